Background: an optimization exercise with open tools, aiming at small area, a short achievable clock period and few clock cycles. Do not read the settings as production practice.
Only simulation tests tie the RTL to the original design; equivalence was not proved.
The runs stand in the order in which they began. Some may have run side by side, so a run need not build on the results above it, and the first need not be the original design.
Some runs may be left out. An edit can pass the tests and still lose a function that they never use.
Power figures rest on the tool's default switching activity, not on a simulated workload.

**flow/config.mk**
```make
export PLATFORM = sky130hd
export DESIGN_NAME = tiny_riscv_processor
export DESIGN_NICKNAME = tiny_riscv_processor
export VERILOG_FILES = /design/flow/design.v
export SDC_FILE = /design/flow/constraint.sdc
export NUM_CORES = 4
export LEC_CHECK = 0
export CAP_MARGIN = 20
export CORE_MARGIN = 2
export CORE_UTILIZATION = 40
export SLEW_MARGIN = 20
```
**flow/constraint.sdc**
```tcl
create_clock -name core_clock -period 10.0 [get_ports {i_Clk}]
set_input_delay 2.0000 -clock core_clock [delete_from_list [all_inputs] [get_ports {i_Clk}]]
set_output_delay 2.0000 -clock core_clock [all_outputs]
set_load 0.01 [all_outputs]
```
**flow/design.v**
```verilog
`default_nettype none
module tiny_riscv_processor(
    input wire i_Clk,
    input wire i_Rst_N,
    output wire [31:0] o_mem_addr,
    input wire [31:0] i_mem_data,
    output wire o_read_strobe,
    output wire [31:0] o_mem_write_data,
    output wire [3:0]  o_mem_write_mask
);
    assign o_mem_addr = (r_state == STATE_WAIT_INSTR || r_state == STATE_FETCH_INSTR) ? r_PC : w_load_or_store_address;
    assign o_read_strobe = (r_state == STATE_FETCH_INSTR || r_state == STATE_LOAD_DATA);
    assign o_mem_write_mask = {4{r_state == STATE_STORE_DATA}} & r_store_write_mask;
    assign o_mem_write_data = r_mem_write_data;
    reg [31:0] r_PC;
    reg [31:0] r_instr;
    wire w_is_fence_instr          =  r_instr[6:0] == 7'b000_1111;
    wire w_is_ecall_instr          =  r_instr[6:0] == 7'b111_0011;
    wire w_is_ebreak_instr         =  r_instr[6:0] == 7'b111_0011;
    wire w_is_system_instr         =  r_instr[6:0] == 7'b111_0011;
    wire w_is_ALU_reg_instr        =  r_instr[6:0] == 7'b011_0011;  
    wire w_is_ALU_imm_instr        =  r_instr[6:0] == 7'b001_0011;  
    wire w_is_store_instr          =  r_instr[6:0] == 7'b010_0011;  
    wire w_is_load_instr           =  r_instr[6:0] == 7'b000_0011;
    wire w_is_branch_instr         =  r_instr[6:0] == 7'b110_0011;
    wire w_is_jump_link_r_instr    =  r_instr[6:0] == 7'b110_0111;
    wire w_is_jump_link_instr      =  r_instr[6:0] == 7'b110_1111;
    wire w_is_add_ui_pc_instr      =  r_instr[6:0] == 7'b001_0111;
    wire w_is_load_ui_instr        =  r_instr[6:0] == 7'b011_0111;
    wire [4:0] w_rs1_param = r_instr[19:15];
    wire [4:0] w_rs2_param = r_instr[24:20];
    wire [4:0] w_rd_param  = r_instr[11:7];
    wire [2:0] w_funct3 = r_instr[14:12];
    wire [6:0] w_funct7 = r_instr[31:25];
    wire [31:0] w_U_type_imm = {r_instr[31:12], {12{1'b0}}};  
    wire [31:0] w_I_type_imm = {{21{r_instr[31]}}, r_instr[30:20]};
    wire [31:0] w_S_type_imm = {{21{r_instr[31]}}, r_instr[30:25], r_instr[11:7]};
    wire [31:0] w_B_type_imm = {{20{r_instr[31]}}, r_instr[7], r_instr[30:25], r_instr[11:8], 1'b0};
    wire [31:0] w_J_type_imm = {{12{r_instr[31]}}, r_instr[19:12], r_instr[20], r_instr[30:21], 1'b0};
    reg [31:0] r_RegisterBank[0:31];
    reg [31:0] rs1;
    reg [31:0] rs2;
    wire [31:0] w_load_or_store_address = rs1 + (w_is_store_instr ? w_S_type_imm : w_I_type_imm);
    wire [15:0] w_load_halfword = w_load_or_store_address[1] ? i_mem_data[31:16] : i_mem_data[15:0];          
    reg [7:0] w_load_byte; 
    always @(*) begin
        case(w_load_or_store_address[1:0])
            2'b00: w_load_byte = i_mem_data[7:0];
            2'b01: w_load_byte = i_mem_data[15:8];
            2'b10: w_load_byte = i_mem_data[23:16];
            2'b11: w_load_byte = i_mem_data[31:24];
        endcase
    end
    reg [31:0] w_load_data;
    always @(*) begin
        case(w_funct3)
            3'b000: w_load_data = {{25{w_load_byte[7]}}, w_load_byte[6:0]};              
            3'b001: w_load_data = {{17{w_load_halfword[15]}}, w_load_halfword[14:0]};    
            3'b010: w_load_data = i_mem_data;                                            
            3'b100: w_load_data = {{24{1'b0}},w_load_byte};                              
            3'b101: w_load_data = {{16{1'b0}},w_load_halfword};                          
            default: w_load_data = 0;
        endcase
    end
    reg [31:0] r_mem_write_data;
    always @(*) begin
        case (w_load_or_store_address[1:0])
            2'b00: r_mem_write_data[31:0] = {rs2[31:0]};
            2'b01: r_mem_write_data[31:0] = {rs2[31:24] ,rs2[23:16] ,rs2[7:0], rs2[7:0]};
            2'b10: r_mem_write_data[31:0] = {rs2[15:8] ,rs2[7:0] ,rs2[15:8] ,rs2[7:0]};
            2'b11: r_mem_write_data[31:0] = {rs2[7:0] ,rs2[7:0] ,rs2[7:0], rs2[7:0]};
        endcase
    end
    reg [3:0] w_byte_write_mask;
    always @(*) begin
        case(w_load_or_store_address[1:0])
            2'b00 : w_byte_write_mask = 4'b0001;
            2'b01 : w_byte_write_mask = 4'b0010;
            2'b10 : w_byte_write_mask = 4'b0100;
            2'b11 : w_byte_write_mask = 4'b1000;
        endcase
    end
    wire [3:0] w_half_word_write_mask = w_load_or_store_address[1] ? 4'b1100 : 4'b0011;
    reg [3:0] r_store_write_mask;
    always @(*) begin
        case(w_funct3)
            3'b000: r_store_write_mask = w_byte_write_mask;       
            3'b001: r_store_write_mask = w_half_word_write_mask;  
            3'b010: r_store_write_mask = 4'b1111;                 
            default: r_store_write_mask = 0;
        endcase
    end
    localparam STATE_FETCH_INSTR = 0;
    localparam STATE_WAIT_INSTR  = 1;
    localparam STATE_FETCH_REGS  = 2;
    localparam STATE_EXECUTE     = 3;
    localparam STATE_LOAD_DATA   = 4;
    localparam STATE_WAIT_DATA   = 5;
    localparam STATE_STORE_DATA  = 6;
    reg [2:0] r_state;
    always @(posedge i_Clk) begin
        if(!i_Rst_N) begin  
            r_PC <= 0;
            r_state <= STATE_FETCH_INSTR;
        end
        else begin
            if(w_return_en && (w_rd_param != 0)) begin
                r_RegisterBank[w_rd_param] <= w_return_data;
            end
            case(r_state)
                STATE_FETCH_INSTR: begin
                    r_state <= STATE_WAIT_INSTR;
                end
                STATE_WAIT_INSTR: begin
                    r_instr <= i_mem_data;
                    r_state <= STATE_FETCH_REGS;
                end
                STATE_FETCH_REGS: begin
                    rs1 <= (w_rs1_param == 5'd0) ? 32'd0 : r_RegisterBank[w_rs1_param];
                    rs2 <= (w_rs2_param == 5'd0) ? 32'd0 : r_RegisterBank[w_rs2_param];
                    r_state <= STATE_EXECUTE; 
                end
                STATE_EXECUTE: begin
                    if(!w_is_system_instr) begin
                        r_PC <= w_next_PC;  
                    end
                    if(w_is_load_instr)
                        r_state <= STATE_LOAD_DATA;
                    else if(w_is_store_instr)
                        r_state <= STATE_STORE_DATA;
                    else
                        r_state <= STATE_FETCH_INSTR;
                end
                STATE_LOAD_DATA: begin
                    r_state <= STATE_WAIT_DATA;
                end
                STATE_WAIT_DATA: begin
                    r_state <= STATE_FETCH_INSTR;
                end
                STATE_STORE_DATA: begin
                    r_state <= STATE_FETCH_INSTR;
                end
            endcase
        end
    end
    wire [31:0] w_ALU_in_1 = rs1;
    wire [31:0] w_ALU_in_2 = (w_is_ALU_reg_instr | w_is_branch_instr) ? rs2 : w_I_type_imm;
    reg [31:0] r_ALU_out; 
    wire [4:0] w_shift_amount = w_is_ALU_reg_instr ? rs2[4:0] : r_instr[24:20];
    wire [32:0] w_alu_minus = {1'b0, w_ALU_in_1} - {1'b0, w_ALU_in_2};
    wire w_equal                = (w_alu_minus[31:0] == 0);  
    wire w_less_than_unsigned   = w_alu_minus[32];           
    wire w_less_than_signed     = (w_ALU_in_1[31] ^ w_ALU_in_2[31]) ? w_ALU_in_1[31] : w_alu_minus[32];  
    wire [31:0] w_alu_plus      = w_ALU_in_1 + w_ALU_in_2;
    function [31:0] flipped(input [31:0] in);
        begin
            flipped = { in[0],  in[1],  in[2],  in[3],  in[4],  in[5],
                        in[6],  in[7],  in[8],  in[9],  in[10], in[11],
                        in[12], in[13], in[14], in[15], in[16], in[17],
                        in[18], in[19], in[20], in[21], in[22], in[23],
                        in[24], in[25], in[26], in[27], in[28], in[29],
                        in[30], in[31]
                       };
        end
    endfunction
    wire [31:0] w_shifter_input = (w_funct3 == 3'b001) ? flipped(w_ALU_in_1) : w_ALU_in_1;  
    wire [32:0] w_bit_shifter_temp = $signed({r_instr[30] & w_ALU_in_1[31], w_shifter_input}) >>> w_shift_amount;  
    wire [31:0] w_bit_shifter = w_bit_shifter_temp[31:0];
    wire [31:0] w_left_shift = flipped(w_bit_shifter);
    always @(*) begin
        case (w_funct3)
            3'b000: r_ALU_out = (w_funct7[5] & r_instr[5]) ? (w_alu_minus[31:0]) : w_alu_plus;  
            3'b001: r_ALU_out = w_left_shift;  
            3'b010: r_ALU_out = {31'b0, w_less_than_signed};
            3'b011: r_ALU_out = {31'b0, w_less_than_unsigned};  
            3'b100: r_ALU_out = (w_ALU_in_1 ^ w_ALU_in_2);  
            3'b101: r_ALU_out = w_bit_shifter;  
            3'b110: r_ALU_out = (w_ALU_in_1 | w_ALU_in_2);  
            3'b111: r_ALU_out = (w_ALU_in_1 & w_ALU_in_2);  
        endcase
    end
    reg r_branch_criterion_fulfilled;
    always @(*) begin
        case(w_funct3)
            3'b000: r_branch_criterion_fulfilled = w_equal;
            3'b001: r_branch_criterion_fulfilled = !w_equal;
            3'b100: r_branch_criterion_fulfilled = w_less_than_signed;
            3'b101: r_branch_criterion_fulfilled = !w_less_than_signed;
            3'b110: r_branch_criterion_fulfilled = w_less_than_unsigned;
            3'b111: r_branch_criterion_fulfilled = !w_less_than_unsigned;
            default: r_branch_criterion_fulfilled = 1'b0;
        endcase
    end
    wire [31:0] w_PC_plus4 = r_PC + 4;
    wire [31:0] w_PC_plus_imm = r_PC + ( r_instr[3] ? w_J_type_imm[31:0] :
                                         r_instr[4] ? w_U_type_imm[31:0] :
                                         w_B_type_imm[31:0] );
    wire w_return_en;
    assign w_return_en =    ((r_state == STATE_EXECUTE) && 
                            (w_is_ALU_reg_instr || w_is_ALU_imm_instr || w_is_jump_link_instr || w_is_jump_link_r_instr || w_is_load_ui_instr || w_is_add_ui_pc_instr))  ||
                            (r_state == STATE_WAIT_DATA);
    wire [31:0] w_return_data;
    assign w_return_data = (w_is_jump_link_instr || w_is_jump_link_r_instr) ? (w_PC_plus4)  :  
                            w_is_load_ui_instr ? w_U_type_imm                               :  
                            w_is_add_ui_pc_instr ? w_PC_plus_imm                            :
                            w_is_load_instr ? w_load_data                                   :  
                            r_ALU_out;
    wire [31:0] w_next_PC;
    assign w_next_PC =  ((w_is_branch_instr && r_branch_criterion_fulfilled) || w_is_jump_link_instr) ? w_PC_plus_imm : 
                        w_is_jump_link_r_instr                              ? {w_alu_plus[31:1],1'b0} :
                        w_PC_plus4;
endmodule
```
**flow/run.sh**
```bash
#!/bin/bash
# synth_recipe.tcl (not shown) runs the flow's synth.tcl, then flattens the netlist and writes it again
# the make line also repeats each setting of config.mk as NAME=value (left out here)
make -C /OpenROAD-flow-scripts/flow DESIGN_CONFIG=/design/flow/config.mk WORK_HOME=/design/flow/orfs CLKGATE_MAP_FILE= SYNTH_SCRIPT=/design/flow/synth_recipe.tcl finish
```
==> flow_summary.toml, run 1 <==
[flow_run]
drv_cap = 0

[final_layout]
final_cell_mix = "edfxtp_1 (1,120), mux4_2 (583), nor2_1 (309)"
seqCellArea_sq_um = 34310
drive_above_1_share = 0.2329
syn2layout_area_growth_pct = 13.03
multi_input_area_sq_um = 30920
layout.filler_cells = 14590
final_common_cell = "edfxtp_1"
utilization = 0.4550
nets = 5028
design_area_sq_um = 75070

[detailed_routing]
ant_nets = 0
vias = 47760
drc = 0
first_iter_violations = 7133
vias_per_cell = 6.694
drt_pass1_iterations = 26
drt_wl_total_um = 265300
wl_per_cell_um = 37.19

[placed_design]
dp_hpwl_um = 175500
placed_area_sq_um = 70800
dp_worst_setup_slack_ns = 1.811
place_congestion = 1.107
io_buffers = 102

[sta]
fin_crit_ns = 8.943
finalCritPeriodShare = 0.8943
relSlewSlack = 0.1077
setup_viol = 0
finalClockSkew_ns = 0.04965
max_freq_ghz = 0.1118
slew_viol_final = 0
setup_ws_ns = 1.057
hold_viol = 0
tns_ns = 0
worst_pin_slew_ns = 1.325
rsz0062_at_grt = "false"

[cts]
numCtsBuffers = 130
cts_root_buf = "clkbuf_16"
clk_latency_ns = 0.79
cts_tree = "built"
cts.sinks = 1154
ctsResizeCount = 0
clock_path_buffers = 3
hold_buffers = 0
htree_levels = 4
cts.reportedPaths.clkPinSlew_ns = 0.06
cts_setup_buffers = 0

[yosys]
ys_top_cells_by_area = "edfxtp_1 (51%), mux4_2 (20%), mux2i_1 (3.1%)"
async_flop_share = 0
synth.top_cell.area_share = 0.5064
yosysWarnings = 1
yosysSeqAreaShare = 0.5166
synthCells = 4748
synth_ff_type = "edfxtp_1"
netlist_area_sq_um = 66420
synth.largest_area_cell = "edfxtp_1"
avgSynthCellArea_sq_um = 13.99
ys_ff_latch = 1154
synth_enable_flop_cells = 1120
synth_cell_type_count = 81

[setup_path]
critical_path_required_ns = 8.00
regToRegEndpoint = "r_PC[15]"
reg2reg_depth = 22
cp_slowest_cell = "o41ai_1"
worstSetupEndpointType = "output port"
cp_max_fo = 14
rrSetupSlack_ns = 2.01
timing_worst_setup_path_type = "flip-flop to output port"
rr_startpoint = "r_instr[5]"
arrival_ns = 6.94
critPathLaunchType = "flip-flop"
slowest_delay_ns = 0.82
path_cells = "nor2_1, nand2_1, nor2_1, nand2_1, mux2_2, ha_1, inv_1, fa_1, nor2b_1, o21a_1, o21ai_0, and2_1, o311a_1, o41ai_1, a21oi_1, nor3_1, o221a_2, a31o_2, o41ai_1, xor2_1, a21oi_1, clkdlybuf4s50_1"

[die]
die_h_um = 411.5
num_rows = 149
initial_core_util = 0.4026
ios = 103
design.die.area_sq_um = 169300
die_w_um = 411.5
coreArea_sq_um = 165000

[grt]
grt_overflow_total = 0
grt_pass1_vias = 45400
track_usage = 0.3097
grt_max_degree = 127
grt_pass1_wl_um = 364200
grt_antenna_before_repair = 18

[power]
leakage_nw = 25.35
power_density_nw_per_um2 = 153.1
power_w = 0.01149
irDropWorstVdd_mv = 0.1487

[run_status]
outcome = "no timing/DRC/antenna violations"

[min_path]
min_path_type = "flip-flop to flip-flop"
hold_depth = 2
worstHoldStart = "r_PC[31]"
holdPathEnd = "r_PC[31]"
## critical path, delay by kind of cell (launching register included)
kind / cells / cell delay (ns)
DFF: 1 / 0.58
and+or+nand+nor: 7 / 1.59
buffers and inverters: 2 / 0.62
muxes: 1 / 0.30
AOI/OAI and AO/OA: 9 / 2.32
xor gates and xnor gates: 1 / 0.15
adders and majority gates: 2 / 0.61
## metal layers
layer  routed length (um)  GRT usage  up-vias  share of wire
met4                16160     0.1585        4          0.061
met1               101700     0.4208    24680           0.38
met5                   27          0        -        0.00010
met2               114600     0.4518     3215           0.43
met3                32830    0.08966      587           0.12
li1                     -          -    19270              -
## per-stage QoR
stage                     cells  hold slack, ns
after CTS                  7117          0.5371
after global placement     6887          0.5306
final                      7134          0.5430
after global routing       7118          0.5634
after detailed placement   6888          0.5280
after floorplan            4779          0.4881
## power breakdown
group | switching (W) | internal (W) | leakage (nW)
Combinational | 0.000841 | 0.000470 | 12.9
Clock | 0.00202 | 0.00273 | 2.02
Sequential | 0.0000447 | 0.00539 | 10.5
## state kept, by name (all words and copies together), names as in the netlist
| name | flops |
|---|---|
| r_RegisterBank | 1024 |
| r_instr | 32 |
| rs1 | 32 |
| rs2 | 32 |
| r_PC | 31 |
| r_state | 3 |
## synthesized netlist by cell type, types with 16 or more instances
cell / instances
a211o_1: 18
a211oi_1: 35
a21o_1: 86
a21oi_1: 291
a221oi_1: 39
a22o_1: 17
a31oi_1: 26
and2_1: 16
and3_1: 19
buf_1: 69
clkbuf_1: 273
dfxtp_1: 34
edfxtp_1: 1120
ha_1: 158
inv_1: 113
mux2_2: 91
mux2i_1: 203
mux4_2: 583
nand2_1: 239
nand2b_1: 39
nand3_1: 65
nor2_1: 346
nor2b_1: 28
nor3_1: 62
o211ai_1: 36
o21a_1: 22
o21ai_0: 233
o21bai_1: 21
o221ai_1: 42
o22ai_1: 45
o31ai_1: 17
or2_2: 16
or3_1: 16
xnor2_1: 107
xor2_1: 34
## logic make-up after synthesis
group / synth area share
AOI/OAI and AO/OA: 0.1004
other: 0.00005646
adders and majority gates: 0.03097
xor gates and xnor gates: 0.01859
DFF: 0.5166
and+or+nand+nor: 0.06200
muxes: 0.2437
buffers and inverters: 0.02764
## worst max-delay path by stage
stage,startpoint,to,depth (start not counted)
5_1_grt,r_instr[3],o_mem_addr[30],22
6_report,r_instr[3],o_mem_addr[30],22
3_3_place_gp,r_instr[3],o_mem_addr[30],22
2_1_floorplan,i_Rst_N,rs1[0],2
3_5_place_dp,r_instr[5],r_PC[4],21
4_1_cts,r_instr[3],o_mem_addr[30],22
## cell type report
| type | count | share of cell area |
|---|---|---|
| repair buffers | 277 | 0.03232 |
| clock buffers | 164 | 0.04602 |
| well taps | 2189 | 0.03648 |
| flip-flops and latches | 1154 | 0.4571 |
| multi-input cells | 3151 | 0.4119 |
| clock inverters | 65 | 0.009816 |
| inverters | 118 | 0.005900 |
| diodes | 16 | 0.0005333 |
Testbench counts, summed over its fixed seeds: cycles 101,210.
==> run 2, diff against run 1 <==
==> flow/design.v (replaced) <==
`default_nettype none
module tiny_riscv_processor(
    input wire i_Clk,
    input wire i_Rst_N,
    output wire [31:0] o_mem_addr,
    input wire [31:0] i_mem_data,
    output wire o_read_strobe,
    output wire [31:0] o_mem_write_data,
    output wire [3:0]  o_mem_write_mask
);
    function [31:0] rev(input [31:0] in);
        integer k;
        begin
            for (k = 0; k < 32; k = k + 1) rev[k] = in[31-k];
        end
    endfunction
    reg [29:0] pc_f;         
    reg        a_v;          
    reg [31:0] ir;           
    reg        ir_v;
    reg [29:0] pc_d;         
    reg        e_v;
    reg [31:0] e_a, e_b, e_t;
    reg [4:0]  e_rd;
    reg        e_wen;        
    reg        e_ldw;        
    reg        e_ld, e_st, e_br, e_jalr, e_link, e_pred;
    reg [2:0]  e_f3;
    reg        e_sub, e_sra;
    reg [1:0]  dA, dB;       
    reg        m_ld, m_st;
    reg [29:0] m_addr;
    reg [31:0] m_wdata;
    reg [3:0]  m_mask;
    reg [4:0]  m_rd;
    reg        m_wen;
    reg [2:0]  m_f3;
    reg [1:0]  m_lo;
    reg        w_v;
    reg [4:0]  w_rd;
    reg [2:0]  w_f3;
    reg [1:0]  w_lo;
    reg        l_v;
    reg [4:0]  l_rd;
    reg [31:0] l_val;
    reg [31:0] rf [1:31];
    wire m_busy = m_ld | m_st;
    assign o_mem_addr       = {m_busy ? m_addr : pc_f, 2'b00};
    assign o_read_strobe    = ~m_st;
    assign o_mem_write_data = m_wdata;
    assign o_mem_write_mask = m_mask;
    wire [31:0] w_sh = i_mem_data >> {w_lo, 3'b000};
    reg  [31:0] w_data;
    always @(*) begin
        case (w_f3[1:0])
            2'b00:   w_data = {{24{w_sh[7]  & ~w_f3[2]}}, w_sh[7:0]};
            2'b01:   w_data = {{16{w_sh[15] & ~w_f3[2]}}, w_sh[15:0]};
            default: w_data = w_sh;
        endcase
    end
    wire e_dep    = (dA != 2'd0) | (dB != 2'd0);
    wire e_wr_req = e_v & e_wen & ~e_dep;
    wire e_hold   = e_v & (e_dep | (l_v & w_v & e_wen));
    wire e_exec   = e_v & ~e_hold;
    wire e_wr_now = e_exec & e_wen;
    wire [31:0] e_bx  = e_b ^ {32{e_sub}};
    wire [32:0] e_sum = {1'b0, e_a} + {1'b0, e_bx} + {32'd0, e_sub};
    wire e_ltu = ~e_sum[32];
    wire e_lt  = (e_a[31] ^ e_b[31]) ? e_a[31] : e_sum[31];
    wire e_eq  = (e_a == e_b);
    wire        e_left  = (e_f3 == 3'b001);
    wire [31:0] e_shin  = e_left ? rev(e_a) : e_a;
    wire [32:0] e_sht   = $signed({e_sra & e_a[31], e_shin}) >>> e_b[4:0];
    wire [31:0] e_shr   = e_sht[31:0];
    reg [31:0] e_alu;
    always @(*) begin
        case (e_f3)
            3'b000: e_alu = e_sum[31:0];
            3'b001: e_alu = rev(e_shr);
            3'b010: e_alu = {31'd0, e_lt};
            3'b011: e_alu = {31'd0, e_ltu};
            3'b100: e_alu = e_a ^ e_b;
            3'b101: e_alu = e_shr;
            3'b110: e_alu = e_a | e_b;
            3'b111: e_alu = e_a & e_b;
        endcase
    end
    wire [31:0] e_res = e_link ? e_t : e_alu;
    reg e_taken;
    always @(*) begin
        case (e_f3)
            3'b000:  e_taken = e_eq;
            3'b001:  e_taken = ~e_eq;
            3'b100:  e_taken = e_lt;
            3'b101:  e_taken = ~e_lt;
            3'b110:  e_taken = e_ltu;
            3'b111:  e_taken = ~e_ltu;
            default: e_taken = 1'b0;
        endcase
    end
    wire        e_redir = e_exec & (e_jalr | (e_br & (e_taken ^ e_pred)));
    wire [29:0] e_tgt   = e_jalr ? e_sum[31:2] : e_t[31:2];
    reg [31:0] e_wdata;
    reg [3:0]  e_mask;
    always @(*) begin
        case (e_f3[1:0])
            2'b00: begin
                e_wdata = {4{e_t[7:0]}};
                e_mask  = 4'b0001 << e_sum[1:0];
            end
            2'b01: begin
                e_wdata = {2{e_t[15:0]}};
                e_mask  = e_sum[1] ? 4'b1100 : 4'b0011;
            end
            default: begin
                e_wdata = e_t;
                e_mask  = 4'b1111;
            end
        endcase
    end
    wire l_write_now = l_v & ~e_wr_now;
    wire w_keep = w_v & ~(e_wr_now & (e_rd == w_rd));
    wire l_keep = l_v & ~l_write_now & ~(e_wr_now & (e_rd == l_rd));
    wire [31:0] d_ins = ir_v ? ir : i_mem_data;
    wire        d_val = ir_v | a_v;
    wire [4:0] d_op = d_ins[6:2];
    wire d_lui   = d_op == 5'b01101;
    wire d_auipc = d_op == 5'b00101;
    wire d_jal   = d_op == 5'b11011;
    wire d_jalr  = d_op == 5'b11001;
    wire d_br    = d_op == 5'b11000;
    wire d_ld    = d_op == 5'b00000;
    wire d_st    = d_op == 5'b01000;
    wire d_alui  = d_op == 5'b00100;
    wire d_alur  = d_op == 5'b01100;
    wire d_sys   = d_op == 5'b11100;
    wire [2:0] d_f3 = d_ins[14:12];
    wire [4:0] d_rs1 = d_ins[19:15];
    wire [4:0] d_rs2 = d_ins[24:20];
    wire [4:0] d_rd  = d_ins[11:7];
    wire d_rd_nz = (d_rd != 5'd0);
    wire [31:0] d_immI = {{20{d_ins[31]}}, d_ins[31:20]};
    wire [31:0] d_immS = {{20{d_ins[31]}}, d_ins[31:25], d_ins[11:7]};
    wire [31:0] d_immB = {{19{d_ins[31]}}, d_ins[31], d_ins[7], d_ins[30:25], d_ins[11:8], 1'b0};
    wire [31:0] d_immJ = {{11{d_ins[31]}}, d_ins[31], d_ins[19:12], d_ins[20], d_ins[30:21], 1'b0};
    wire [31:0] d_immU = {d_ins[31:12], 12'd0};
    wire [29:0] d_off    = d_sys ? 30'd0 : d_jal ? d_immJ[31:2] : d_immB[31:2];
    wire [29:0] d_target = pc_d + d_off;
    wire [29:0] d_pc4    = pc_d + 30'd1;
    wire        d_pred   = d_br & d_ins[31];
    wire d_use1 = d_alur | d_alui | d_ld | d_st | d_br | d_jalr;
    wire d_use2 = d_alur | d_st | d_br;
    wire [31:0] rf_a = (d_rs1 == 5'd0) ? 32'd0 : rf[d_rs1];
    wire [31:0] rf_b = (d_rs2 == 5'd0) ? 32'd0 : rf[d_rs2];
    wire eA = e_wr_now & (e_rd == d_rs1);
    wire eB = e_wr_now & (e_rd == d_rs2);
    wire [31:0] d_a = eA ? e_res :
                      (w_v & (w_rd == d_rs1)) ? w_data :
                      (l_v & (l_rd == d_rs1)) ? l_val : rf_a;
    wire [31:0] d_b = eB ? e_res :
                      (w_v & (w_rd == d_rs2)) ? w_data :
                      (l_v & (l_rd == d_rs2)) ? l_val : rf_b;
    wire eLA = e_exec & e_ldw & (e_rd == d_rs1);
    wire eLB = e_exec & e_ldw & (e_rd == d_rs2);
    wire mA  = m_ld & m_wen & (m_rd == d_rs1);
    wire mB  = m_ld & m_wen & (m_rd == d_rs2);
    wire [1:0] d_dA = ~d_use1 ? 2'd0 : eLA ? 2'd2 : (~eA & mA) ? 2'd1 : 2'd0;
    wire [1:0] d_dB = ~d_use2 ? 2'd0 : eLB ? 2'd2 : (~eB & mB) ? 2'd1 : 2'd0;
    wire d_redir = d_val & ~e_hold & ~e_redir & (d_jal | d_sys | d_pred);
    wire drop    = a_v & ir_v & e_hold;
    always @(posedge i_Clk) begin
        if (i_Rst_N) begin
            if (e_wr_now)
                rf[e_rd] <= e_res;
            else if (l_v)
                rf[l_rd] <= l_val;
        end
    end
    always @(posedge i_Clk) begin
        if (!i_Rst_N) begin
            pc_f  <= 30'd0;
            pc_d  <= 30'd0;
            a_v   <= 1'b0;
            ir_v  <= 1'b0;
            e_v   <= 1'b0;
            dA    <= 2'd0;
            dB    <= 2'd0;
            m_ld  <= 1'b0;
            m_st  <= 1'b0;
            m_mask <= 4'd0;
            w_v   <= 1'b0;
            l_v   <= 1'b0;
        end else begin
            if (e_redir) begin
                pc_f <= e_tgt;
                a_v  <= 1'b0;
            end else if (d_redir) begin
                pc_f <= d_target;
                a_v  <= 1'b0;
            end else if (drop) begin
                pc_f <= d_pc4;
                a_v  <= 1'b0;
            end else if (!m_busy) begin
                pc_f <= pc_f + 30'd1;
                a_v  <= 1'b1;
            end else begin
                a_v  <= 1'b0;
            end
            if (e_redir) begin
                ir_v <= 1'b0;
                pc_d <= e_tgt;
            end else if (d_redir) begin
                ir_v <= 1'b0;
                pc_d <= d_target;
            end else if (!e_hold) begin
                if (d_val)
                    pc_d <= d_pc4;
                if (ir_v & a_v)
                    ir <= i_mem_data;
                else
                    ir_v <= 1'b0;
            end else begin
                if (!ir_v & a_v) begin
                    ir   <= i_mem_data;
                    ir_v <= 1'b1;
                end
            end
            if (e_hold) begin
                if (dA == 2'd1) e_a <= w_data;
                if (dB == 2'd1) begin
                    if (e_st) e_t <= w_data;
                    else      e_b <= w_data;
                end
                if (dA != 2'd0) dA <= dA - 2'd1;
                if (dB != 2'd0) dB <= dB - 2'd1;
            end else begin
                e_v    <= d_val & ~e_redir;
                e_a    <= d_lui ? 32'd0 : d_auipc ? {pc_d, 2'b00} : d_a;
                e_b    <= (d_alur | d_br) ? d_b :
                          d_st ? d_immS :
                          (d_lui | d_auipc) ? d_immU : d_immI;
                e_t    <= d_st ? d_b :
                          (d_jal | d_jalr | d_pred) ? {d_pc4, 2'b00} : {d_target, 2'b00};
                e_rd   <= d_rd;
                e_wen  <= d_rd_nz & (d_alur | d_alui | d_lui | d_auipc | d_jal | d_jalr);
                e_ldw  <= d_rd_nz & d_ld;
                e_ld   <= d_ld;
                e_st   <= d_st;
                e_br   <= d_br;
                e_jalr <= d_jalr;
                e_link <= d_jal | d_jalr;
                e_pred <= d_pred;
                e_f3   <= (d_lui | d_auipc) ? 3'b000 : d_f3;
                e_sub  <= d_br | ((d_alur | d_alui) & (d_f3[2:1] == 2'b01)) |
                          (d_alur & (d_f3 == 3'b000) & d_ins[30]);
                e_sra  <= d_ins[30];
                dA     <= (d_val & ~e_redir) ? d_dA : 2'd0;
                dB     <= (d_val & ~e_redir) ? d_dB : 2'd0;
            end
            m_ld <= e_exec & e_ld;
            m_st <= e_exec & e_st;
            m_mask <= (e_exec & e_st) ? e_mask : 4'd0;
            m_addr <= e_sum[31:2];
            m_lo   <= e_sum[1:0];
            m_wdata <= e_wdata;
            m_rd   <= e_rd;
            m_wen  <= e_ldw;
            m_f3   <= e_f3;
            w_v  <= m_ld & m_wen & ~(e_wr_now & (e_rd == m_rd));
            w_rd <= m_rd;
            w_f3 <= m_f3;
            w_lo <= m_lo;
            if (w_keep) begin
                l_v   <= 1'b1;
                l_rd  <= w_rd;
                l_val <= w_data;
            end else begin
                l_v <= l_keep;
            end
        end
    end
endmodule
==> flow_summary.toml, run 2 <==
[run_status]
outcome = "no timing/DRC/antenna violations"

[yosys]
synth_fa_ha_area_frac = 0.02174
avgSynthCellArea_sq_um = 9.399
synth_enable_flop_cells = 1256
synth_top_family_by_area = "simple AND/OR/NAND/NOR gates"
ys_ff_latch = 1331
synthCells = 8219
synth_compound_area_frac = 0.1419
netlist_area_sq_um = 77250
synth_mux_area_frac = 0.04656
synth_ff_type = "edfxtp_1"
async_flop_share = 0
synth_cell_type_count = 85
yosysSeqAreaShare = 0.5077
synth-xor-area-share = 0.02290
synth_common_cells = "nand2_1 (2,319), edfxtp_1 (1,256), nand3_1 (838)"
synth.top_cell.area_share = 0.4882
synth.largest_area_cell = "edfxtp_1"
yosysWarnings = 1
synth_simple_gate_area_frac = 0.2163
ys_top_cells_by_area = "edfxtp_1 (49%), nand2_1 (11%), nand3_1 (5.4%)"
yosysMostFrequentCell = "nand2_1"

[sta]
hold_viol = 0
rsz0062_at_grt = "false"
setup_viol = 0
fin_crit_ns = 6.795
finalClockSkew_ns = 0.07313
tns_ns = 0
finalCritPeriodShare = 0.6795
worst_pin_slew_ns = 1.280
max_freq_ghz = 0.1472
relSlewSlack = 0.1225
slew_viol_final = 0

[cts]
numCtsBuffers = 152
cts_root_buf = "clkbuf_16"
htree_levels = 4
cts_setup_buffers = 0
clk_latency_ns = 0.83
cts.reportedPaths.clkPinSlew_ns = 0.06
clock_path_buffers = 3
cts_tree = "built"
ctsResizeCount = 0
hold_buffers = 0
cts.sinks = 1331

[setup_path]
cp_max_fo = 11
endpoint = "e_t[31]"
critical_path_required_ns = 10.51
arrival_ns = 7.31
rr_startpoint = "e_sub"
rrSetupSlack_ns = 3.29
critPathLaunchType = "input pin"
worstSetupEndpointType = "flip-flop"
cp_slowest_cell = "clkdlybuf4s50_1"
reg2reg_depth = 14
cp-startpoint = "i_mem_data[5]"
slowest_delay_ns = 0.52
regToRegEndpoint = "rf[31][28]"
cp_common_cell = "a21oi_1"
timing_worst_setup_path_type = "input pin to flip-flop"
path_cells = "clkdlybuf4s50_1, or3b_1, and2_1, or3_1, inv_2, and2_1, or2_2, nor2_1, a21oi_1, inv_1, ha_1, a21oi_1, a2bb2oi_1, a21oi_1, a31o_2, a41oi_1, o21a_1, o21ai_0, a21oi_1, xnor2_1, o211ai_1, a31oi_1"

[final_layout]
largest_reg_flops = 992
final_cell_mix = "nand2_1 (2,308), edfxtp_1 (1,256), nand3_1 (835)"
utilization = 0.4463
regMostFlops = "rf"
design_area_sq_um = 85760
syn2layout_area_growth_pct = 11.02
drive_above_1_share = 0.08247
layout.cells.non_filler = 10670
layout.filler_cells = 17800
final_common_cell = "nand2_1"
nets = 8183

[power]
pwr-share-seq = 0.446
power_density_nw_per_um2 = 175.8
irDropWorstVdd_mv = 0.1379
power.share.clock = 0.356
p_sw_frac = 0.3158
p_int_w = 0.01031
switchingPower_w = 0.004760
leakage_nw = 31.04
power_frac_comb = 0.198

[detailed_routing]
ant_nets = 0
first_iter_violations = 11170
drt_wl_total_um = 324400
vias = 68960
vias_per_cell = 6.466
wl_per_cell_um = 30.42
drc = 0
drt_pass1_iterations = 10

[die]
initial_core_util = 0.4020
design.die.area_sq_um = 196700
ios = 103
die_w_um = 443.5
die_h_um = 443.5
num_rows = 161
coreArea_sq_um = 192200

[placed_design]
dp_cells = 10390
placed_area_sq_um = 81010
place_congestion = 1.055
dp_hpwl_um = 203300
io_buffers = 100

[grt]
grt_pass1_vias = 63710
grt_max_degree = 142
grt_pass1_wl_um = 459900
grt_overflow_total = 0
track_usage = 0.3186
grt_antenna_before_repair = 16

[min_path]
min_path_type = "flip-flop to flip-flop"

[flow_run]
drv_cap = 0
-- run 2: layout make-up --
type / count / area [sq um] / area share
Tap cell: 2526 / 3161 / 0.03685
Timing Repair Buffer: 310 / 2897 / 0.03377
Clock inverter: 85 / 634.4 / 0.007397
Multi-Input combinational cell: 6107 / 35380 / 0.4125
Antenna cell: 3 / 7.507 / 0.00008754
Inverter: 114 / 427.9 / 0.004990
Clock buffer: 189 / 4036 / 0.04707
Sequential cell: 1331 / 39220 / 0.4573
-- run 2: how the worst min path moves through the flow --
stage	from	endpoint	slack, ns	cells after the start
2_1_floorplan	m_f3[0]	w_f3[0]	0.40	0
3_3_place_gp	m_f3[0]	w_f3[0]	0.41	0
3_5_place_dp	m_lo[1]	w_lo[1]	0.40	0
4_1_cts	m_lo[1]	w_lo[1]	0.42	0
5_1_grt	m_f3[1]	w_f3[1]	0.43	0
6_report	m_lo[1]	w_lo[1]	0.42	0
-- run 2: logic make-up after synthesis --
group / after synthesis
AND/OR/NAND/NOR: 3922
AO/OA/AOI/OAI: 1566
flip-flops: 1331
buffers and inverters: 782
multiplexers: 282
XOR/XNOR: 202
adder cells (fa/ha/maj): 133
other: 1
-- run 2: metrics by stage --
step	setup slack (ns)	hold slack [ns]	power (W)
floorplan	3.828	0.4003	0.008355
global placement	2.472	0.4051	0.009675
detailed placement	2.500	0.4045	0.009694
CTS	3.157	0.4174	0.01498
global route	2.790	0.4335	0.01546
finish	3.205	0.4182	0.01508
-- run 2: worst max-delay path: cells and delay by family --
family,cells,cell delay (ns)
simple gates,6,1.63
compound gates,11,2.52
fa+ha+maj,1,0.29
xor+xnor,1,0.13
buf+inv,3,0.72
-- run 2: power groups by stage --
| stage | Clock, W | Combinational, W | Sequential (W) |
|---|---|---|---|
| floorplan | 0 | 0.00168 | 0.00667 |
| global placement | 0 | 0.00285 | 0.00683 |
| detailed placement | 0 | 0.00287 | 0.00683 |
| CTS | 0.00539 | 0.00288 | 0.00671 |
| global route | 0.00562 | 0.00313 | 0.00672 |
| finish | 0.00536 | 0.00299 | 0.00672 |
-- run 2: metal layers --
| layer | track usage | vias up | part of all wire |
|---|---|---|---|
| met3 | 0.06986 | 1057 | 0.12 |
| met1 | 0.4091 | 33370 | 0.37 |
| li1 | - | 29640 | - |
| met4 | 0.2034 | 18 | 0.075 |
| met5 | 0 | - | 0.00035 |
| met2 | 0.4872 | 4879 | 0.44 |
Testbench counts for the RTL of run 2, summed over its fixed seeds: cycles 32,341.
==> run 3, diff against run 2 <==
--- a/flow/design.v
+++ b/flow/design.v
@@ -18,4 +18,2 @@
     reg        a_v;          
-    reg [31:0] ir;           
-    reg        ir_v;
     reg [29:0] pc_d;         
@@ -26,5 +24,6 @@
     reg        e_ldw;        
-    reg        e_ld, e_st, e_br, e_jalr, e_link, e_pred;
+    reg        e_ld, e_st, e_br, e_jalr, e_pred;
     reg [2:0]  e_f3;
     reg        e_sub, e_sra;
+    reg [8:0]  e_sel;        
     reg [1:0]  dA, dB;       
@@ -66,3 +65,4 @@
     wire [31:0] e_bx  = e_b ^ {32{e_sub}};
-    wire [32:0] e_sum = {1'b0, e_a} + {1'b0, e_bx} + {32'd0, e_sub};
+    wire [33:0] e_sum1 = {1'b0, e_a, 1'b1} + {1'b0, e_bx, e_sub};
+    wire [32:0] e_sum  = e_sum1[33:1];
     wire e_ltu = ~e_sum[32];
@@ -70,3 +70,3 @@
     wire e_eq  = (e_a == e_b);
-    wire        e_left  = (e_f3 == 3'b001);
+    wire        e_left  = e_sel[1];
     wire [31:0] e_shin  = e_left ? rev(e_a) : e_a;
@@ -74,16 +74,11 @@
     wire [31:0] e_shr   = e_sht[31:0];
-    reg [31:0] e_alu;
-    always @(*) begin
-        case (e_f3)
-            3'b000: e_alu = e_sum[31:0];
-            3'b001: e_alu = rev(e_shr);
-            3'b010: e_alu = {31'd0, e_lt};
-            3'b011: e_alu = {31'd0, e_ltu};
-            3'b100: e_alu = e_a ^ e_b;
-            3'b101: e_alu = e_shr;
-            3'b110: e_alu = e_a | e_b;
-            3'b111: e_alu = e_a & e_b;
-        endcase
-    end
-    wire [31:0] e_res = e_link ? e_t : e_alu;
+    wire [31:0] e_res = ({32{e_sel[0]}} & e_sum[31:0]) |
+                        ({32{e_sel[1]}} & rev(e_shr)) |
+                        {31'd0, e_sel[2] & e_lt} |
+                        {31'd0, e_sel[3] & e_ltu} |
+                        ({32{e_sel[4]}} & (e_a ^ e_b)) |
+                        ({32{e_sel[5]}} & e_shr) |
+                        ({32{e_sel[6]}} & (e_a | e_b)) |
+                        ({32{e_sel[7]}} & (e_a & e_b)) |
+                        ({32{e_sel[8]}} & e_t);
     reg e_taken;
@@ -123,4 +118,4 @@
     wire l_keep = l_v & ~l_write_now & ~(e_wr_now & (e_rd == l_rd));
-    wire [31:0] d_ins = ir_v ? ir : i_mem_data;
-    wire        d_val = ir_v | a_v;
+    wire [31:0] d_ins = i_mem_data;
+    wire        d_val = a_v;
     wire [4:0] d_op = d_ins[6:2];
@@ -146,4 +141,5 @@
     wire [31:0] d_immU = {d_ins[31:12], 12'd0};
-    wire [29:0] d_off    = d_sys ? 30'd0 : d_jal ? d_immJ[31:2] : d_immB[31:2];
-    wire [29:0] d_target = pc_d + d_off;
+    wire [29:0] d_tgtB   = pc_d + d_immB[31:2];
+    wire [29:0] d_tgtJ   = pc_d + d_immJ[31:2];
+    wire [29:0] d_target = d_sys ? pc_d : d_jal ? d_tgtJ : d_tgtB;
     wire [29:0] d_pc4    = pc_d + 30'd1;
@@ -152,4 +148,12 @@
     wire d_use2 = d_alur | d_st | d_br;
-    wire [31:0] rf_a = (d_rs1 == 5'd0) ? 32'd0 : rf[d_rs1];
-    wire [31:0] rf_b = (d_rs2 == 5'd0) ? 32'd0 : rf[d_rs2];
+    reg [31:0] rf_a, rf_b;
+    integer r;
+    always @(*) begin
+        rf_a = 32'd0;
+        rf_b = 32'd0;
+        for (r = 1; r < 32; r = r + 1) begin
+            rf_a = rf_a | (rf[r] & {32{d_rs1 == r[4:0]}});
+            rf_b = rf_b | (rf[r] & {32{d_rs2 == r[4:0]}});
+        end
+    end
     wire eA = e_wr_now & (e_rd == d_rs1);
@@ -169,3 +173,3 @@
     wire d_redir = d_val & ~e_hold & ~e_redir & (d_jal | d_sys | d_pred);
-    wire drop    = a_v & ir_v & e_hold;
+    wire drop    = a_v & e_hold;
     always @(posedge i_Clk) begin
@@ -183,3 +187,2 @@
             a_v   <= 1'b0;
-            ir_v  <= 1'b0;
             e_v   <= 1'b0;
@@ -200,3 +203,3 @@
             end else if (drop) begin
-                pc_f <= d_pc4;
+                pc_f <= pc_d;
                 a_v  <= 1'b0;
@@ -208,21 +211,8 @@
             end
-            if (e_redir) begin
-                ir_v <= 1'b0;
+            if (e_redir)
                 pc_d <= e_tgt;
-            end else if (d_redir) begin
-                ir_v <= 1'b0;
+            else if (d_redir)
                 pc_d <= d_target;
-            end else if (!e_hold) begin
-                if (d_val)
-                    pc_d <= d_pc4;
-                if (ir_v & a_v)
-                    ir <= i_mem_data;
-                else
-                    ir_v <= 1'b0;
-            end else begin
-                if (!ir_v & a_v) begin
-                    ir   <= i_mem_data;
-                    ir_v <= 1'b1;
-                end
-            end
+            else if (d_val & ~e_hold)
+                pc_d <= d_pc4;
             if (e_hold) begin
@@ -250,3 +240,5 @@
                 e_jalr <= d_jalr;
-                e_link <= d_jal | d_jalr;
+                e_sel  <= {d_jal | d_jalr,
+                           {8{d_alur | d_alui}} & (8'd1 << d_f3)} |
+                          {8'd0, d_lui | d_auipc};
                 e_pred <= d_pred;
--- a/flow/config.mk
+++ b/flow/config.mk
@@ -7,2 +7,3 @@
 export LEC_CHECK = 0
+export ABC_CLOCK_PERIOD_IN_PS = 4000
 export CAP_MARGIN = 20
@@ -10,2 +11,3 @@
 export CORE_UTILIZATION = 40
+export SETUP_SLACK_MARGIN = 5
 export SLEW_MARGIN = 20
==> flow_summary.toml, run 3 <==
[final_layout]
seqCellArea_sq_um = 38540
drive_above_1_share = 0.1619
regMostFlops = "rf"
multi_input_area_sq_um = 30720
final_cell_mix = "edfxtp_1 (1,234), a22oi_1 (817), nand2_1 (477)"
layout.filler_cells = 15780
syn2layout_area_growth_pct = 17.63
final_common_cell = "edfxtp_1"
largest_reg_flops = 992
nets = 6419
layout.cells.non_filler = 8712

[setup_path]
timing_worst_setup_path_type = "input pin to flip-flop"
worstSetupEndpointType = "flip-flop"
reg2reg_depth = 7
critical_path_required_ns = 10.53
arrival_ns = 5.71
cp_max_fo = 20
critPathLaunchType = "input pin"

[sta]
rsz0062_at_grt = "true"
relSlewSlack = 0.1676
hold_viol = 0
worst_pin_slew_ns = 1.240
fin_crit_ns = 5.185
slew_viol_final = 0
finalCritPeriodShare = 0.5185
setup_viol = 0
tns_ns = 0
finalClockSkew_ns = 0.08374
max_freq_ghz = 0.1929

[die]
coreArea_sq_um = 173400
initial_core_util = 0.4013
ios = 103
die_h_um = 421.2
num_rows = 153
design.die.area_sq_um = 177400
die_w_um = 421.2

[cts]
cts_tree = "built"
numCtsBuffers = 144
hold_buffers = 0
clock_path_buffers = 3
clk_latency_ns = 0.84
cts_root_buf = "clkbuf_16"
cts.reportedPaths.clkPinSlew_ns = 0.06
htree_levels = 4
cts.sinks = 1308

[grt]
grt_pass1_wl_um = 503900
track_usage = 0.4070
grt_pass1_vias = 59520
grt_max_degree = 59
grt_antenna_before_repair = 18
grt_overflow_total = 0

[detailed_routing]
drt_pass1_iterations = 13
first_iter_violations = 15540
drc = 0
ant_nets = 0
wl_per_cell_um = 43.22
drt_wl_total_um = 376500
vias_per_cell = 7.482
vias = 65180

[yosys]
synth_top_family_by_area = "compound AO/OA/AOI/OAI gates"
synth_ff_type = "edfxtp_1"
synth_simple_gate_area_frac = 0.1125
netlist_area_sq_um = 69610
yosysSeqAreaShare = 0.5536
synth_compound_area_frac = 0.2093
synth_cell_type_count = 95
synth.largest_area_cell = "edfxtp_1"
ys_ff_latch = 1308
synth.top_cell.area_share = 0.5324
synth-xor-area-share = 0.02366
synth_mux_area_frac = 0.04138
ys_top_cells_by_area = "edfxtp_1 (53%), a22oi_1 (8.8%), nand2_1 (2.6%)"
yosysMostFrequentCell = "edfxtp_1"
synth_enable_flop_cells = 1234
synthCells = 6164
async_flop_share = 0
synth_common_cells = "edfxtp_1 (1,234), a22oi_1 (817), nand2_1 (484)"
avgSynthCellArea_sq_um = 11.29
yosysWarnings = 1
synth_fa_ha_area_frac = 0.02384

[min_path]
hold_depth = 0
min_path_type = "flip-flop to flip-flop"

[placed_design]
place_congestion = 1.039
dp_cells = 8329
io_buffers = 100
dp_hpwl_um = 235200

[power]
irDropWorstVdd_mv = 0.1482
power_density_nw_per_um2 = 195.2
leakage_nw = 28.61

[run_status]
outcome = "no timing/DRC/antenna violations"

[flow_run]
drv_cap = 0
-- run 3: power by group --
group	switching [W]	internal, W
Sequential	0.000378	0.00643
Clock	0.00243	0.00327
Combinational	0.00234	0.00114
Total	0.00514	0.0108
-- run 3: critical path: stages --
cell and delay [ns]:
clkdlybuf4s50_1 0.44, buf_8 0.20, and2_1 0.27, and2_4 0.36, buf_4 0.30, a222oi_1 0.70
nand3_1 0.15, nor3_1 0.23, a31oi_1 0.14, a211oi_2 0.41, nor2_1 0.07, a221oi_1 0.31
nor2_1 0.09
-- run 3: timing repair --
action                                  in CTS  in global routing
endpoints found under the setup margin     659                220
gates resized for setup                    238                138
cloned                                       4                  2
pin swaps                                   42                 68
setup buffers                               61                 35
-- run 3: stage by stage --
step	util	power (W)	instance area [sq um]	worst slack (ns)	hold WS, ns
detailed placement	0.4286	0.01001	74340	2.899	0.4054
global route	0.4720	0.01625	81860	4.874	0.4154
global placement	0.4279	0.009991	74220	2.273	0.4029
finish	0.4721	0.01598	81880	4.815	0.4041
floorplan	-	0.008425	69770	4.689	0.4003
CTS	0.4661	0.01569	80840	4.996	0.4012
-- run 3: cell families after synthesis --
| group | count (synthesis) |
|---|---|
| compound gates | 2037 |
| xor+xnor | 188 |
| fa+ha+maj | 132 |
| buf+inv | 642 |
| flops | 1308 |
| mux | 208 |
| other cells | 1 |
| simple gates | 1648 |
-- run 3: path summary, 6_finish.rpt --
check / start / endpoint / slack [ns]
worst max register to register: e_sel[1] / rf[3][3] / 5.06
worst max-delay path: i_mem_data[23] / e_b[14] / 4.82
worst min register to register: m_f3[1] / w_f3[1] / 0.40
worst min-delay path: m_f3[1] / w_f3[1] / 0.40
-- run 3: area by class of cell --
type / instances / share of cell area
Clock buffer: 169 / 0.04566
Tap cell: 2325 / 0.03553
Inverter: 137 / 0.006342
Antenna cell: 11 / 0.0003362
Clock inverter: 100 / 0.01569
Sequential cell: 1308 / 0.4707
Timing Repair Buffer: 442 / 0.05055
Multi-Input combinational cell: 4220 / 0.3752
-- run 3: per-layer routing --
layer / share of wire / track usage
met1: 0.33 / 0.4862
met2: 0.40 / 0.5746
met3: 0.16 / 0.1654
met4: 0.11 / 0.3300
met5: 0.0010 / 0.006720
Testbench counts for the RTL of run 3, summed over its fixed seeds: cycles 32,349.
==> run 4, diff against run 3 <==
--- a/flow/design.v
+++ b/flow/design.v
@@ -18,3 +18,3 @@
     reg        a_v;          
-    reg [29:0] pc_d;         
+    wire [29:0] pc_d = pc_f - 30'd1;
     reg        e_v;
@@ -28,3 +28,2 @@
     reg [8:0]  e_sel;        
-    reg [1:0]  dA, dB;       
     reg        m_ld, m_st;
@@ -59,13 +58,9 @@
     end
-    wire e_dep    = (dA != 2'd0) | (dB != 2'd0);
-    wire e_wr_req = e_v & e_wen & ~e_dep;
-    wire e_hold   = e_v & (e_dep | (l_v & w_v & e_wen));
-    wire e_exec   = e_v & ~e_hold;
-    wire e_wr_now = e_exec & e_wen;
-    wire [31:0] e_bx  = e_b ^ {32{e_sub}};
-    wire [33:0] e_sum1 = {1'b0, e_a, 1'b1} + {1'b0, e_bx, e_sub};
+    wire e_exec   = e_v;
+    wire e_wr_now = e_v & e_wen;
+    wire [33:0] e_sum1;
+    tr_add #(.W(34)) u_alu_add (.a({1'b0, e_a, 1'b1}), .b({1'b0, e_b, e_sub}), .s(e_sum1));
     wire [32:0] e_sum  = e_sum1[33:1];
-    wire e_ltu = ~e_sum[32];
-    wire e_lt  = (e_a[31] ^ e_b[31]) ? e_a[31] : e_sum[31];
-    wire e_eq  = (e_a == e_b);
+    wire e_eq, e_lt, e_ltu;
+    tr_cmp u_cmp (.a(e_a), .b(e_b), .eq(e_eq), .lt(e_lt), .ltu(e_ltu));
     wire        e_left  = e_sel[1];
@@ -115,5 +110,3 @@
     end
-    wire l_write_now = l_v & ~e_wr_now;
     wire w_keep = w_v & ~(e_wr_now & (e_rd == w_rd));
-    wire l_keep = l_v & ~l_write_now & ~(e_wr_now & (e_rd == l_rd));
     wire [31:0] d_ins = i_mem_data;
@@ -141,6 +134,7 @@
     wire [31:0] d_immU = {d_ins[31:12], 12'd0};
-    wire [29:0] d_tgtB   = pc_d + d_immB[31:2];
-    wire [29:0] d_tgtJ   = pc_d + d_immJ[31:2];
+    wire [29:0] d_tgtB, d_tgtJ;
+    tr_add #(.W(30)) u_tgt_b (.a(pc_d), .b(d_immB[31:2]), .s(d_tgtB));
+    tr_add #(.W(30)) u_tgt_j (.a(pc_d), .b(d_immJ[31:2]), .s(d_tgtJ));
     wire [29:0] d_target = d_sys ? pc_d : d_jal ? d_tgtJ : d_tgtB;
-    wire [29:0] d_pc4    = pc_d + 30'd1;
+    wire [29:0] d_pc4    = pc_f;
     wire        d_pred   = d_br & d_ins[31];
@@ -160,8 +154,24 @@
     wire eB = e_wr_now & (e_rd == d_rs2);
-    wire [31:0] d_a = eA ? e_res :
-                      (w_v & (w_rd == d_rs1)) ? w_data :
-                      (l_v & (l_rd == d_rs1)) ? l_val : rf_a;
-    wire [31:0] d_b = eB ? e_res :
-                      (w_v & (w_rd == d_rs2)) ? w_data :
-                      (l_v & (l_rd == d_rs2)) ? l_val : rf_b;
+    wire wA = w_v & (w_rd == d_rs1);
+    wire wB = w_v & (w_rd == d_rs2);
+    wire lA = l_v & (l_rd == d_rs1);
+    wire lB = l_v & (l_rd == d_rs2);
+    wire aE  = ~d_lui & ~d_auipc & eA;
+    wire aW  = ~d_lui & ~d_auipc & ~eA & wA;
+    wire aL  = ~d_lui & ~d_auipc & ~eA & ~wA & lA;
+    wire aR  = ~d_lui & ~d_auipc & ~eA & ~wA & ~lA;
+    wire [31:0] d_a = ({32{aR}} & rf_a) | ({32{aE}} & e_res) | ({32{aW}} & w_data) |
+                      ({32{aL}} & l_val) | ({32{d_auipc}} & {pc_d, 2'b00});
+    wire bE  = eB;
+    wire bW  = ~eB & wB;
+    wire bL  = ~eB & ~wB & lB;
+    wire bR  = ~eB & ~wB & ~lB;
+    wire [31:0] d_b = ({32{bR}} & rf_b) | ({32{bE}} & e_res) | ({32{bW}} & w_data) |
+                      ({32{bL}} & l_val);
+    wire [31:0] d_imm = d_st ? d_immS : (d_lui | d_auipc) ? d_immU : d_immI;
+    wire        d_b_rs2 = d_alur | d_br;
+    wire        d_sub = d_alur & (d_f3 == 3'b000) & d_ins[30];
+    wire [31:0] d_bop = d_b_rs2 ? (d_b ^ {32{d_sub}}) : d_imm;
+    wire        d_t_link = d_jal | d_jalr | d_pred;
+    wire [31:0] d_top = d_st ? d_b : d_t_link ? {d_pc4, 2'b00} : {d_target, 2'b00};
     wire eLA = e_exec & e_ldw & (e_rd == d_rs1);
@@ -170,13 +180,10 @@
     wire mB  = m_ld & m_wen & (m_rd == d_rs2);
-    wire [1:0] d_dA = ~d_use1 ? 2'd0 : eLA ? 2'd2 : (~eA & mA) ? 2'd1 : 2'd0;
-    wire [1:0] d_dB = ~d_use2 ? 2'd0 : eLB ? 2'd2 : (~eB & mB) ? 2'd1 : 2'd0;
-    wire d_redir = d_val & ~e_hold & ~e_redir & (d_jal | d_sys | d_pred);
-    wire drop    = a_v & e_hold;
+    wire d_stall = d_val & ((d_use1 & (eLA | (~eA & mA))) | (d_use2 & (eLB | (~eB & mB))));
+    wire d_redir = d_val & ~d_stall & ~e_redir & (d_jal | d_sys | d_pred);
+    wire drop    = d_stall & ~e_redir;
     always @(posedge i_Clk) begin
-        if (i_Rst_N) begin
-            if (e_wr_now)
-                rf[e_rd] <= e_res;
-            else if (l_v)
-                rf[l_rd] <= l_val;
-        end
+        if (e_wr_now)
+            rf[e_rd] <= e_res;
+        else if (l_v)
+            rf[l_rd] <= l_val;
     end
@@ -184,13 +191,10 @@
         if (!i_Rst_N) begin
-            pc_f  <= 30'd0;
-            pc_d  <= 30'd0;
-            a_v   <= 1'b0;
-            e_v   <= 1'b0;
-            dA    <= 2'd0;
-            dB    <= 2'd0;
-            m_ld  <= 1'b0;
-            m_st  <= 1'b0;
+            pc_f   <= 30'd0;
+            a_v    <= 1'b0;
+            e_v    <= 1'b0;
+            m_ld   <= 1'b0;
+            m_st   <= 1'b0;
             m_mask <= 4'd0;
-            w_v   <= 1'b0;
-            l_v   <= 1'b0;
+            w_v    <= 1'b0;
+            l_v    <= 1'b0;
         end else begin
@@ -211,64 +215,58 @@
             end
-            if (e_redir)
-                pc_d <= e_tgt;
-            else if (d_redir)
-                pc_d <= d_target;
-            else if (d_val & ~e_hold)
-                pc_d <= d_pc4;
-            if (e_hold) begin
-                if (dA == 2'd1) e_a <= w_data;
-                if (dB == 2'd1) begin
-                    if (e_st) e_t <= w_data;
-                    else      e_b <= w_data;
-                end
-                if (dA != 2'd0) dA <= dA - 2'd1;
-                if (dB != 2'd0) dB <= dB - 2'd1;
-            end else begin
-                e_v    <= d_val & ~e_redir;
-                e_a    <= d_lui ? 32'd0 : d_auipc ? {pc_d, 2'b00} : d_a;
-                e_b    <= (d_alur | d_br) ? d_b :
-                          d_st ? d_immS :
-                          (d_lui | d_auipc) ? d_immU : d_immI;
-                e_t    <= d_st ? d_b :
-                          (d_jal | d_jalr | d_pred) ? {d_pc4, 2'b00} : {d_target, 2'b00};
-                e_rd   <= d_rd;
-                e_wen  <= d_rd_nz & (d_alur | d_alui | d_lui | d_auipc | d_jal | d_jalr);
-                e_ldw  <= d_rd_nz & d_ld;
-                e_ld   <= d_ld;
-                e_st   <= d_st;
-                e_br   <= d_br;
-                e_jalr <= d_jalr;
-                e_sel  <= {d_jal | d_jalr,
-                           {8{d_alur | d_alui}} & (8'd1 << d_f3)} |
-                          {8'd0, d_lui | d_auipc};
-                e_pred <= d_pred;
-                e_f3   <= (d_lui | d_auipc) ? 3'b000 : d_f3;
-                e_sub  <= d_br | ((d_alur | d_alui) & (d_f3[2:1] == 2'b01)) |
-                          (d_alur & (d_f3 == 3'b000) & d_ins[30]);
-                e_sra  <= d_ins[30];
-                dA     <= (d_val & ~e_redir) ? d_dA : 2'd0;
-                dB     <= (d_val & ~e_redir) ? d_dB : 2'd0;
-            end
-            m_ld <= e_exec & e_ld;
-            m_st <= e_exec & e_st;
+            e_v    <= d_val & ~d_stall & ~e_redir;
+            m_ld   <= e_exec & e_ld;
+            m_st   <= e_exec & e_st;
             m_mask <= (e_exec & e_st) ? e_mask : 4'd0;
-            m_addr <= e_sum[31:2];
-            m_lo   <= e_sum[1:0];
-            m_wdata <= e_wdata;
-            m_rd   <= e_rd;
-            m_wen  <= e_ldw;
-            m_f3   <= e_f3;
-            w_v  <= m_ld & m_wen & ~(e_wr_now & (e_rd == m_rd));
-            w_rd <= m_rd;
-            w_f3 <= m_f3;
-            w_lo <= m_lo;
-            if (w_keep) begin
-                l_v   <= 1'b1;
-                l_rd  <= w_rd;
-                l_val <= w_data;
-            end else begin
-                l_v <= l_keep;
-            end
+            w_v    <= m_ld & m_wen & ~(e_wr_now & (e_rd == m_rd));
+            l_v    <= w_keep;
         end
     end
+    always @(posedge i_Clk) begin
+        e_a    <= d_a;
+        e_b    <= d_bop;
+        e_t    <= d_top;
+        e_rd   <= d_rd;
+        e_wen  <= d_rd_nz & (d_alur | d_alui | d_lui | d_auipc | d_jal | d_jalr);
+        e_ldw  <= d_rd_nz & d_ld;
+        e_ld   <= d_ld;
+        e_st   <= d_st;
+        e_br   <= d_br;
+        e_jalr <= d_jalr;
+        e_sel  <= {d_jal | d_jalr,
+                   {8{d_alur | d_alui}} & (8'd1 << d_f3)} |
+                  {8'd0, d_lui | d_auipc};
+        e_pred <= d_pred;
+        e_f3   <= (d_lui | d_auipc) ? 3'b000 : d_f3;
+        e_sub  <= d_sub;
+        e_sra  <= d_ins[30];
+        m_addr  <= e_sum[31:2];
+        m_lo    <= e_sum[1:0];
+        m_wdata <= e_wdata;
+        m_rd    <= e_rd;
+        m_wen   <= e_ldw;
+        m_f3    <= e_f3;
+        w_rd <= m_rd;
+        w_f3 <= m_f3;
+        w_lo <= m_lo;
+        l_rd  <= w_rd;
+        l_val <= w_data;
+    end
 endmodule
+module tr_add #(parameter W = 32) (
+    input  wire [W-1:0] a,
+    input  wire [W-1:0] b,
+    output wire [W-1:0] s
+);
+    assign s = a + b;
+endmodule
+module tr_cmp (
+    input  wire [31:0] a,
+    input  wire [31:0] b,
+    output wire        eq,
+    output wire        lt,
+    output wire        ltu
+);
+    assign eq  = (a == b);
+    assign ltu = (a < b);
+    assign lt  = ($signed(a) < $signed(b));
+endmodule
==> flow/flow/run.sh (new file) <==
#!/bin/bash
set -o pipefail
bash standard.sh \
  "BUFFER_PORTS_ARGS=-buffer_cell sky130_fd_sc_hd__buf_4" \
  "CTS_ARGS=-sink_clustering_enable -repair_clock_nets -dont_use_dummy_load" \
  finish > flow_make.log 2>&1
==> flow/standard.sh (new file) <==
#!/bin/bash
# synth_recipe.tcl (not shown) runs the flow's synth.tcl, then flattens the netlist and writes it again
# the make line also repeats each setting of config.mk as NAME=value (left out here)
make -C /OpenROAD-flow-scripts/flow DESIGN_CONFIG=/design/flow/config.mk WORK_HOME=/design/flow/orfs CLKGATE_MAP_FILE= SYNTH_SCRIPT=/design/flow/synth_recipe.tcl "${@:-finish}"
--- a/flow/config.mk
+++ b/flow/config.mk
@@ -10,4 +10,5 @@
 export CORE_MARGIN = 2
-export CORE_UTILIZATION = 40
+export CORE_UTILIZATION = 35
 export SETUP_SLACK_MARGIN = 5
 export SLEW_MARGIN = 20
+export SYNTH_HIERARCHICAL = 1
removed: flow/run.sh
==> flow_summary.toml, run 4 <==
[sta]
relSlewSlack = 0.1092
setup_ws_ns = 4.812
tns_ns = 0
hold_viol = 0
finalClockSkew_ns = 0.1038
worst_pin_slew_ns = 1.322
fin_crit_ns = 5.188
slew_viol_final = 0
max_freq_ghz = 0.1928
setup_viol = 0
finalCritPeriodShare = 0.5188
rsz0062_at_grt = "true"

[final_layout]
regMostFlops = "rf"
drive_above_1_share = 0.1635
final_common_cell = "edfxtp_1"
final_cell_mix = "edfxtp_1 (992), a22oi_1 (549), nand2_1 (403)"
largest_reg_flops = 992
layout.filler_cells = 18520
syn2layout_area_growth_pct = 12.69
nets = 6312

[setup_path]
worstSetupEndpointType = "flip-flop"
critPathLaunchType = "input pin"
cp_max_fo = 24
critical_path_required_ns = 10.65
arrival_ns = 5.84
timing_worst_setup_path_type = "input pin to flip-flop"

[placed_design]
place_congestion = 1.032
dp_hpwl_um = 214600
dp_worst_setup_slack_ns = 3.675
io_buffers = 100

[detailed_routing]
first_iter_violations = 15150
vias = 63840
vias_per_cell = 7.391
drt_wl_total_um = 354000
wl_per_cell_um = 40.98
drc = 0
ant_nets = 0
drt_pass1_iterations = 12

[grt]
grt_max_degree = 78
grt_antenna_before_repair = 21
track_usage = 0.3413
grt_pass1_wl_um = 474900
grt_overflow_total = 0
grt_pass1_vias = 58130

[yosys]
avgSynthCellArea_sq_um = 11.25
synthCells = 6076
netlist_area_sq_um = 68350
yosysWarnings = 7

[cts]
hold_buffers = 0
clk_latency_ns = 0.81
clock_path_buffers = 3
htree_levels = 4
cts_tree = "built"
cts.reportedPaths.clkPinSlew_ns = 0.06
cts.sinks = 1274
cts_root_buf = "clkbuf_16"
numCtsBuffers = 130

[min_path]
min_path_type = "flip-flop to flip-flop"

[power]
power_frac_comb = 0.278
power.share.clock = 0.289
leakage_nw = 27.23
power_density_nw_per_um2 = 191.3
p_sw_frac = 0.3420
p_int_w = 0.009696
irDropWorstVdd_mv = 0.1914
pwr-share-seq = 0.433
switchingPower_w = 0.005040

[flow_run]
drv_cap = 0

[die]
num_rows = 162
coreArea_sq_um = 194600
initial_core_util = 0.3512
die_h_um = 445.9
ios = 103
die_w_um = 445.9
design.die.area_sq_um = 198800

[run_status]
outcome = "no timing/DRC/antenna violations"
==> run 4: final cells by class <==
cell class                      count  area, sq um  share of cell area
Timing Repair Buffer              363         2909             0.03777
Multi-Input combinational cell   4133        31500              0.4089
Inverter                          184        696.9            0.009048
Antenna cell                       12        30.03           0.0003899
Clock buffer                      130         3253             0.04224
Sequential cell                  1274        35460              0.4603
Tap cell                         2542         3181             0.04129
==> run 4: path summary, 6_finish.rpt <==
path                  startpoint        to  slack, ns  cells after the start
hold / removal           m_f3[2]   w_f3[2]       0.34                      0
setup / recovery  i_mem_data[22]   e_b[13]       4.81                     11
hold reg to reg          m_f3[2]   w_f3[2]       0.34                      0
setup reg to reg        pc_f[15]  pc_f[25]       4.99                     18
==> run 4: layer usage <==
metal / track usage / routed length [um] / vias to the layer above
met5: 0.009035 / 385 / -
met4: 0.2363 / 34180 / 20
met3: 0.1588 / 59880 / 2127
met2: 0.4703 / 137500 / 6940
met1: 0.4188 / 122000 / 30630
li1: - / - / 24130
==> run 4: worst max-delay path, cell delays in order <==
cell and delay (ns):
buf_6 0.25, nor2b_4 0.63, and2_2 0.48, buf_4 0.61, a22oi_1 0.21, nand2_1 0.13
nor3_1 0.06, a21oi_2 0.50, a2bb2oi_1 0.54, mux2i_1 0.25, nand2_1 0.07
==> run 4: power groups by stage <==
stage          combinational, W  clock, W  sequential (W)
3_3_place_gp            0.00372         0         0.00646
3_5_place_dp            0.00374         0         0.00646
6_report                0.00409   0.00426         0.00638
2_1_floorplan           0.00219         0         0.00634
4_1_cts                 0.00382   0.00424         0.00635
5_1_grt                 0.00421   0.00443         0.00638
==> run 4: what timing repair did <==
| action | CTS | global route |
|---|---|---|
| gates cloned | 1 | 2 |
| setup buffers | 12 | 17 |
| pin swaps | 7 | 15 |
| resized for setup | 73 | 109 |
| endpoints found under the setup margin | 178 | 205 |
==> run 4: stage by stage <==
stage / hold WS (ns) / total power, W / instances / util / area (sq um)
after floorplan: 0.3096 / 0.008532 / 6077 / - / 68350
after global placement: 0.3133 / 0.01018 / 8463 / 0.3735 / 72670
after detailed placement: 0.3168 / 0.01020 / 8464 / 0.3736 / 72690
after CTS: 0.3339 / 0.01442 / 8607 / 0.3926 / 76390
after global routing: 0.3420 / 0.01502 / 8627 / 0.3957 / 77000
final: 0.3369 / 0.01474 / 8638 / 0.3958 / 77020
Testbench counts for the RTL of run 4, summed over its fixed seeds: cycles 32,418.
==> run 5, diff against run 4 <==
==> flow/run.sh (new file) <==
#!/bin/bash
# synth_recipe.tcl (not shown) runs the flow's synth.tcl, then flattens the netlist and writes it again
# the make line also repeats each setting of config.mk as NAME=value (left out here)
make -C /OpenROAD-flow-scripts/flow DESIGN_CONFIG=/design/flow/config.mk WORK_HOME=/design/flow/orfs CLKGATE_MAP_FILE= SYNTH_SCRIPT=/design/flow/synth_recipe.tcl finish
removed: flow/flow/run.sh
removed: flow/standard.sh
==> flow_summary.toml, run 5 <==
[setup_path]
arrival_ns = 5.89
critPathLaunchType = "input pin"
worstSetupEndpointType = "flip-flop"
timing_worst_setup_path_type = "input pin to flip-flop"
path_cells = "clkbuf_4, buf_8, nor2b_2, buf_4, and2_4, buf_4, a222oi_1, nand3_1, nor4_2, buf_4, o21ai_0, a311o_1, nand2_1, o21ai_0"
slowest_delay_ns = 0.52
cp_common_cell = "buf_4"
cp_slowest_cell = "and2_4"
cp_max_fo = 23
critical_path_required_ns = 10.68

[final_layout]
largest_reg_flops = 992
final_common_cell = "edfxtp_1"
nets = 6343
layout.filler_cells = 18440
utilization = 0.4054
syn2layout_area_growth_pct = 15.41
drive_above_1_share = 0.1642
layout.cells.non_filler = 8777
final_cell_mix = "edfxtp_1 (992), a22oi_1 (549), nand2_1 (406)"
multi_input_area_sq_um = 31640
regMostFlops = "rf"
seqCellArea_sq_um = 35480

[power]
leakage_nw = 27.88
p_sw_frac = 0.3462
pwr-share-seq = 0.408
power_density_nw_per_um2 = 199.0
power_frac_comb = 0.266
switchingPower_w = 0.005434
power.share.clock = 0.326
p_int_w = 0.01026
irDropWorstVdd_mv = 0.1937

[sta]
hold_viol = 0
finalCritPeriodShare = 0.5210
slew_viol_final = 0
fin_crit_ns = 5.210
worst_pin_slew_ns = 1.250
setup_ws_ns = 4.790
rsz0062_at_grt = "true"
tns_ns = 0
relSlewSlack = 0.1576
setup_viol = 0
finalClockSkew_ns = 0.06499
max_freq_ghz = 0.1919

[yosys]
synthCells = 6076
avgSynthCellArea_sq_um = 11.25
yosysWarnings = 7
netlist_area_sq_um = 68350

[detailed_routing]
vias_per_cell = 7.348
drc = 0
drt_pass1_iterations = 14
first_iter_violations = 14160
ant_nets = 0
vias = 64490
drt_wl_total_um = 361500
wl_per_cell_um = 41.18

[cts]
clk_latency_ns = 0.84
cts_tree = "built"
hold_buffers = 0
cts_root_buf = "clkbuf_16"
cts.reportedPaths.clkPinSlew_ns = 0.07
clock_path_buffers = 3
numCtsBuffers = 132
cts.sinks = 1274
htree_levels = 4

[grt]
grt_pass1_vias = 59200
grt_pass1_wl_um = 484100
grt_antenna_before_repair = 24
grt_overflow_total = 0
track_usage = 0.3488
grt_max_degree = 73

[placed_design]
place_congestion = 1.031
dp_cells = 8475
dp_worst_setup_slack_ns = 3.033
dp_hpwl_um = 221600
io_buffers = 100

[die]
ios = 103
initial_core_util = 0.3512
die_h_um = 445.9
coreArea_sq_um = 194600
design.die.area_sq_um = 198800
num_rows = 162
die_w_um = 445.9

[run_status]
outcome = "no timing/DRC/antenna violations"

[flow_run]
drv_cap = 0

[min_path]
min_path_type = "flip-flop to flip-flop"
## run 5: cell count changes in the layout (fill, tap and decap cells not counted), sizes merged
| cell | delta |
|---|---|
| buf | -71 |
| bufinv | +11 |
| clkbuf | +39 |
| clkdlybuf4s15 | +3 |
| clkdlybuf4s50 | +77 |
| clkinv | +55 |
| clkinvlp | +9 |
| dlygate4sd2 | +6 |
| dlymetal6s2s | +4 |
| inv | +6 |
## run 5: repair_timing
action	in CTS	in global routing
resized for setup	140	147
endpoints found under the setup margin	190	274
gates cloned	2	2
pin swaps	9	22
buffers inserted	19	25
## run 5: metrics by stage
stage	area (sq um)	power [W]	hold slack, ns
floorplan	68350	0.008532	0.3096
global placement	72980	0.01025	0.3236
detailed placement	73060	0.01028	0.3161
CTS	78120	0.01536	0.3345
global route	78850	0.01601	0.3467
finish	78880	0.01570	0.3394
## run 5: layer usage
layer | track usage | share of wire | wire [um]
met3 | 0.1542 | 0.17 | 61420
met1 | 0.4265 | 0.34 | 123000
met5 | 0.008547 | 0.00084 | 305
met4 | 0.2465 | 0.097 | 34940
met2 | 0.4862 | 0.39 | 141800
## run 5: worst paths after layout
| check | startpoint | endpoint | slack [ns] | cells after the start |
|---|---|---|---|---|
| setup / recovery | i_mem_data[22] | e_t[16] | 4.79 | 14 |
| hold / removal | m_f3[2] | w_f3[2] | 0.34 | 0 |
| setup reg to reg | pc_f[4] | e_t[15] | 5.05 | 16 |
| hold reg to reg | m_f3[2] | w_f3[2] | 0.34 | 0 |
## run 5: critical path, delay by kind of cell
family	cells	cell delay (ns)
buffers and inverters	5	1.54
and+or+nand+nor	5	1.06
AOI/OAI and AO/OA	4	1.17
## run 5: power groups by stage
stage                     sequential, W  combinational (W)  clock, W
final                           0.00640            0.00418   0.00512
after global routing            0.00639            0.00429   0.00533
after CTS                       0.00637            0.00389   0.00510
after detailed placement        0.00648            0.00380         0
after global placement          0.00648            0.00377         0
after floorplan                 0.00634            0.00219         0
## run 5: area by class of cell
class,count,area share
Timing Repair inverter,1,0.00006345
Inverter,184,0.008883
Multi-Input combinational cell,4133,0.4011
Timing Repair Buffer,391,0.04319
Tap cell,2542,0.04032
Clock buffer,160,0.04361
Clock inverter,80,0.01266
Sequential cell,1274,0.4498
Antenna cell,12,0.0003807
==> run 6, diff against run 5 <==
==> flow/flow/run.sh (new file) <==
#!/bin/bash
set -o pipefail
bash standard.sh \
  "BUFFER_PORTS_ARGS=-buffer_cell sky130_fd_sc_hd__buf_4" \
  "CTS_ARGS=-sink_clustering_enable -repair_clock_nets -dont_use_dummy_load" \
  finish > flow_make.log 2>&1
==> flow/standard.sh (new file) <==
#!/bin/bash
# synth_recipe.tcl (not shown) runs the flow's synth.tcl, then flattens the netlist and writes it again
# the make line also repeats each setting of config.mk as NAME=value (left out here)
make -C /OpenROAD-flow-scripts/flow DESIGN_CONFIG=/design/flow/config.mk WORK_HOME=/design/flow/orfs CLKGATE_MAP_FILE= SYNTH_SCRIPT=/design/flow/synth_recipe.tcl "${@:-finish}"
--- a/flow/config.mk
+++ b/flow/config.mk
@@ -10,3 +10,3 @@
 export CORE_MARGIN = 2
-export CORE_UTILIZATION = 35
+export CORE_UTILIZATION = 45
 export SETUP_SLACK_MARGIN = 5
removed: flow/run.sh
==> flow_summary.toml, run 6 <==
[cts]
cts_tree = "built"
clk_latency_ns = 0.80
hold_buffers = 0
numCtsBuffers = 138
htree_levels = 4
cts.reportedPaths.clkPinSlew_ns = 0.06
clock_path_buffers = 3
cts.sinks = 1274
cts_root_buf = "clkbuf_16"

[final_layout]
largest_reg_flops = 992
nets = 6319
layout.cells.non_filler = 8132
layout.filler_cells = 13380
drive_above_1_share = 0.1660
regMostFlops = "rf"
syn2layout_area_growth_pct = 12.04
multi_input_area_sq_um = 31480
seqCellArea_sq_um = 35480
design_area_sq_um = 76570
final_cell_mix = "edfxtp_1 (992), a22oi_1 (549), nand2_1 (405)"
final_common_cell = "edfxtp_1"

[placed_design]
dp_cells = 7956
place_congestion = 1.052
placed_area_sq_um = 72100
io_buffers = 100
dp_hpwl_um = 223200

[setup_path]
rr_startpoint = "e_a[31]"
worstSetupPathDepth = 13
critical_path_buf_inv_count = 4
slowest_delay_ns = 0.66
timing_worst_setup_path_type = "input pin to flip-flop"
cp-startpoint = "i_mem_data[23]"
worstSetupEndpointType = "flip-flop"
path_cells = "buf_6, nor2b_2, buf_4, and2_2, buf_6, a22oi_1, nand3_1, nor4_1, buf_4, o21ai_0, a311o_1, mux2i_1, nand2_1"
cp_max_fo = 21
critPathLaunchType = "input pin"
arrival_ns = 5.74
reg2reg_depth = 18
cp_slowest_cell = "and2_2"
critPathTopFamily = "simple AND/OR/NAND/NOR gates"
critical_path_required_ns = 10.61

[yosys]
yosysWarnings = 7
netlist_area_sq_um = 68350
synthCells = 6076
avgSynthCellArea_sq_um = 11.25

[sta]
fin_crit_ns = 5.135
finalClockSkew_ns = 0.08600
tns_ns = 0
hold_viol = 0
slew_viol_final = 0
setup_viol = 0
worst_pin_slew_ns = 1.300
rsz0062_at_grt = "false"
max_freq_ghz = 0.1948
relSlewSlack = 0.1242
finalCritPeriodShare = 0.5135

[die]
ios = 103
initial_core_util = 0.4515
num_rows = 143
die_w_um = 393.7
die_h_um = 393.7
design.die.area_sq_um = 155000
coreArea_sq_um = 151400

[min_path]
worstHoldStart = "m_lo[1]"
min_path_type = "flip-flop to flip-flop"
hold_depth = 0

[power]
power_density_nw_per_um2 = 193.6
irDropWorstVdd_mv = 0.1761
power_w = 0.01482
leakage_nw = 27.34

[detailed_routing]
vias_per_cell = 7.786
wl_per_cell_um = 43.87
drt_pass1_iterations = 12
first_iter_violations = 13290
ant_nets = 0
drt_wl_total_um = 356700
vias = 63310
drc = 0

[grt]
grt_max_degree = 77
grt_overflow_total = 0
grt_antenna_before_repair = 26
track_usage = 0.4421
grt_pass1_vias = 58760
grt_pass1_wl_um = 478600

[flow_run]
drv_cap = 0

[run_status]
outcome = "no timing/DRC/antenna violations"
-- run 6: layer usage --
layer  up-vias  GRT usage  wire (um)
met1     30370     0.5245     118700
met5         -   0.002771        153
met4        14     0.3571      38300
li1      24160          -          -
met2      6563     0.6423     146600
met3      2210     0.1634      53020
-- run 6: path summary, 6_finish.rpt --
kind               to  slack, ns
max           e_b[16]       4.87
min reg2reg   w_lo[1]       0.33
max reg2reg  pc_f[24]       5.07
min           w_lo[1]       0.33
-- run 6: metrics by stage --
stage / hold WS [ns] / utilization / worst slack (ns)
after detailed placement: 0.3175 / 0.4763 / 3.440
after global routing: 0.3420 / 0.5057 / 4.982
after floorplan: 0.3096 / - / 5.383
after CTS: 0.3290 / 0.5023 / 4.955
after global placement: 0.3174 / 0.4760 / 3.364
final: 0.3304 / 0.5059 / 4.865
-- run 6: cell type report --
type,count,share of cell area
flip-flops and latches,1274,0.4634
multi-input cells,4132,0.4111
clock buffers,138,0.04510
repair buffers,363,0.03781
well taps,2030,0.03317
inverters,184,0.009101
diodes,11,0.0003595
-- run 6: power breakdown --
part | switching, W | internal [W] | leakage, nW
logic | 0.00268 | 0.00136 | 14.1
registers | 0.000321 | 0.00605 | 11.5
clock network | 0.00199 | 0.00241 | 1.70
-- run 6: repair_timing --
item | in CTS | in global routing
pin swaps | 10 | 22
setup endpoints to repair | 126 | 161
buffers inserted | 10 | 15
cloned | 1 | 1
gates resized for setup | 96 | 94

==> port drivers added, routing unchanged <==
The results above use ideal ports. As a check the final layouts listed here were re-extracted and re-timed, cells and wires unchanged.
Step 1, drivers: a clkbuf_16 drives i_Clk and a buf_2 each remaining input, both assumed.
Step 2 adds t to the input delays and takes it off the output delays; t is the mean of the earliest and latest rising clock arrival at the registers after step 1. Input paths then give back, and output paths get back, about the clock's delay inside the block.
Slacks: ideal / step 1 / step 2; pairs: ideal / step 1.
| run | shift t [ns] | slack for setup (ns) | latest minus earliest clock arrival (ns) | worst data-port slew with drivers (ns) | cell pins on the clock port's net |
|---|---|---|---|---|---|
| run 1 | 0.849 | 1.057 / 0.968 / 1.817 | 0.049 / 0.050 | 0.04 | 1 |
| run 2 | 0.877 | 3.205 / 3.264 / 2.386 | 0.073 / 0.073 | 0.04 | 1 |
| run 3 | 0.889 | 4.815 / 4.885 / 3.996 | 0.084 / 0.084 | 0.07 | 1 |
| run 4 | 0.845 | 4.812 / 4.776 / 3.931 | 0.104 / 0.104 | 0.15 | 1 |
| run 5 | 0.891 | 4.790 / 4.844 / 3.953 | 0.077 / 0.077 | 0.14 | 1 |
| run 6 | 0.838 | 4.865 / 4.812 / 3.974 | 0.087 / 0.086 | 0.14 | 1 |
After both steps every run listed still meets setup and hold. The setup slack of run 6, which loses most, moves by -0.053 ns with the drivers and by -0.891 ns with both steps.
